Source: an optimization exercise on an open RTL-to-GDS flow (aim: small area and a short achievable clock period). Production flows keep margins and buffers that such runs may drop.
Function was checked by simulation only, so behaviour that the tests miss may differ from the original.
Order is by start time. A run may have started before the one above it ended, and the first run may already hold edits.
The series may have gaps, and a smaller design here may also do less where the tests do not look.
Power figures rest on the tool's default switching activity, not on a simulated workload.

==> design.v <==
module ALU(func, op1, op2, result);
parameter DataWidth = 32;
input [3:0]func;
input [DataWidth-1:0] op1;
input [DataWidth-1:0] op2;
output reg [DataWidth-1:0] result;
localparam ZERO = 0,
        ADD = 1,
        SUB = 2,
        SLL = 3,
        SLT = 4,
        XOR = 5,
        OR = 6, 
        AND = 7,
        SRL = 8,
        SRA = 9,
        SLTU= 10;
always@(*)begin
        case(func)
            ADD:begin
                result <= op1 + op2;
            end
            SUB:begin
                result <= op1 - op2;
            end
            SLL:begin
                result <= (op1 << op2[4:0]);
            end
            SLT:begin
                result <= ($signed(op1) < $signed(op2));
            end
            XOR:begin
                result <= op1 ^ op2;
            end
            OR:begin
                result <= op1 | op2;
            end
            AND:begin
                result <= op1 & op2;
            end
            SRL:begin
               result <= (op1 >> op2[4:0]); 
            end
            SRA:begin
                result <= ({{32{op1[31]}}, op1} >> op2[4:0] );
            end
            SLTU:begin
                result <= op1 < op2;
            end
            default: result <= 0;
        endcase
    end
endmodule
module ALU_Ctrl(opcode, funct3, funct7, alu_funct);
input [6:0]opcode;
input [2:0]funct3;
input [6:0]funct7;
output reg [3:0]alu_funct;
localparam ZERO = 0,
        ADD = 1,
        SUB = 2,
        SLL = 3,
        SLT = 4,
        XOR = 5,
        OR = 6, 
        AND = 7,
        SRL = 8,
        SRA = 9,
        SLTU= 10;
always@(*)begin
    case(opcode)
        7'b0000011:begin     
            alu_funct <= ADD; 
        end                  
        7'b0010011:begin     
            case(funct3)
                0:  alu_funct <= ADD;
                1:  alu_funct <= SLL;
                2:  alu_funct <= SLT;
                3:  alu_funct <= SLTU;
                4:  alu_funct <= XOR;
                5:  alu_funct <= (funct7[5]) ? SRA : SRL;
                6:  alu_funct <= OR;
                7:  alu_funct <= AND;
                default: alu_funct <= ZERO;
            endcase
        end
        7'b1100111:begin     
            alu_funct <= ADD; 
        end
        7'b0100011:begin     
            alu_funct <= ADD; 
        end
        7'b0110011:begin     
            case(funct3)
                0:  alu_funct <= (funct7[5]) ? SUB : ADD;
                1:  alu_funct <= SLL;
                2:  alu_funct <= SLT;
                3:  alu_funct <= SLTU;
                4:  alu_funct <= XOR;
                5:  alu_funct <= (funct7[5]) ? SRA : SRL;
                6:  alu_funct <= OR;
                7:  alu_funct <= AND;
                default: alu_funct <= ZERO;
            endcase
        end
        7'b1100011:begin     
            alu_funct <= ADD;
        end                  
        7'b0110111:begin     
            alu_funct <= ADD; 
        end
        7'b0010111:begin     
            alu_funct <= ADD; 
        end
        7'b1101111:begin     
            alu_funct <= ADD; 
        end
        default: alu_funct <= ZERO;   
    endcase
end
endmodule
module EXE (instruction,instruction_address,reg1_data,reg2_data,immediate,aluop1_source,aluop2_source,mem_alu_result,if_jump_flag,if_jump_address);
input [31:0]instruction;
input [31:0]instruction_address;
input [31:0]reg1_data;
input [31:0]reg2_data;
input [31:0]immediate;
input aluop1_source;
input aluop2_source;
output [31:0]mem_alu_result;
output reg if_jump_flag;
output [31:0]if_jump_address;
wire [6:0] opcode;
wire [2:0] funct3;
wire [6:0] funct7;
wire [4:0] rd;
wire [4:0] uimm;
assign opcode = instruction[6:0];
assign funct3 = instruction[14:12];
assign funct7 = instruction[31:25];
assign rd = instruction[11:7];
assign uimm = instruction[19:15];
wire [3:0] func;
wire [31:0] op1;
wire [31:0] op2;
wire [31:0] result;
ALU u_ALU(.func(func), .op1(op1), .op2(op2), .result(result));
ALU_Ctrl u_ALU_Ctrl(.opcode(opcode), .funct3(funct3), .funct7(funct7), .alu_funct(func));
assign op1 = (aluop1_source == 0) ? reg1_data : instruction_address;
assign op2 = (aluop2_source == 0) ? reg2_data : immediate;
assign mem_alu_result = result;
assign if_jump_address = immediate + ((opcode == 7'b1100111) ? reg1_data : instruction_address);
always @(*)begin
        if((opcode == 7'b1101111) || 
           (opcode == 7'b1100111) || 
           ((opcode == 7'b1100011) && (
           (funct3 == 3'b000 && reg1_data == reg2_data) || 
           (funct3 == 3'b001 && reg1_data != reg2_data) ||
           (funct3 == 3'b100 && ($signed(reg1_data) < $signed(reg2_data)))  ||
           (funct3 == 3'b101 && ($signed(reg1_data) >= $signed(reg2_data))) ||
           (funct3 == 3'b110 && reg1_data < reg2_data) ||
           (funct3 == 3'b111 && reg1_data >= reg2_data)))
        )
        begin
            if_jump_flag <= 1'b1;
        end
        else 
            if_jump_flag <= 1'b0;
    end
endmodule
module ID (clk, rst, instruction, pre_jump_flag_id,instruction_to_exe,instruction_address,instruction_address_to_exe_and_wb,ex_immediate,ex_aluop1_source,ex_aluop2_source,memory_read_enable,memory_write_enable,wb_reg_write_source, read_data1, read_data2, write_data);
input clk,rst;
input  [31:0] instruction;
input pre_jump_flag_id;
input [31:0] instruction_address;
output reg [31:0] instruction_to_exe;
output reg [31:0] instruction_address_to_exe_and_wb;
input [31:0]write_data;
reg [4:0] regs_reg1_read_address;
reg [4:0] regs_reg2_read_address;
output reg [31:0] ex_immediate;
output reg ex_aluop1_source;
output reg ex_aluop2_source;
output reg memory_read_enable;
output reg memory_write_enable;
output reg [1:0] wb_reg_write_source;
reg reg_write_enable;
reg [4:0] reg_write_address;
wire [6:0] opcode;
wire [2:0] funct3;
wire [6:0] funct7;
wire [4:0] rd;
wire [4:0] rs1;
wire [4:0] rs2;
assign opcode = instruction[6:0];
assign funct3 = instruction[14:12];
assign funct7 = instruction[31:25];
assign rd = instruction[11:7];
assign rs1 = instruction[19:15];
assign rs2 = instruction[24:20];
output [31:0]read_data1;
output [31:0]read_data2;
reg [31:0]registers[0:31];
integer i;
assign read_data1 = (regs_reg1_read_address == 0) ? 0 : registers[regs_reg1_read_address];
assign read_data2 = (regs_reg2_read_address == 0) ? 0 : registers[regs_reg2_read_address];
always@(posedge clk or posedge rst)begin
    if(rst)begin
        for (i = 0;i < 32;i = i + 1) begin
            registers[i] <= 0;
        end
    end
    else begin
        if(reg_write_enable && reg_write_address != 0)begin
            registers[reg_write_address] <= write_data;
        end
    end
end
always @(posedge clk or posedge rst)begin
    if(rst)begin
        regs_reg1_read_address <= 5'd0;
        regs_reg2_read_address <= 5'd0;
        ex_immediate <= 32'd0;
        ex_aluop1_source <= 1'd0;
        ex_aluop2_source <= 1'd1;
        memory_read_enable <= 1'd0;
        memory_write_enable <= 1'd0;
        wb_reg_write_source <= 1'd0;
        reg_write_enable <= 1'd1;
        reg_write_address <= 1'd0;
        instruction_to_exe <= 32'h0000_0013;
        instruction_address_to_exe_and_wb <= 32'h00;
    end
    else begin
        regs_reg1_read_address <= (opcode == 7'b0110111)?5'd0:rs1;
        regs_reg2_read_address <= rs2;
        instruction_to_exe <= instruction;
        instruction_address_to_exe_and_wb <= instruction_address;
        case (opcode)
            7'b0010011:ex_immediate <= {{21{instruction[31]}},instruction[30:20]};                    
            7'b0000011:ex_immediate <= {{21{instruction[31]}},instruction[30:20]};                    
            7'b1100111:ex_immediate <= {{21{instruction[31]}},instruction[30:20]};                    
            7'b0100011:ex_immediate <= {{21{instruction[31]}},instruction[30:25],instruction[11:7]};  
            7'b1100011:ex_immediate <= {{20{instruction[31]}},instruction[7],instruction[30:25],instruction[11:8],1'b0};  
            7'b0110111:ex_immediate <= {{{instruction[31:12]}},{12{1'b0}}};                             
            7'b0010111:ex_immediate <= {{{instruction[31:12]}},{12{1'b0}}};                             
            7'b1101111:ex_immediate <= {{12{instruction[31]}},instruction[19:12],instruction[20],instruction[30:21],1'b0};  
            default:   ex_immediate <= {{20{instruction[31]}},instruction[31:20]};
        endcase
        case (opcode)
            7'b1100011:ex_aluop1_source <= 1'b1;  
            7'b0010111:ex_aluop1_source <= 1'b1;  
            7'b1101111:ex_aluop1_source <= 1'b1;  
            default:   ex_aluop1_source <= 1'b0;
        endcase
        ex_aluop2_source <= (opcode == 7'b0110011)?1'b0:1'b1;  
        memory_read_enable <= (opcode == 7'b0000011);        
        memory_write_enable <= (opcode == 7'b0100011);       
        case (opcode)
            7'b0000011 : wb_reg_write_source <= 2'd1;        
            7'b1101111 : wb_reg_write_source <= 2'd3;        
            7'b1100111 : wb_reg_write_source <= 2'd3;        
            default:     wb_reg_write_source <= 2'd0;        
        endcase
        case (opcode)
            7'b0110011:reg_write_enable <= 1'b1;  
            7'b0010011:reg_write_enable <= 1'b1;  
            7'b0000011:reg_write_enable <= 1'b1;  
            7'b0010111:reg_write_enable <= 1'b1;  
            7'b0110111:reg_write_enable <= 1'b1;  
            7'b1101111:reg_write_enable <= 1'b1;  
            7'b1100111:reg_write_enable <= 1'b1;  
            default:   reg_write_enable <= 1'b0;
        endcase
        reg_write_address <= rd;
        if(pre_jump_flag_id)begin
            regs_reg1_read_address <= 5'd0;
            regs_reg2_read_address <= 5'd0;
            ex_immediate <= 32'd0;
            ex_aluop1_source <= 1'd0;
            ex_aluop2_source <= 1'd1;
            memory_read_enable <= 1'd0;
            memory_write_enable <= 1'd0;
            wb_reg_write_source <= 1'd0;
            reg_write_enable <= 1'd1;
            reg_write_address <= 1'd0;
            instruction_to_exe <= 32'h0000_0013;
            instruction_address_to_exe_and_wb <= instruction_address_to_exe_and_wb;
        end
    end
end
endmodule
module IF (clk,rst,jump_flag_id,jump_address_id,instruction_read_data,instruction_address);
input clk,rst;
input jump_flag_id;
input [31:0] jump_address_id;
input [31:0] instruction_read_data;
output reg [31:0] instruction_address;
reg [31:0] pre_instruction_address;
always @(posedge clk or posedge rst)begin
    if(rst)begin
        instruction_address <= 32'h0;
        pre_instruction_address <= 32'h0;
    end
    else begin
        pre_instruction_address <= (jump_flag_id) ? jump_address_id: pre_instruction_address + 32'd4;
        instruction_address <= (jump_flag_id) ? jump_address_id: pre_instruction_address + 32'd4;
    end
end
endmodule
module MemoryAccess(alu_result, reg2_data, memory_read_enable, memory_write_enable, funct3, wb_memory_read_data, address, write_data, write_strobe, read_data); 
parameter DataWidth = 32;
parameter AddrWidth = 32;
parameter WordSize = 4;
parameter ByteBits = 8;
input [DataWidth-1:0]alu_result;
input [DataWidth-1:0]reg2_data;
input memory_read_enable;
input memory_write_enable;
input [2:0]funct3;
output reg [DataWidth-1:0]wb_memory_read_data;
output [AddrWidth-1:0]address;
output reg [DataWidth-1:0]write_data;
output reg [WordSize-1:0]write_strobe;
input [DataWidth-1:0]read_data;
wire [1:0]mem_address_index = alu_result[1:0];
wire [DataWidth-1:0]data = read_data;
assign address = alu_result;
wire [DataWidth-1:0]index_shift = (mem_address_index << 3);
integer i;
always@(*)begin
    write_data <= 0;
    write_strobe <= 0;
    wb_memory_read_data <= 0;
    if(memory_read_enable)begin
        case(funct3)
            3'b000:begin
                case(mem_address_index)
                    0:begin
                        wb_memory_read_data <= {{24{data[7]}}, data[7:0]};
                    end
                    1:begin
                        wb_memory_read_data <= {{24{data[15]}}, data[15:8]};
                    end
                    2:begin
                        wb_memory_read_data <= {{24{data[23]}}, data[23:16]};
                    end
                    default: wb_memory_read_data <= {{24{data[31]}}, data[31:24]};
                endcase
            end
            3'b100:begin
                case(mem_address_index)
                    0:begin
                        wb_memory_read_data <= {{24'd0}, data[7:0]};
                    end
                    1:begin
                        wb_memory_read_data <= {{24'd0}, data[15:8]};
                    end
                    2:begin
                        wb_memory_read_data <= {{24'd0}, data[23:16]};
                    end
                    default: wb_memory_read_data <= {{24'd0}, data[31:24]};
                endcase
            end
            3'b001:begin
                if(mem_address_index == 0)
                    wb_memory_read_data <= {{16{data[15]}}, data[15:0]};
                else
                    wb_memory_read_data <= {{16{data[31]}}, data[31:16]};
            end
            3'b101:begin
                if(mem_address_index == 0)
                    wb_memory_read_data <= {{16'd0}, data[15:0]};
                else
                    wb_memory_read_data <= {{16'd0}, data[31:16]};
            end
            3'b010:begin
                wb_memory_read_data <= data;
            end
            default: wb_memory_read_data <= 0;
        endcase
      end
      else if(memory_write_enable)begin
        write_data <= reg2_data;
        write_strobe <= 0;
        if(funct3 == 3'b000)begin
            write_strobe[mem_address_index] <= 1;
            write_data <= (reg2_data[ByteBits-1:0] << index_shift);
        end
        else if(funct3 == 3'b001)begin
            if(mem_address_index == 0)begin
                for(i=0;i<2;i=i+1)
                    write_strobe[i] <= 1;
                write_data <= reg2_data[15:0];
            end
            else begin
                for(i=2;i<4;i=i+1)begin
                    write_strobe[i] <= 1;
                end
                write_data <= (reg2_data[15:0] << 16);
            end
        end
        else if(funct3 == 3'b010)begin
            for(i=0;i<4;i=i+1)
                write_strobe[i] <= 1;
        end
      end
    end
endmodule
module WriteBack(instruction_address, alu_result, memory_read_data, regs_write_source, regs_write_data);
parameter DataWidth = 32;
parameter AddrWidth = 32;
input [AddrWidth-1:0]instruction_address;
input [DataWidth-1:0]alu_result;
input [DataWidth-1:0]memory_read_data;
input [1:0]regs_write_source;
output reg [DataWidth-1:0]regs_write_data;
always@(*)begin
    if(regs_write_source == 2'd1)
        regs_write_data <= memory_read_data;
    else if(regs_write_source == 2'd3)
        regs_write_data <= instruction_address + 4;
    else 
        regs_write_data <= alu_result;
end
endmodule
module CPU(clk,rst,data_out,instr_out,instr_read,data_read,instr_addr,data_addr,data_write,data_in);
parameter PhysicalRegisterAddrWidth = 5;
parameter DataWidth = 32;
parameter AddrWidth = 32;
parameter WordSize = 4;
parameter ByteBits = 8;
input             clk;                               
input             rst;                               
input      [31:0] data_out;   
input      [31:0] instr_out;  
output            instr_read; 
output     [31:0] instr_addr; 
output            data_read;  
output [31:0] data_addr;  
output [3:0]  data_write; 
output [31:0] data_in;    
wire [11:0] real_data_addr;
assign real_data_addr = data_addr[13:2];
assign instr_read = 1;
wire write_enable;
wire [PhysicalRegisterAddrWidth-1:0]write_address;
wire [DataWidth-1:0]write_data;
wire [PhysicalRegisterAddrWidth-1:0]read_address1;
wire [PhysicalRegisterAddrWidth-1:0]read_address2;
wire [DataWidth-1:0]read_data1;
wire [DataWidth-1:0]read_data2;
wire [31:0] instruction = instr_out;
wire jump_flag_id;
wire [31:0] jump_address_id;
wire [31:0] instruction_address;
assign instr_addr = instruction_address;
IF U_IF(
    .clk(clk),
    .rst(rst),
    .jump_flag_id(jump_flag_id),
    .jump_address_id(jump_address_id),
    .instruction_read_data(instr_out), 
    .instruction_address(instruction_address)
    );
wire [31:0] ex_immediate;
wire ex_aluop1_source;
wire ex_aluop2_source;
wire memory_read_enable;
assign data_read = memory_read_enable;
wire memory_write_enable;
wire [1:0] wb_reg_write_source;
wire [31:0] instruction_to_exe;
wire [31:0] instruction_address_to_exe_and_wb;
ID U_ID(
    .clk(clk),
    .rst(rst),
    .instruction(instr_out),
    .pre_jump_flag_id(jump_flag_id),
    .instruction_to_exe(instruction_to_exe),
    .instruction_address(instruction_address),
    .instruction_address_to_exe_and_wb(instruction_address_to_exe_and_wb),
    .read_data1(read_data1),
    .read_data2(read_data2),
    .write_data(write_data),
    .ex_immediate(ex_immediate),
    .ex_aluop1_source(ex_aluop1_source),
    .ex_aluop2_source(ex_aluop2_source),
    .memory_read_enable(memory_read_enable),
    .memory_write_enable(memory_write_enable),
    .wb_reg_write_source(wb_reg_write_source)
    );
wire [31:0]mem_alu_result;
EXE U_EXE(
    .instruction(instruction_to_exe),
    .instruction_address(instruction_address_to_exe_and_wb),
    .reg1_data(read_data1),
    .reg2_data(read_data2),
    .immediate(ex_immediate),
    .aluop1_source(ex_aluop1_source),
    .aluop2_source(ex_aluop2_source),
    .mem_alu_result(mem_alu_result),
    .if_jump_flag(jump_flag_id),
    .if_jump_address(jump_address_id)
    );
wire [DataWidth-1:0]memory_read_data;
WriteBack U_WB(
    .instruction_address(instruction_address_to_exe_and_wb), 
    .alu_result(mem_alu_result), 
    .memory_read_data(memory_read_data), 
    .regs_write_source(wb_reg_write_source),
    .regs_write_data(write_data)
    );
wire [2:0]funct3;
assign funct3 = instruction_to_exe[14:12];
MemoryAccess U_MemoryAccess(
    .alu_result(mem_alu_result), 
    .reg2_data(read_data2), 
    .memory_read_enable(memory_read_enable),
    .memory_write_enable(memory_write_enable), 
    .funct3(funct3), 
    .wb_memory_read_data(memory_read_data),
    .address(data_addr),
    .write_data(data_in),
    .write_strobe(data_write),
    .read_data(data_out)
    ); 
endmodule
==> run.sh <==
#!/bin/bash
# synth_recipe.tcl (not shown) runs the flow's synth.tcl, then flattens the netlist and writes it again
# the make line also repeats each setting of config.mk as NAME=value (left out here)
make -C /OpenROAD-flow-scripts/flow DESIGN_CONFIG=/design/flow/config.mk WORK_HOME=/design/flow/orfs CLKGATE_MAP_FILE= SYNTH_SCRIPT=/design/flow/synth_recipe.tcl finish
==> config.mk <==
export PLATFORM = sky130hd
export DESIGN_NAME = CPU
export DESIGN_NICKNAME = CPU
export VERILOG_FILES = /design/flow/design.v
export SDC_FILE = /design/flow/constraint.sdc
export NUM_CORES = 4
export LEC_CHECK = 0
export CAP_MARGIN = 20
export CORE_MARGIN = 2
export CORE_UTILIZATION = 30
export PLACE_DENSITY = 0.5
export SETUP_SLACK_MARGIN = 0.5
export SLEW_MARGIN = 20
==> constraint.sdc <==
create_clock -name core_clock -period 12.0 [get_ports {clk}]
set_input_delay 2.4000 -clock core_clock [delete_from_list [all_inputs] [get_ports {clk}]]
set_output_delay 2.4000 -clock core_clock [all_outputs]
set_load 0.01 [all_outputs]
==> reports/qor.log, run 1 <==
qor: run_status.result_of_the_run finished clean
qor: logic_synthesis.netlist-cell-type-count 123
qor: routing.drcViolationCount 0
qor: worst_setup_path.worst_ep_required_time 9600 ps
qor: worst_setup_path.critical_path_class reg -> out
qor: die.placementRows 182
qor: die.initial_core_util 30.1%
qor: timing.setup_tns 0 ps
qor: logic_synthesis.synth-compound-area-share 24.1%
qor: worst_setup_path.crit_path_max_fanout 23
qor: worst_setup_path.timing.rr.end U_ID.registers[9][23]
qor: logic_synthesis.synth-warning-count 8
qor: logic_synthesis.synth.top_cell.area_share 37.7%
qor: global_routing.maximum_number_of_pins_on_one_net_before_global_route_repair 170
qor: clocking.cts_buffers 136
qor: worst_setup_path.setup_slack_reg_to_reg 2750 ps
qor: clocking.clk_pin_slew 60 ps
qor: global_routing.via_count_of_the_first_global_routing_pass 75000
qor: worst_setup_path.critical_path_endpoint_category output port
qor: routing.dr_wl_met2 205000 um
qor: timing.max_slew.worst_pin.slew 1310 ps
qor: logic_synthesis.synth-edff-count 0
qor: routing.dr_wl_met3 71800 um
qor: logic_synthesis.synth_nets 8976
qor: die.die_width 501 um
qor: routing.ant_nets 0
qor: worst_setup_path.cp_num_cells 28
qor: logic_synthesis.synth_area_leaders sky130_fd_sc_hd__dfrtp_1, sky130_fd_sc_hd__nor2_1, sky130_fd_sc_hd__and3_1
qor: clocking.clock_sink_count 1121
qor: timing.post-route-period-util 95.5%
qor: worst_setup_path.worst_r2r_path_depth 27
qor: routing.viasPerCell 6.80
qor: die.num_io_pins 168
qor: routing.m1WireLength 206000 um
qor: worst_setup_path.critPathSlowestCell sky130_fd_sc_hd__nor4_2
qor: logic_synthesis.ys_ff_latch 1121
qor: layout.areaGrowthSynthToFinish 17.1%
qor: logic_synthesis.synth.largest_area_cell sky130_fd_sc_hd__dfrtp_1
qor: clocking.insertion_delay 900 ps
qor: routing.routed_wl 528000 um
qor: timing.finClkSkew 85.5 ps
qor: clocking.cts_max_path_buffers 3
qor: worst_setup_path.timing.critical_path.from_type flip-flop
qor: logic_synthesis.synthesized_area_per_cell 8.47 um2
qor: routing.via_count 82900
qor: routing.per_cell_routed_wire_length 43.4 um
qor: power.worst_ir_drop_vdd 0.154 mV
qor: logic_synthesis.synth_mux_area_share 5.44%
qor: power.power.density_cell_area 166 nW/um2
qor: hold_path.hold_depth 2
qor: layout.nFillCells 25100
qor: hold_path.hold_path_class reg -> reg
qor: global_routing.grtUsageTotal 40.5%
qor: timing.setup_violations 0
qor: logic_synthesis.largest_family_of_logic_cells_by_synthesized_area compound AO/OA/AOI/OAI gates
qor: layout.finalInstanceArea 86700 um2
qor: logic_synthesis.post_synth_design_cell_area 74100 um2
qor: layout.fin_nets 9022
qor: place.place_hpwl 361000 um
qor: die.die_area 251000 um2
qor: place.io_buffer_count 166
qor: worst_setup_path.crit_family compound AO/OA/AOI/OAI gates
qor: job.max-cap-violations 0
qor: timing.drv_slew 0
qor: routing.first_pass_iters 11
qor: layout.drive_gt1_share 17.4%
qor: global_routing.grt_antenna_before_repair 59
qor: logic_synthesis.postSynth.asyncResetShare 100%
qor: logic_synthesis.dominantRegCellSynth sky130_fd_sc_hd__dfrtp_1
qor: clocking.clock-root-buffer sky130_fd_sc_hd__clkbuf_16
qor: global_routing.grt_overflow_total 0
qor: die.chipHeight 501 um
qor: timing.timing.slew.headroom 12.2%
qor: clocking.clock_tree_from_tritoncts done
qor: worst_setup_path.path_buf_inv 9
qor: hold_path.timing.hold.worst_endpoint U_ID.registers[3][2]
qor: timing.worst_hold_slack 487 ps
qor: logic_synthesis.post_synth_fa_ha_maj_area_fraction 2.83%
qor: logic_synthesis.synth_simple_gate_area_share 22.7%
qor: clocking.cts-htree-levels 4
qor: worst_setup_path.cp_slowest_stage_delay 910 ps
qor: power.static-leakage-power 0.0381 uW
qor: logic_synthesis.synthXorXnorAreaFrac 1.12%
qor: global_routing.global_route_wire_length_before_repair 695000 um
qor: timing.achievable-frequency 87.3 MHz
qor: hold_path.hold_start U_ID.registers[3][2]
qor: worst_setup_path.path_common_cell sky130_fd_sc_hd__buf_4
qor: worst_setup_path.reg2reg_from U_ID.regs_reg1_read_address[2]
qor: place.gp_congestion 1.06
qor: routing.dr.max_layer_used met5
qor: logic_synthesis.synthesis.instances 8745
qor: timing.report.final.hold_viol_count 0
qor: logic_synthesis.sequential_fraction_of_the_synthesis_area 37.9%
qor: place.postPlaceCellArea 81000 um2
qor: routing.drtIter0Drc 15600
qor: worst_setup_path.worstPathArrival 9060 ps
qor: timing.fin_crit 11460 ps
qor: logic_synthesis.yosys-top-cells-count sky130_fd_sc_hd__nor2_1, sky130_fd_sc_hd__dfrtp_1, sky130_fd_sc_hd__nand2_1
qor: logic_synthesis.most_frequently_used_cell_type_in_the_post_synthesis_netlist sky130_fd_sc_hd__nor2_1
qor: timing.rsz0062_at_grt yes
qor: die.core-area 246000 um2
## kinds of logic after synthesis
logic type / after synthesis
adders and majority gates: 166
buffers and inverters: 979
and+or+nand+nor: 3487
DFF: 1121
AOI/OAI and AO/OA: 2556
xor gates and xnor gates: 95
muxes: 340
other: 1
## where the power goes
| part | leakage, uW | internal (uW) | switching [uW] | total, uW |
|---|---|---|---|---|
| Sequential | 0.0113 | 4280 | 853 | 5130 |
| Clock | 0.00238 | 2670 | 1890 | 4560 |
| Combinational | 0.0244 | 1610 | 3070 | 4680 |
| Total | 0.0381 | 8560 | 5820 | 14400 |
## per-stage QoR
stage | setup WS (ps) | utilization, % | std cells | power [uW]
finish | 540 | 35.3 | 12200 | 14400
global route | 448 | 35.2 | 12100 | 14700
CTS | 513 | 35.0 | 12100 | 14100
detailed placement | 833 | 33.0 | 11800 | 9580
global placement | 855 | 33.0 | 11800 | 9580
floorplan | -5870 | - | 8745 | 7220
## registers in the layout, summed over array words and instances, names as in the netlist
signal	cells
U_ID.ex_immediate	32
U_ID.wb_reg_write_source	2
U_ID.memory_write_enable	1
U_ID.memory_read_enable	1
U_ID.registers	992
U_ID.regs_reg1_read_address	5
U_ID.ex_aluop1_source	1
U_ID.instruction_to_exe	21
U_ID.reg_write_enable	1
U_ID.ex_aluop2_source	1
U_IF.pre_instruction_address	32
U_ID.instruction_address_to_exe_and_wb	32
## worst register-to-register path, delay by kind of cell, from the launching register on
family          cells  cell delay [ps]
compound gates     12             3620
simple gates        7             2820
buf+inv             7             1750
flops               1              610
fa+ha+maj           1              290
## metal layers
metal / GRT usage (%) / vias to the layer above
li1: - / 32100
met1: 53.0 / 41500
met2: 53.9 / 7250
met3: 15.3 / 1973
met4: 28.5 / 36
met5: 0.791 / -
## area by class of cell
cell class | count | area (um2) | area share (%)
Multi-Input combinational cell | 6650 | 42800 | 49.4
Sequential cell | 1121 | 28100 | 32.4
Timing Repair Buffer | 700 | 6140 | 7.07
Tap cell | 3220 | 4030 | 4.64
Clock buffer | 190 | 3970 | 4.58
Clock inverter | 57 | 841 | 0.969
Inverter | 182 | 687 | 0.792
Antenna cell | 63 | 158 | 0.182
## worst max-delay path by stage
stage / startpoint / end / slack, ps
2_1_floorplan: rst / U_ID.ex_aluop1_source / -5870
3_3_place_gp: U_ID.instruction_to_exe[24] / data_addr[29] / 850
3_5_place_dp: U_ID.instruction_to_exe[24] / data_in[29] / 830
4_1_cts: U_ID.instruction_to_exe[24] / data_in[29] / 510
5_1_grt: U_ID.instruction_to_exe[20] / data_in[27] / 450
6_report: U_ID.regs_reg1_read_address[2] / data_in[29] / 540
## placed cells by master, fill, tap and decap left out, drive strengths merged, types with 31 or more instances in the layout
cell           count
a2111oi          140
a211oi            66
a21boi            31
a21o              52
a21oi            802
a221oi            82
a22o              36
a22oi            368
a31oi            132
and2              62
and3             572
and4              33
buf              534
clkbuf           190
clkdlybuf4s50    166
clkinv            32
dfrtp           1116
diode             63
ha               162
inv              188
mux2             214
mux2i            102
nand2            726
nand2b            34
nand3            264
nand4            105
nor2            1290
nor2b             34
nor3             145
nor4              56
o21ai            427
o22ai             41
xnor2             54
xor2              41
## timing repair
item / in CTS / in global routing
hold endpoints to repair: 0 / 0
gates cloned: 0 / 5
endpoints found under the setup margin: 48 / 43
buffers inserted: 27 / 31
pin swaps: 11 / 14
gates resized for setup: 5 / 22
hold buffers: 0 / 0
==> run 2, diff against run 1 <==
==> design.v (replaced) <==
module CPU(clk,rst,data_out,instr_out,instr_read,data_read,instr_addr,data_addr,data_write,data_in);
input             clk;
input             rst;
input      [31:0] data_out;
input      [31:0] instr_out;
output            instr_read;
output     [31:0] instr_addr;
output            data_read;
output     [31:0] data_addr;
output     [3:0]  data_write;
output     [31:0] data_in;
localparam OP_LOAD   = 7'b0000011,
           OP_IMM    = 7'b0010011,
           OP_AUIPC  = 7'b0010111,
           OP_STORE  = 7'b0100011,
           OP_OP     = 7'b0110011,
           OP_LUI    = 7'b0110111,
           OP_BRANCH = 7'b1100011,
           OP_JALR   = 7'b1100111,
           OP_JAL    = 7'b1101111;
localparam F_ADD = 4'd0, F_SUB = 4'd1, F_SLL = 4'd2, F_SLT = 4'd3, F_SLTU = 4'd4,
           F_XOR = 4'd5, F_OR  = 4'd6, F_AND = 4'd7, F_SRL = 4'd8, F_SRA  = 4'd9;
assign instr_read = 1'b1;
reg  [31:0] pc;
reg  [31:0] x1, x2, x3;
reg  [4:0]  e_rd;
reg  [2:0]  e_f3;
reg  [3:0]  e_fn;
reg         e_wen;       
reg         e_load;
reg         e_store;
reg         e_jal;       
reg         e_br;        
reg  [31:0] rf [1:31];
reg  [31:1] rf_v;
wire [31:0] sum  = x1 + x2;
wire [32:0] diff = {1'b0, x1} - {1'b0, x2};
wire        ltu  = diff[32];
wire        lt   = diff[32] ^ x1[31] ^ x2[31];
wire        eq   = (x1 == x2);
wire [4:0]  sh   = x2[4:0];
wire        sll  = (e_fn == F_SLL);
reg  [31:0] x1_rev, sh_rev;
integer k;
always @(*) for (k = 0; k < 32; k = k + 1) x1_rev[k] = x1[31-k];
wire [31:0] sh_in  = sll ? x1_rev : x1;
wire        sh_fill = (e_fn == F_SRA) & x1[31];
wire [63:0] sh_ext = {{32{sh_fill}}, sh_in} >> sh;
wire [31:0] sh_out = sh_ext[31:0];
always @(*) for (k = 0; k < 32; k = k + 1) sh_rev[k] = sh_out[31-k];
reg  [31:0] alu;
always @(*) begin
    case (e_fn)
        F_ADD:   alu = sum;
        F_SUB:   alu = diff[31:0];
        F_SLL:   alu = sh_rev;
        F_SLT:   alu = {31'd0, lt};
        F_SLTU:  alu = {31'd0, ltu};
        F_XOR:   alu = x1 ^ x2;
        F_OR:    alu = x1 | x2;
        F_AND:   alu = x1 & x2;
        F_SRL:   alu = sh_out;
        F_SRA:   alu = sh_out;
        default: alu = 32'd0;
    endcase
end
wire [1:0] idx = sum[1:0];
assign data_addr = sum;
assign data_read = e_load;
assign data_in   = e_f3[1] ? x3 : e_f3[0] ? {2{x3[15:0]}} : {4{x3[7:0]}};
reg [3:0] strobe;
always @(*) begin
    strobe = 4'd0;
    if (e_store) begin
        case (e_f3)
            3'b000:  strobe = 4'b0001 << idx;
            3'b001:  strobe = (idx == 2'd0) ? 4'b0011 : 4'b1100;
            3'b010:  strobe = 4'b1111;
            default: strobe = 4'd0;
        endcase
    end
end
assign data_write = strobe;
reg [31:0] ld;
always @(*) begin
    case (e_f3)
        3'b000:  case (idx)
                     2'd0: ld = {{24{data_out[7]}},  data_out[7:0]};
                     2'd1: ld = {{24{data_out[15]}}, data_out[15:8]};
                     2'd2: ld = {{24{data_out[23]}}, data_out[23:16]};
                     default: ld = {{24{data_out[31]}}, data_out[31:24]};
                 endcase
        3'b100:  case (idx)
                     2'd0: ld = {24'd0, data_out[7:0]};
                     2'd1: ld = {24'd0, data_out[15:8]};
                     2'd2: ld = {24'd0, data_out[23:16]};
                     default: ld = {24'd0, data_out[31:24]};
                 endcase
        3'b001:  ld = (idx == 2'd0) ? {{16{data_out[15]}}, data_out[15:0]} : {{16{data_out[31]}}, data_out[31:16]};
        3'b101:  ld = (idx == 2'd0) ? {16'd0, data_out[15:0]} : {16'd0, data_out[31:16]};
        3'b010:  ld = data_out;
        default: ld = 32'd0;
    endcase
end
wire [31:0] wb = e_load ? ld : e_jal ? x3 : alu;
reg cond;
always @(*) begin
    case (e_f3)
        3'b000:  cond = eq;
        3'b001:  cond = ~eq;
        3'b100:  cond = lt;
        3'b101:  cond = ~lt;
        3'b110:  cond = ltu;
        3'b111:  cond = ~ltu;
        default: cond = 1'b0;
    endcase
end
wire        jump   = e_jal | (e_br & cond);
wire [31:0] target = e_br ? x3 : sum;
wire [31:0] pc4    = pc + 32'd4;
always @(posedge clk or posedge rst) begin
    if (rst) pc <= 32'd0;
    else     pc <= jump ? target : pc4;
end
assign instr_addr = pc;
integer r;
always @(posedge clk) begin
    for (r = 1; r < 32; r = r + 1)
        if (e_wen && e_rd == r) rf[r] <= wb;
end
always @(posedge clk or posedge rst) begin
    if (rst) rf_v <= 31'd0;
    else if (e_wen) rf_v[e_rd] <= 1'b1;
end
wire [31:0] in = instr_out;
wire [6:0]  opc = in[6:0];
wire [2:0]  f3  = in[14:12];
wire [4:0]  rd  = in[11:7];
wire [4:0]  rs1 = (opc == OP_LUI) ? 5'd0 : in[19:15];
wire [4:0]  rs2 = in[24:20];
reg  [31:0] rd1, rd2;
always @(*) begin
    rd1 = 32'd0;
    rd2 = 32'd0;
    for (r = 1; r < 32; r = r + 1) begin
        if (rs1 == r && rf_v[r]) rd1 = rd1 | rf[r];
        if (rs2 == r && rf_v[r]) rd2 = rd2 | rf[r];
    end
end
wire fw1 = e_wen && (e_rd == rs1);
wire fw2 = e_wen && (e_rd == rs2);
wire [31:0] v1 = fw1 ? wb : rd1;
wire [31:0] v2 = fw2 ? wb : rd2;
reg [31:0] imm;
always @(*) begin
    case (opc)
        OP_STORE:          imm = {{21{in[31]}}, in[30:25], in[11:7]};
        OP_LUI, OP_AUIPC:  imm = {in[31:12], 12'd0};
        OP_JAL:            imm = {{12{in[31]}}, in[19:12], in[20], in[30:21], 1'b0};
        default:           imm = {{21{in[31]}}, in[30:20]};
    endcase
end
wire [31:0] immb = {{20{in[31]}}, in[7], in[30:25], in[11:8], 1'b0};
wire d_op  = (opc == OP_OP);
wire d_imm = (opc == OP_IMM);
wire d_br  = (opc == OP_BRANCH);
wire d_st  = (opc == OP_STORE);
wire d_pc1 = (opc == OP_AUIPC) || (opc == OP_JAL);
wire d_jal = (opc == OP_JAL) || (opc == OP_JALR);
wire d_wen = (d_op || d_imm || opc == OP_LOAD || opc == OP_AUIPC || opc == OP_LUI || d_jal) && (rd != 5'd0);
reg [3:0] d_fn;
always @(*) begin
    d_fn = F_ADD;
    if (d_op || d_imm) begin
        case (f3)
            3'd0: d_fn = (d_op && in[30]) ? F_SUB : F_ADD;
            3'd1: d_fn = F_SLL;
            3'd2: d_fn = F_SLT;
            3'd3: d_fn = F_SLTU;
            3'd4: d_fn = F_XOR;
            3'd5: d_fn = in[30] ? F_SRA : F_SRL;
            3'd6: d_fn = F_OR;
            default: d_fn = F_AND;
        endcase
    end
end
always @(posedge clk) begin
    x1   <= d_pc1 ? pc : v1;
    x2   <= (d_op || d_br) ? v2 : imm;
    x3   <= d_st ? v2 : d_br ? (pc + immb) : pc4;
    e_rd <= rd;
    e_f3 <= f3;
    e_fn <= d_fn;
end
always @(posedge clk or posedge rst) begin
    if (rst) begin
        e_wen   <= 1'b0;
        e_load  <= 1'b0;
        e_store <= 1'b0;
        e_jal   <= 1'b0;
        e_br    <= 1'b0;
    end else if (jump) begin
        e_wen   <= 1'b0;
        e_load  <= 1'b0;
        e_store <= 1'b0;
        e_jal   <= 1'b0;
        e_br    <= 1'b0;
    end else begin
        e_wen   <= d_wen;
        e_load  <= (opc == OP_LOAD);
        e_store <= d_st;
        e_jal   <= d_jal;
        e_br    <= d_br;
    end
end
endmodule
==> run 2 against run 1 <==
  * Non-clock buffer count fell by 284
  * Core utilization fell by 0.17 points
  * Power fell by 24%
  * Synthesized cell count fell by 38%
  * Clock power fell by 13%
  * Clock-buffer cell count fell by 49
  * Clock skew fell by 9.4 ps
  * Sequential cell count rose by 47
  * Sequential share of layout area rose by 14 points
  * Maximum frequency rose by 38%
  * Still clean on timing, DRC and antenna
  * Area after synthesis fell by 16%
==> reports/qor.log, run 2 <==
qor: worst_setup_path.crit_chain buf_4 > inv_1 > ha_1 > and3_1 > a22o_1 > nand3_1 > a2111oi_1 > buf_4 > o2111ai_1 > nand3_1 > nor3b_1 > inv_1 > clkdlybuf4s50_1
qor: power.power.sequential.fraction 45.9%
qor: die.initial_core_util 30.2%
qor: power.worst_ir_drop_vdd 0.159 mV
qor: routing.routed_wl 380000 um
qor: place.gp_congestion 1.02
qor: power.internal-power 7520 uW
qor: layout.largest_reg_flops 992
qor: die.num_io_pins 168
qor: timing.finClkSkew 76.1 ps
qor: routing.first_pass_iters 14
qor: power.power.net_switching 3430 uW
qor: global_routing.grt_overflow_total 0
qor: timing.rsz0062_at_grt no
qor: clocking.cts-htree-levels 3
qor: power.switching_share_of_power 31.3%
qor: die.die_width 459 um
qor: routing.ant_nets 0
qor: die.chipHeight 459 um
qor: global_routing.global_route_wire_length_before_repair 498000 um
qor: global_routing.grtUsageTotal 34.6%
qor: clocking.cts_max_path_buffers 3
qor: power.power.density_cell_area 152 nW/um2
qor: logic_synthesis.ys_ff_latch 1168
qor: logic_synthesis.yosys-top-cells-count sky130_fd_sc_hd__edfxtp_1, sky130_fd_sc_hd__a22oi_1, sky130_fd_sc_hd__nand2_1
qor: power.power_frac_clock 36.2%
qor: logic_synthesis.synth-warning-count 2
qor: worst_setup_path.timing.critical_path.from_type flip-flop
qor: logic_synthesis.synth.largest_area_cell sky130_fd_sc_hd__edfxtp_1
qor: timing.achievable-frequency 120 MHz
qor: worst_setup_path.critical_path_endpoint_category output port
qor: routing.per_cell_routed_wire_length 45.3 um
qor: layout.areaGrowthSynthToFinish 16.2%
qor: layout.layout_common_cells sky130_fd_sc_hd__edfxtp_1, sky130_fd_sc_hd__a22oi_1, sky130_fd_sc_hd__nand2_1
qor: power.static-leakage-power 0.0241 uW
qor: timing.max_slew.worst_pin.slew 1280 ps
qor: worst_setup_path.cp_slowest_stage_delay 940 ps
qor: layout.layout.cells.most_common sky130_fd_sc_hd__edfxtp_1
qor: logic_synthesis.postSynth.asyncResetShare 5.82%
qor: global_routing.via_count_of_the_first_global_routing_pass 55200
qor: global_routing.maximum_number_of_pins_on_one_net_before_global_route_repair 69
qor: layout.drive_gt1_share 12.7%
qor: timing.report.final.hold_viol_count 0
qor: worst_setup_path.critical_path_class reg -> out
qor: timing.setup_tns 0 ps
qor: die.placementRows 166
qor: timing.timing.slew.headroom 13.8%
qor: routing.viasPerCell 7.16
qor: logic_synthesis.synth-edff-count 992
qor: clocking.postCtsSetupBuffers 0
qor: clocking.clock_sink_count 1168
qor: routing.drtIter0Drc 13500
qor: worst_setup_path.worst_ep_required_time 9600 ps
qor: timing.post-route-period-util 69.4%
qor: logic_synthesis.synthesized_area_per_cell 11.4 um2
qor: worst_setup_path.crit_path_max_fanout 32
qor: logic_synthesis.synth_area_leaders sky130_fd_sc_hd__edfxtp_1, sky130_fd_sc_hd__a22oi_1, sky130_fd_sc_hd__a221oi_1
qor: clocking.clk_pin_slew 60 ps
qor: die.die_area 210000 um2
qor: routing.via_count 60100
qor: job.max-cap-violations 0
qor: layout.top_reg_by_flops rf
qor: clocking.clock_tree_from_tritoncts done
qor: die.core-area 205000 um2
qor: logic_synthesis.post_synth_design_cell_area 62000 um2
qor: clocking.clock-root-buffer sky130_fd_sc_hd__clkbuf_16
qor: worst_setup_path.worstPathArrival 5930 ps
qor: logic_synthesis.sequential_fraction_of_the_synthesis_area 54.3%
qor: timing.setup_violations 0
qor: logic_synthesis.synthesis.instances 5460
qor: logic_synthesis.netlist-cell-type-count 100
qor: run_status.result_of_the_run finished clean
qor: clocking.post_cts.resized_instances 0
qor: layout.nFillCells 20200
qor: place.place_hpwl 245000 um
qor: place.io_buffer_count 166
qor: timing.fin_crit 8330 ps
qor: routing.drcViolationCount 0
qor: layout.fin_nets 5771
qor: clocking.insertion_delay 820 ps
qor: logic_synthesis.dominantRegCellSynth sky130_fd_sc_hd__edfxtp_1
qor: logic_synthesis.most_frequently_used_cell_type_in_the_post_synthesis_netlist sky130_fd_sc_hd__edfxtp_1
qor: power.pwr-share-comb 17.8%
qor: logic_synthesis.synth_nets 5669
qor: logic_synthesis.synth.top_cell.area_share 48.1%
qor: clocking.cts_buffers 121
qor: global_routing.grt_antenna_before_repair 42
qor: hold_path.hold_path_class reg -> reg
qor: clocking.hold_buffers 0
qor: worst_setup_path.critPathSlowestCell sky130_fd_sc_hd__nor3b_1
qor: layout.layout.core_utilization 35.1%
qor: timing.drv_slew 0
## run 2: cell count changes in the layout (fill, tap and decap cells not counted), moves of 251 or more
cell and change:
sky130_fd_sc_hd__and3_1 -539, sky130_fd_sc_hd__buf_4 -251, sky130_fd_sc_hd__a21oi_1 -318, sky130_fd_sc_hd__dfrtp_1 -1042
sky130_fd_sc_hd__nor2_1 -967, sky130_fd_sc_hd__edfxtp_1 +992, sky130_fd_sc_hd__nand2_1 -324
## run 2: worst paths after layout
| kind | from | to | slack, ps | depth (start not counted) |
|---|---|---|---|---|
| worst max-delay path | x2[4] | data_addr[28] | 3670 | 13 |
| worst min-delay path | x3[19] | pc[19] | 600 | 2 |
| worst max register to register | e_fn[1] | x1[1] | 5410 | 12 |
| worst min register to register | x3[19] | pc[19] | 600 | 2 |
| max in group asynchronous | rst | e_jal | 9030 | 3 |
| min in group asynchronous | rst | pc[13] | 2240 | 3 |
## run 2: per-layer routing
metal	vias up	track usage, %	wire (um)
met3	1683	13.2	54400
met1	29900	42.0	134000
met2	6064	49.9	156000
li1	22300	-	-
met5	-	0.0918	595
met4	38	24.6	34400
## run 2: critical path: cells and delay by family (launching register included)
family          cells  cell delay [ps]
flops               1              310
compound gates      3              930
buf+inv             5             1800
simple gates        4             1510
fa+ha+maj           1              580
## run 2: power groups by stage
stage          Combinational (uW)  Clock (uW)  Sequential [uW]
6_report                     1950        3960             5030
5_1_grt                      2020        4120             5000
4_1_cts                      1880        3960             5000
3_5_place_dp                 1880           0             5080
3_3_place_gp                 1870           0             5090
2_1_floorplan                 989           0             4860
## run 2: logic make-up after synthesis
kind of cell | synth area share [%]
buffers and inverters | 3.67
other | 0.00605
muxes | 3.26
xor gates and xnor gates | 1.47
DFF | 54.3
adders and majority gates | 2.92
and+or+nand+nor | 11.1
AOI/OAI and AO/OA | 23.3
## run 2: per-stage QoR
| step | total power [uW] | std cells | cell area, um2 | worst slack [ps] | hold WS, ps |
|---|---|---|---|---|---|
| after detailed placement | 6960 | 8125 | 67800 | 4290 | 562 |
| after global placement | 6950 | 8122 | 67800 | 3950 | 575 |
| after floorplan | 5850 | 5460 | 62000 | 5730 | 433 |
| after global routing | 11100 | 8363 | 72000 | 3570 | 610 |
| final | 10900 | 8383 | 72000 | 3670 | 600 |
| after CTS | 10800 | 8354 | 71900 | 3770 | 588 |
## run 2: cell type report
class                           instances  area (um2)  share of cell area [%]
Sequential cell                      1168       33700                    46.7
Multi-Input combinational cell       3713       26700                    37.1
Timing Repair Buffer                  416        3560                    4.94
Tap cell                             2688        3360                    4.67
Clock buffer                          141        3180                    4.41
Clock inverter                         88         923                    1.28
Inverter                              142         534                   0.742
Antenna cell                           27        67.6                  0.0938
==> run 3, diff against run 2 <==
--- a/config.mk
+++ b/config.mk
@@ -7,7 +7,7 @@
 export LEC_CHECK = 0
 export CAP_MARGIN = 20
 export CORE_MARGIN = 2
-export CORE_UTILIZATION = 30
-export PLACE_DENSITY = 0.5
-export SETUP_SLACK_MARGIN = 0.5
+export CORE_UTILIZATION = 45
+export PLACE_DENSITY = 0.6
+export SETUP_SLACK_MARGIN = 5
 export SLEW_MARGIN = 20
==> run 3 against run 2 <==
  * Maximum frequency is 18% higher
  * Clock-buffer cell count is 2 higher
  * Global-route usage is 14 points higher
  * Still clean on timing, DRC and antenna
  * Critical path depth is 2 lower
  * First-iteration DRC count is 12% higher
  * Setup slack better by 1300 ps
  * Non-clock buffer count is 28 lower
==> reports/qor.log, run 3 <==
qor: routing.ant_nets 0
qor: global_routing.global_route_wire_length_before_repair 470000 um
qor: global_routing.grt_antenna_before_repair 35
qor: layout.largest_reg_flops 992
qor: die.placementRows 136
qor: layout.drive_gt1_share 13.1%
qor: logic_synthesis.synth-compound-area-share 23.3%
qor: worst_setup_path.critical_path_class reg -> out
qor: power.static-leakage-power 0.0240 uW
qor: clocking.hold_buffers 0
qor: clocking.clock_sink_count 1168
qor: worst_setup_path.worst_ep_required_time 9600 ps
qor: logic_synthesis.synth_simple_gate_area_share 11.1%
qor: power.worst_ir_drop_vdd 0.129 mV
qor: place.place_hpwl 223000 um
qor: layout.areaGrowthSynthToFinish 14.5%
qor: logic_synthesis.post_synth_design_cell_area 62000 um2
qor: global_routing.maximum_number_of_pins_on_one_net_before_global_route_repair 69
qor: global_routing.grtUsageTotal 48.7%
qor: place.place_inst 7200
qor: timing.max_slew.worst_pin.slew 1390 ps
qor: worst_setup_path.timing.critical_path.from x2[4]
qor: logic_synthesis.postSynth.asyncResetShare 5.82%
qor: layout.layout_common_cells sky130_fd_sc_hd__edfxtp_1, sky130_fd_sc_hd__a22oi_1, sky130_fd_sc_hd__nand2_1
qor: timing.timing.slew.headroom 6.62%
qor: clocking.cts_max_path_buffers 3
qor: logic_synthesis.synth_nets 5669
qor: worst_setup_path.critical_path_endpoint_category output port
qor: logic_synthesis.dominantRegCellSynth sky130_fd_sc_hd__edfxtp_1
qor: timing.rsz0062_at_grt yes
qor: logic_synthesis.largest_family_of_logic_cells_by_synthesized_area compound AO/OA/AOI/OAI gates
qor: layout.instances_no_fill 7445
qor: worst_setup_path.worstPathArrival 4670 ps
qor: timing.drv_slew 0
qor: job.max-cap-violations 0
qor: run_status.result_of_the_run finished clean
qor: routing.first_pass_iters 14
qor: logic_synthesis.most_frequently_used_cell_type_in_the_post_synthesis_netlist sky130_fd_sc_hd__edfxtp_1
qor: logic_synthesis.post_synth_fa_ha_maj_area_fraction 2.92%
qor: die.num_io_pins 168
qor: timing.setup_tns 0 ps
qor: die.initial_core_util 45.2%
qor: worst_setup_path.path_common_cell sky130_fd_sc_hd__o21bai_1
qor: timing.finClkSkew 55.9 ps
qor: logic_synthesis.synth_mux_area_share 3.26%
qor: layout.fin_nets 5742
qor: routing.drcViolationCount 0
qor: global_routing.via_count_of_the_first_global_routing_pass 54900
qor: logic_synthesis.netlist-cell-type-count 100
qor: clocking.cts_buffers 119
qor: logic_synthesis.synthXorXnorAreaFrac 1.47%
qor: worst_setup_path.crit_family compound AO/OA/AOI/OAI gates
qor: routing.drtIter0Drc 15100
qor: worst_setup_path.cp_slowest_stage_delay 590 ps
qor: routing.via_count 60100
qor: timing.report.final.hold_viol_count 0
qor: timing.fin_crit 7070 ps
qor: die.die_area 141000 um2
qor: power.power.density_cell_area 153 nW/um2
qor: worst_setup_path.timing.critical_path.from_type flip-flop
qor: worst_setup_path.reg2reg_from e_fn[3]
qor: logic_synthesis.synth-edff-count 992
qor: worst_setup_path.critPathSlowestCell sky130_fd_sc_hd__clkdlybuf4s50_1
qor: clocking.cts-htree-levels 3
qor: routing.viasPerCell 8.08
qor: logic_synthesis.synth_area_leaders sky130_fd_sc_hd__edfxtp_1, sky130_fd_sc_hd__a22oi_1, sky130_fd_sc_hd__a221oi_1
qor: clocking.clk_pin_slew 70 ps
qor: logic_synthesis.synthesis.instances 5460
qor: logic_synthesis.ys_ff_latch 1168
qor: logic_synthesis.synthesized_area_per_cell 11.4 um2
qor: clocking.insertion_delay 780 ps
qor: layout.layout.cells.most_common sky130_fd_sc_hd__edfxtp_1
qor: logic_synthesis.sequential_fraction_of_the_synthesis_area 54.3%
qor: worst_setup_path.crit_path_max_fanout 32
qor: logic_synthesis.synth.largest_area_cell sky130_fd_sc_hd__edfxtp_1
qor: logic_synthesis.synth-warning-count 2
qor: routing.per_cell_routed_wire_length 47.6 um
qor: logic_synthesis.yosys-top-cells-count sky130_fd_sc_hd__edfxtp_1, sky130_fd_sc_hd__a22oi_1, sky130_fd_sc_hd__nand2_1
qor: hold_path.hold_path_class reg -> reg
qor: place.io_buffer_count 166
qor: global_routing.grt_overflow_total 0
qor: die.chipHeight 375 um
qor: timing.achievable-frequency 142 MHz
qor: routing.routed_wl 355000 um
qor: hold_path.hold_start rf_v[15]
qor: die.core-area 137000 um2
qor: logic_synthesis.synth.top_cell.area_share 48.1%
qor: layout.top_reg_by_flops rf
qor: worst_setup_path.path_buf_inv 3
qor: timing.setup_violations 0
qor: die.die_width 375 um
qor: timing.post-route-period-util 58.9%
qor: place.gp_congestion 1.07
qor: worst_setup_path.crit_chain buf_8 > clkinvlp_4 > ha_2 > a21o_1 > a22o_1 > a211oi_1 > o21bai_1 > a311oi_2 > o21bai_1 > xnor2_1 > clkdlybuf4s50_1
qor: clocking.clock_tree_from_tritoncts done
qor: clocking.clock-root-buffer sky130_fd_sc_hd__clkbuf_16
## run 3: cell counts after synthesis
No cell type changed its count.
## run 3: power by group
| part | total, uW | leakage (uW) | internal, uW | switching (uW) |
|---|---|---|---|---|
| Combinational | 1930 | 0.0113 | 677 | 1250 |
| Clock | 3950 | 0.00199 | 2250 | 1700 |
| Sequential | 5010 | 0.0107 | 4640 | 371 |
| Total | 10900 | 0.0240 | 7570 | 3320 |
## run 3: cells by family after synthesis
logic type | after synthesis
AO/OA/AOI/OAI | 1926
XOR/XNOR | 104
adder cells (fa/ha/maj) | 143
buffers and inverters | 579
flip-flops | 1168
multiplexers | 140
other | 1
AND/OR/NAND/NOR | 1399
## run 3: layer usage
layer | global-route usage [%] | wire (um) | up-vias
met3 | 20.9 | 58100 | 2180
met4 | 39.5 | 38700 | 46
li1 | - | - | 22300
met2 | 68.9 | 142000 | 6753
met5 | 1.61 | 665 | -
met1 | 57.3 | 115000 | 28900
## run 3: per-stage QoR
stage | cell area, um2 | setup WS, ps | util [%] | power [uW] | hold WS, ps
after floorplan | 62000 | 5730 | - | 5850 | 433
after global placement | 66400 | 4920 | 48.4 | 6870 | 540
after detailed placement | 66400 | 4860 | 48.4 | 6880 | 521
after CTS | 70700 | 4960 | 51.6 | 10700 | 544
after global routing | 70900 | 4860 | 51.7 | 11100 | 553
final | 70900 | 4930 | 51.7 | 10900 | 556
## run 3: cell type report
type                            count  area (um2)
Antenna cell                       22        55.1
Clock buffer                      143        3160
Clock inverter                     74         933
Fill cell                       12000       66200
Inverter                          142         544
Multi-Input combinational cell   3713       26900
Sequential cell                  1168       33700
Tap cell                         1794        2240
Timing Repair Buffer              388        3430
Timing Repair inverter              1        5.00
## run 3: what timing repair did
action / in CTS / in global routing
buffers inserted: 2 / 1
resized for setup: 55 / 12
endpoints found under the setup margin: 22 / 11
gates cloned: 1 / 0
## run 3: final timing paths
| path | to | slack [ps] | cells after the start |
|---|---|---|---|
| max | data_addr[20] | 4930 | 11 |
| min reg2reg | rf_v[15] | 560 | 1 |
| max reg2reg | x2[9] | 5910 | 12 |
| min in group asynchronous | pc[13] | 2230 | 3 |
| min | rf_v[15] | 560 | 1 |
| max in group asynchronous | e_jal | 9080 | 3 |
==> run 4, diff against run 3 <==
--- a/design.v
+++ b/design.v
@@ -23,9 +23,12 @@
 assign instr_read = 1'b1;
 reg  [31:0] pc;
 reg  [31:0] x1, x2, x3;
+reg  [31:0] a1, a2;      
+reg  [4:0]  e_sh;        
 reg  [4:0]  e_rd;
 reg  [2:0]  e_f3;
 reg  [3:0]  e_fn;
+reg         e_sub;
 reg         e_wen;       
 reg         e_load;
 reg         e_store;
@@ -33,26 +36,29 @@
 reg         e_br;        
 reg  [31:0] rf [1:31];
 reg  [31:1] rf_v;
-wire [31:0] sum  = x1 + x2;
-wire [32:0] diff = {1'b0, x1} - {1'b0, x2};
-wire        ltu  = diff[32];
-wire        lt   = diff[32] ^ x1[31] ^ x2[31];
+wire [32:0] as;
+Alu_Add u_as(.a(x1), .b(x2), .sub(e_sub), .s(as));
+wire        ltu  = ~as[32];
+wire        lt   = ltu ^ x1[31] ^ x2[31];
 wire        eq   = (x1 == x2);
-wire [4:0]  sh   = x2[4:0];
+wire [4:0]  sh   = e_sh;
 wire        sll  = (e_fn == F_SLL);
 reg  [31:0] x1_rev, sh_rev;
 integer k;
 always @(*) for (k = 0; k < 32; k = k + 1) x1_rev[k] = x1[31-k];
 wire [31:0] sh_in  = sll ? x1_rev : x1;
 wire        sh_fill = (e_fn == F_SRA) & x1[31];
-wire [63:0] sh_ext = {{32{sh_fill}}, sh_in} >> sh;
-wire [31:0] sh_out = sh_ext[31:0];
+wire [31:0] sh_s1  = sh[0] ? {{1{sh_fill}},  sh_in[31:1]}  : sh_in;
+wire [31:0] sh_s2  = sh[1] ? {{2{sh_fill}},  sh_s1[31:2]}  : sh_s1;
+wire [31:0] sh_s3  = sh[2] ? {{4{sh_fill}},  sh_s2[31:4]}  : sh_s2;
+wire [31:0] sh_s4  = sh[3] ? {{8{sh_fill}},  sh_s3[31:8]}  : sh_s3;
+wire [31:0] sh_out = sh[4] ? {{16{sh_fill}}, sh_s4[31:16]} : sh_s4;
 always @(*) for (k = 0; k < 32; k = k + 1) sh_rev[k] = sh_out[31-k];
 reg  [31:0] alu;
 always @(*) begin
     case (e_fn)
-        F_ADD:   alu = sum;
-        F_SUB:   alu = diff[31:0];
+        F_ADD:   alu = as[31:0];
+        F_SUB:   alu = as[31:0];
         F_SLL:   alu = sh_rev;
         F_SLT:   alu = {31'd0, lt};
         F_SLTU:  alu = {31'd0, ltu};
@@ -64,8 +70,10 @@
         default: alu = 32'd0;
     endcase
 end
-wire [1:0] idx = sum[1:0];
-assign data_addr = sum;
+wire [31:0] ea;
+Addr_Add u_ea(.a(a1), .b(a2), .s(ea));
+wire [1:0] idx = ea[1:0];
+assign data_addr = ea;
 assign data_read = e_load;
 assign data_in   = e_f3[1] ? x3 : e_f3[0] ? {2{x3[15:0]}} : {4{x3[7:0]}};
 reg [3:0] strobe;
@@ -116,7 +124,7 @@
     endcase
 end
 wire        jump   = e_jal | (e_br & cond);
-wire [31:0] target = e_br ? x3 : sum;
+wire [31:0] target = ea;
 wire [31:0] pc4    = pc + 32'd4;
 always @(posedge clk or posedge rst) begin
     if (rst) pc <= 32'd0;
@@ -136,7 +144,7 @@
 wire [6:0]  opc = in[6:0];
 wire [2:0]  f3  = in[14:12];
 wire [4:0]  rd  = in[11:7];
-wire [4:0]  rs1 = (opc == OP_LUI) ? 5'd0 : in[19:15];
+wire [4:0]  rs1 = in[19:15];
 wire [4:0]  rs2 = in[24:20];
 reg  [31:0] rd1, rd2;
 always @(*) begin
@@ -165,7 +173,7 @@
 wire d_imm = (opc == OP_IMM);
 wire d_br  = (opc == OP_BRANCH);
 wire d_st  = (opc == OP_STORE);
-wire d_pc1 = (opc == OP_AUIPC) || (opc == OP_JAL);
+wire d_lui = (opc == OP_LUI);
 wire d_jal = (opc == OP_JAL) || (opc == OP_JALR);
 wire d_wen = (d_op || d_imm || opc == OP_LOAD || opc == OP_AUIPC || opc == OP_LUI || d_jal) && (rd != 5'd0);
 reg [3:0] d_fn;
@@ -185,12 +193,16 @@
     end
 end
 always @(posedge clk) begin
-    x1   <= d_pc1 ? pc : v1;
+    x1   <= d_lui ? 32'd0 : (opc == OP_AUIPC) ? pc : v1;
+    a1   <= (d_br || opc == OP_JAL) ? pc : v1;
+    a2   <= d_br ? immb : imm;
+    e_sh <= d_op ? v2[4:0] : imm[4:0];
     x2   <= (d_op || d_br) ? v2 : imm;
-    x3   <= d_st ? v2 : d_br ? (pc + immb) : pc4;
+    x3   <= d_st ? v2 : pc4;
     e_rd <= rd;
     e_f3 <= f3;
     e_fn <= d_fn;
+    e_sub <= d_br || d_fn == F_SUB || d_fn == F_SLT || d_fn == F_SLTU;
 end
 always @(posedge clk or posedge rst) begin
     if (rst) begin
@@ -214,3 +226,14 @@
     end
 end
 endmodule
+module Addr_Add(a, b, s);
+input  [31:0] a, b;
+output [31:0] s;
+assign s = a + b;
+endmodule
+module Alu_Add(a, b, sub, s);
+input  [31:0] a, b;
+input         sub;
+output [32:0] s;
+assign s = {1'b0, a} + {1'b0, b ^ {32{sub}}} + {32'd0, sub};
+endmodule
==> flow/run.sh (new file) <==
#!/bin/bash
# The standard layout (standard.sh: standard synthesis, floorplan,
# placement, CTS, routing) with a larger setup repair margin, so that the
# resizer keeps improving paths beyond the 12 ns clock. Constraints and
# clock period are unchanged.
set -euo pipefail
bash standard.sh SETUP_SLACK_MARGIN=6.5 finish > standard_flow.log 2>&1
==> standard.sh (new file) <==
#!/bin/bash
# synth_recipe.tcl (not shown) runs the flow's synth.tcl, then flattens the netlist and writes it again
# the make line also repeats each setting of config.mk as NAME=value (left out here)
make -C /OpenROAD-flow-scripts/flow DESIGN_CONFIG=/design/flow/config.mk WORK_HOME=/design/flow/orfs CLKGATE_MAP_FILE= SYNTH_SCRIPT=/design/flow/synth_recipe.tcl "${@:-finish}"
--- a/config.mk
+++ b/config.mk
@@ -7,7 +7,10 @@
 export LEC_CHECK = 0
 export CAP_MARGIN = 20
 export CORE_MARGIN = 2
-export CORE_UTILIZATION = 45
+export CORE_UTILIZATION = 35
+export CTS_CLUSTER_DIAMETER = 100
+export CTS_CLUSTER_SIZE = 20
 export PLACE_DENSITY = 0.6
 export SETUP_SLACK_MARGIN = 5
 export SLEW_MARGIN = 20
+export SYNTH_HIERARCHICAL = 1
removed: run.sh
==> run 4 against run 3 <==
  * Still clean on timing, DRC and antenna
  * Clock power decreased by 32%
  * Area after synthesis increased by 0.96%
  * Hold slack got worse by 43 ps
  * Wire length decreased by 6.2%
  * First-iteration DRC count decreased by 6.1%
  * Register-to-register slack improved by 660 ps
  * Via count decreased by 4.1%
  * Global-route usage decreased by 13 points
  * Largest power group unchanged
==> reports/qor.log, run 4 <==
qor: layout.layout.cells.most_common sky130_fd_sc_hd__edfxtp_1
qor: timing.finClkSkew 48.0 ps
qor: routing.per_cell_routed_wire_length 42.4 um
qor: die.die_area 182000 um2
qor: die.die_width 427 um
qor: timing.postLayoutSetupSlackWorst 6150 ps
qor: routing.via_count 57700
qor: logic_synthesis.postSynth.asyncResetShare 5.49%
qor: die.placementRows 155
qor: worst_setup_path.critical_path_endpoint_category output port
qor: layout.largest_reg_flops 992
qor: logic_synthesis.yosys-top-cells-count sky130_fd_sc_hd__edfxtp_1, sky130_fd_sc_hd__a22oi_1, sky130_fd_sc_hd__nand2_1
qor: logic_synthesis.dominantRegCellSynth sky130_fd_sc_hd__edfxtp_1
qor: routing.viasPerCell 7.36
qor: die.core-area 178000 um2
qor: worst_setup_path.setup_slack_reg_to_reg 6570 ps
qor: timing.drv_slew 0
qor: routing.dr.max_layer_used met5
qor: worst_setup_path.crit_chain ha_4 > fa_2 > a21o_1 > a31o_4 > buf_6 > nand3_4 > o221ai_4 > buf_12 > nand4_1 > nand2_2 > xor2_4 > buf_6
qor: timing.report.final.hold_viol_count 0
qor: logic_synthesis.synthesized_area_per_cell 11.6 um2
qor: logic_synthesis.ys_ff_latch 1238
qor: clocking.clk_pin_slew 90 ps
qor: logic_synthesis.sequential_fraction_of_the_synthesis_area 56.0%
qor: timing.achievable-frequency 171 MHz
qor: global_routing.via_count_of_the_first_global_routing_pass 53400
qor: timing.rsz0062_at_grt yes
qor: timing.timing.slew.headroom 19.8%
qor: timing.post-route-period-util 48.7%
qor: logic_synthesis.synth-edff-count 992
qor: worst_setup_path.critPathSlowestCell sky130_fd_sc_hd__fa_2
qor: timing.max_slew.worst_pin.slew 1200 ps
qor: job.max-cap-violations 0
qor: power.static-leakage-power 0.0247 uW
qor: die.num_io_pins 168
qor: routing.routed_wl 332000 um
qor: layout.register_area 35100 um2
qor: place.postPlaceCellArea 67400 um2
qor: global_routing.maximum_number_of_pins_on_one_net_before_global_route_repair 69
qor: logic_synthesis.synth.largest_area_cell sky130_fd_sc_hd__edfxtp_1
qor: logic_synthesis.most_frequently_used_cell_type_in_the_post_synthesis_netlist sky130_fd_sc_hd__edfxtp_1
qor: timing.setup_tns 0 ps
qor: place.io_buffer_count 166
qor: logic_synthesis.synth-warning-count 8
qor: clocking.cts-htree-levels 3
qor: routing.dr_wl_met2 137000 um
qor: hold_path.hold_path_class reg -> reg
qor: die.chipHeight 427 um
qor: clocking.insertion_delay 770 ps
qor: logic_synthesis.post_synth_design_cell_area 62600 um2
qor: worst_setup_path.crit_path_max_fanout 3
qor: global_routing.grt_antenna_before_repair 16
qor: global_routing.grt_overflow_total 0
qor: layout.area_taken_by_multi_input_logic_gates 26900 um2
qor: routing.first_pass_iters 13
qor: layout.top_reg_by_flops rf
qor: run_status.result_of_the_run finished clean
qor: layout.fin_nets 5643
qor: routing.drcViolationCount 0
qor: worst_setup_path.critical_path_class reg -> out
qor: routing.drtIter0Drc 14100
qor: layout.areaGrowthSynthToFinish 13.3%
qor: clocking.cts_max_path_buffers 3
qor: routing.m1WireLength 108000 um
qor: logic_synthesis.synthesis.instances 5396
qor: clocking.clock-root-buffer sky130_fd_sc_hd__clkbuf_16
qor: logic_synthesis.synth_area_leaders sky130_fd_sc_hd__edfxtp_1, sky130_fd_sc_hd__a22oi_1, sky130_fd_sc_hd__dfxtp_1
qor: global_routing.global_route_wire_length_before_repair 444000 um
qor: layout.finalInstanceArea 70900 um2
qor: layout.nFillCells 16900
qor: timing.fin_crit 5850 ps
qor: place.gp_congestion 1.08
qor: worst_setup_path.path_common_cell sky130_fd_sc_hd__buf_6
qor: global_routing.grtUsageTotal 35.2%
qor: clocking.clock_tree_from_tritoncts done
qor: worst_setup_path.timing.critical_path.from_type flip-flop
qor: power.worst_ir_drop_vdd 0.0970 mV
qor: logic_synthesis.synth.top_cell.area_share 47.6%
qor: worst_setup_path.worstPathArrival 3450 ps
qor: layout.drive_gt1_share 13.3%
qor: timing.worst_hold_slack 514 ps
qor: routing.dr_wl_met3 52300 um
qor: layout.layout_common_cells sky130_fd_sc_hd__edfxtp_1, sky130_fd_sc_hd__a22oi_1, sky130_fd_sc_hd__nand2_1
qor: clocking.cts_buffers 73
qor: place.place_hpwl 202000 um
qor: die.initial_core_util 35.2%
qor: timing.setup_violations 0
qor: worst_setup_path.cp_slowest_stage_delay 380 ps
qor: power.power.density_cell_area 128 nW/um2
qor: logic_synthesis.synth_nets 5608
qor: place.place_ws 5180 ps
qor: logic_synthesis.netlist-cell-type-count 102
qor: clocking.clock_sink_count 1238
qor: clocking.hold_buffers 0
qor: routing.ant_nets 0
qor: worst_setup_path.worst_ep_required_time 9600 ps
-- run 4: metrics by stage --
| stage | power [uW] | cells | utilization, % |
|---|---|---|---|
| floorplan | 5610 | 5396 | - |
| global placement | 6330 | 7673 | 37.9 |
| detailed placement | 6340 | 7673 | 37.9 |
| CTS | 8940 | 7809 | 39.6 |
| global route | 9220 | 7823 | 39.8 |
| finish | 9060 | 7836 | 39.8 |
-- run 4: report_power, final --
group	internal, uW	switching, uW	leakage [uW]
Combinational	474	809	0.0124
Clock	1190	1500	0.00103
Sequential	4800	277	0.0113
-- run 4: critical path, delay by kind of cell (launching register included) --
kind | cells | cell delay, ps
AND/OR/NAND/NOR | 3 | 280
flip-flops | 1 | 340
adder cells (fa/ha/maj) | 2 | 550
AO/OA/AOI/OAI | 3 | 730
XOR/XNOR | 1 | 280
buffers and inverters | 3 | 510
-- run 4: cell families (layout without fill, tap and decap cells) --
family | Yosys count | count (layout) | share of synthesized area, %
AND/OR/NAND/NOR | 1426 | 1428 | 11.4
adder cells (fa/ha/maj) | 146 | 146 | 2.94
flip-flops | 1238 | 1238 | 56.0
AO/OA/AOI/OAI | 1721 | 1721 | 20.3
other | 1 | 14 | 0.00599
XOR/XNOR | 132 | 132 | 1.85
buffers and inverters | 546 | 616 | 3.38
multiplexers | 186 | 186 | 4.13
-- run 4: final timing paths --
kind	startpoint	to	cells past startpoint
worst max-delay path	a1[0]	data_addr[22]	12
worst min-delay path	rf_v[12]	rf_v[12]	1
worst max register to register	x1[8]	x3[17]	17
worst min register to register	rf_v[12]	rf_v[12]	1
max in group asynchronous	rst	pc[30]	3
min in group asynchronous	rst	pc[2]	2
-- run 4: modules after synthesis, one instance, submodules excluded --
module / flops+latches / cells inside / area [um2] / copies in the design
CPU: 1238 / 4855 / 58700 / 1
Alu_Add: 0 / 300 / 2100 / 1
Addr_Add: 0 / 241 / 1740 / 1
-- run 4: routing by layer --
layer	GRT usage (%)	up-vias
li1	-	21500
met1	41.2	27800
met2	51.0	6314
met3	14.2	2010
met4	27.9	18
met5	0.344	-
-- run 4: final cells by class --
class | instances | share of cell area, %
Antenna cell | 13 | 0.0459
Clock buffer | 101 | 2.78
Clock inverter | 11 | 0.208
Inverter | 118 | 0.632
Multi-Input combinational cell | 3614 | 37.9
Sequential cell | 1238 | 49.5
Tap cell | 2355 | 4.16
Timing Repair Buffer | 385 | 4.79
Timing Repair inverter | 1 | 0.0106
-- run 4: what timing repair did --
item | in CTS | in global routing
setup endpoints to repair | 218 | 265
cloned | 1 | 2
buffers inserted | 23 | 12
gates resized for setup | 214 | 88
pin swaps | 40 | 33
==> run 5, diff against run 4 <==
--- a/design.v
+++ b/design.v
@@ -22,7 +22,7 @@
            F_XOR = 4'd5, F_OR  = 4'd6, F_AND = 4'd7, F_SRL = 4'd8, F_SRA  = 4'd9;
 assign instr_read = 1'b1;
 reg  [31:0] pc;
-reg  [31:0] x1, x2, x3;
+reg  [31:0] x1, x2;      
 reg  [31:0] a1, a2;      
 reg  [4:0]  e_sh;        
 reg  [4:0]  e_rd;
@@ -37,10 +37,11 @@
 reg  [31:0] rf [1:31];
 reg  [31:1] rf_v;
 wire [32:0] as;
-Alu_Add u_as(.a(x1), .b(x2), .sub(e_sub), .s(as));
+wire [31:0] ap, ag;      
+Alu_Add u_as(.a(x1), .b(x2), .sub(e_sub), .s(as), .p(ap), .g(ag));
 wire        ltu  = ~as[32];
 wire        lt   = ltu ^ x1[31] ^ x2[31];
-wire        eq   = (x1 == x2);
+wire        eq   = &ap;     
 wire [4:0]  sh   = e_sh;
 wire        sll  = (e_fn == F_SLL);
 reg  [31:0] x1_rev, sh_rev;
@@ -62,9 +63,9 @@
         F_SLL:   alu = sh_rev;
         F_SLT:   alu = {31'd0, lt};
         F_SLTU:  alu = {31'd0, ltu};
-        F_XOR:   alu = x1 ^ x2;
-        F_OR:    alu = x1 | x2;
-        F_AND:   alu = x1 & x2;
+        F_XOR:   alu = ap;
+        F_OR:    alu = ap | ag;
+        F_AND:   alu = ag;
         F_SRL:   alu = sh_out;
         F_SRA:   alu = sh_out;
         default: alu = 32'd0;
@@ -75,7 +76,7 @@
 wire [1:0] idx = ea[1:0];
 assign data_addr = ea;
 assign data_read = e_load;
-assign data_in   = e_f3[1] ? x3 : e_f3[0] ? {2{x3[15:0]}} : {4{x3[7:0]}};
+assign data_in   = e_f3[1] ? x2 : e_f3[0] ? {2{x2[15:0]}} : {4{x2[7:0]}};
 reg [3:0] strobe;
 always @(*) begin
     strobe = 4'd0;
@@ -110,7 +111,7 @@
         default: ld = 32'd0;
     endcase
 end
-wire [31:0] wb = e_load ? ld : e_jal ? x3 : alu;
+wire [31:0] wb = e_load ? ld : e_jal ? x2 : alu;
 reg cond;
 always @(*) begin
     case (e_f3)
@@ -176,6 +177,9 @@
 wire d_lui = (opc == OP_LUI);
 wire d_jal = (opc == OP_JAL) || (opc == OP_JALR);
 wire d_wen = (d_op || d_imm || opc == OP_LOAD || opc == OP_AUIPC || opc == OP_LUI || d_jal) && (rd != 5'd0);
+wire [31:0] aimm = d_st ? {{21{in[31]}}, in[30:25], in[11:7]}
+                 : (opc == OP_JAL) ? {{12{in[31]}}, in[19:12], in[20], in[30:21], 1'b0}
+                 : {{21{in[31]}}, in[30:20]};
 reg [3:0] d_fn;
 always @(*) begin
     d_fn = F_ADD;
@@ -195,10 +199,9 @@
 always @(posedge clk) begin
     x1   <= d_lui ? 32'd0 : (opc == OP_AUIPC) ? pc : v1;
     a1   <= (d_br || opc == OP_JAL) ? pc : v1;
-    a2   <= d_br ? immb : imm;
+    a2   <= d_br ? immb : aimm;
     e_sh <= d_op ? v2[4:0] : imm[4:0];
-    x2   <= (d_op || d_br) ? v2 : imm;
-    x3   <= d_st ? v2 : pc4;
+    x2   <= (d_op || d_br || d_st) ? v2 : d_jal ? pc4 : imm;
     e_rd <= rd;
     e_f3 <= f3;
     e_fn <= d_fn;
@@ -231,9 +234,13 @@
 output [31:0] s;
 assign s = a + b;
 endmodule
-module Alu_Add(a, b, sub, s);
+module Alu_Add(a, b, sub, s, p, g);
 input  [31:0] a, b;
 input         sub;
 output [32:0] s;
-assign s = {1'b0, a} + {1'b0, b ^ {32{sub}}} + {32'd0, sub};
+output [31:0] p, g;      
+wire   [31:0] bs = b ^ {32{sub}};
+assign p = a ^ bs;
+assign g = a & bs;
+assign s = {1'b0, a} + {1'b0, bs} + {32'd0, sub};
 endmodule
==> flow/run.sh (replaced) <==
#!/bin/bash
# The standard layout (standard.sh: standard synthesis, floorplan,
# placement, CTS, routing), made with two changes:
#  - the resizer's setup repair aims past the 12 ns clock (larger margin);
#  - the port buffers are buf_2 cells instead of delay buffers.
# The clock period and constraints are unchanged; every port keeps a buffer.
set -euo pipefail
bash standard.sh SETUP_SLACK_MARGIN=6.5 "BUFFER_PORTS_ARGS=-buffer_cell sky130_fd_sc_hd__buf_2" finish > standard_flow.log 2>&1
--- a/config.mk
+++ b/config.mk
@@ -10,7 +10,7 @@
 export CORE_UTILIZATION = 35
 export CTS_CLUSTER_DIAMETER = 100
 export CTS_CLUSTER_SIZE = 20
-export PLACE_DENSITY = 0.6
+export PLACE_DENSITY = 0.5
 export SETUP_SLACK_MARGIN = 5
 export SLEW_MARGIN = 20
 export SYNTH_HIERARCHICAL = 1
==> run 5 against run 4 <==
  * Hold slack worse by 4.8 ps
  * Non-clock buffer count is 11 lower
  * Clock skew is 4.3 ps lower
  * Register-to-register slack worse by 20 ps
  * Critical path type unchanged
  * Largest power group unchanged
  * Highest routed layer unchanged
==> reports/qor.log, run 5 <==
qor: clocking.clock-root-buffer sky130_fd_sc_hd__clkbuf_16
qor: place.gp_congestion 1.05
qor: worst_setup_path.cp_slowest_stage_delay 350 ps
qor: timing.rsz0062_at_grt yes
qor: logic_synthesis.dominantRegCellSynth sky130_fd_sc_hd__edfxtp_1
qor: logic_synthesis.postSynth.asyncResetShare 5.69%
qor: global_routing.maximum_number_of_pins_on_one_net_before_global_route_repair 69
qor: logic_synthesis.synth_nets 5302
qor: logic_synthesis.most_frequently_used_cell_type_in_the_post_synthesis_netlist sky130_fd_sc_hd__edfxtp_1
qor: die.initial_core_util 35.3%
qor: timing.fin_crit 5670 ps
qor: timing.finClkSkew 43.7 ps
qor: layout.drive_gt1_share 16.3%
qor: power.static-leakage-power 0.0233 uW
qor: clocking.cts_buffers 71
qor: clocking.insertion_delay 730 ps
qor: clocking.clock_sink_count 1195
qor: logic_synthesis.netlist-cell-type-count 107
qor: logic_synthesis.synth_mux_area_share 4.43%
qor: run_status.result_of_the_run finished clean
qor: logic_synthesis.synth.top_cell.area_share 49.0%
qor: layout.fin_nets 5322
qor: layout.finalInstanceArea 67600 um2
qor: clocking.clock_tree_from_tritoncts done
qor: routing.viasPerCell 7.41
qor: timing.worst_hold_slack 509 ps
qor: global_routing.grt_antenna_before_repair 17
qor: logic_synthesis.largest_family_of_logic_cells_by_synthesized_area compound AO/OA/AOI/OAI gates
qor: layout.layout_common_cells sky130_fd_sc_hd__edfxtp_1, sky130_fd_sc_hd__a22oi_1, sky130_fd_sc_hd__nand2_1
qor: logic_synthesis.synth_area_leaders sky130_fd_sc_hd__edfxtp_1, sky130_fd_sc_hd__a22oi_1, sky130_fd_sc_hd__dfxtp_1
qor: die.die_width 421 um
qor: logic_synthesis.post_synth_fa_ha_maj_area_fraction 1.69%
qor: worst_setup_path.worstPathArrival 3270 ps
qor: logic_synthesis.synthXorXnorAreaFrac 1.99%
qor: worst_setup_path.path_buf_inv 3
qor: global_routing.via_count_of_the_first_global_routing_pass 51700
qor: logic_synthesis.synthesized_area_per_cell 11.8 um2
qor: layout.top_reg_by_flops rf
qor: worst_setup_path.worst_ep_required_time 9600 ps
qor: logic_synthesis.synth-warning-count 8
qor: timing.max_slew.worst_pin.slew 1360 ps
qor: worst_setup_path.crit_family compound AO/OA/AOI/OAI gates
qor: logic_synthesis.synth.largest_area_cell sky130_fd_sc_hd__edfxtp_1
qor: logic_synthesis.sequential_fraction_of_the_synthesis_area 56.3%
qor: logic_synthesis.ys_ff_latch 1195
qor: layout.largest_reg_flops 992
qor: power.worst_ir_drop_vdd 0.0855 mV
qor: die.core-area 172000 um2
qor: routing.drcViolationCount 0
qor: clocking.hold_buffers 0
qor: worst_setup_path.crit_path_max_fanout 4
qor: place.io_buffer_count 166
qor: clocking.cts_max_path_buffers 3
qor: layout.areaGrowthSynthToFinish 11.2%
qor: clocking.cts-htree-levels 3
qor: timing.report.final.hold_viol_count 0
qor: routing.routed_wl 351000 um
qor: die.placementRows 152
qor: clocking.clk_pin_slew 100 ps
qor: place.place_hpwl 214000 um
qor: hold_path.hold_path_class reg -> reg
qor: place.postPlaceCellArea 64600 um2
qor: timing.setup_violations 0
qor: global_routing.grtUsageTotal 38.5%
qor: logic_synthesis.synth_simple_gate_area_share 11.3%
qor: routing.first_pass_iters 14
qor: routing.drtIter0Drc 12500
qor: timing.achievable-frequency 176 MHz
qor: die.die_area 177000 um2
qor: die.chipHeight 421 um
qor: routing.ant_nets 0
qor: die.num_io_pins 168
qor: global_routing.global_route_wire_length_before_repair 461000 um
qor: timing.setup_tns 0 ps
qor: routing.per_cell_routed_wire_length 46.6 um
qor: logic_synthesis.synth-compound-area-share 21.2%
qor: timing.timing.slew.headroom 9.59%
qor: logic_synthesis.synth-edff-count 992
qor: logic_synthesis.synthesis.instances 5156
qor: timing.post-route-period-util 47.3%
qor: worst_setup_path.critical_path_endpoint_category output port
qor: logic_synthesis.post_synth_design_cell_area 60800 um2
qor: worst_setup_path.crit_chain ha_4 > fa_2 > a21o_1 > a31o_4 > nand4_1 > a21oi_2 > buf_4 > a21oi_2 > o21ai_1 > xor2_1 > buf_4 > buf_6
qor: routing.via_count 55900
qor: power.power.density_cell_area 127 nW/um2
qor: logic_synthesis.yosys-top-cells-count sky130_fd_sc_hd__edfxtp_1, sky130_fd_sc_hd__a22oi_1, sky130_fd_sc_hd__nand2_1
qor: layout.layout.cells.most_common sky130_fd_sc_hd__edfxtp_1
qor: worst_setup_path.timing.critical_path.from_type flip-flop
qor: job.max-cap-violations 0
qor: worst_setup_path.critPathSlowestCell sky130_fd_sc_hd__dfxtp_2
qor: global_routing.grt_overflow_total 0
qor: timing.drv_slew 0
qor: worst_setup_path.critical_path_class reg -> out
[run 5: cell count changes in the layout (fill, tap and decap cells not counted), moves of 62 or more]
cell                              previous run  this run
sky130_fd_sc_hd__a22oi_1                   678       744
sky130_fd_sc_hd__buf_2                       4       163
sky130_fd_sc_hd__clkdlybuf4s50_1           132         0
sky130_fd_sc_hd__ha_1                      125        63
sky130_fd_sc_hd__inv_1                     112        47
sky130_fd_sc_hd__nand2_1                   454       386
sky130_fd_sc_hd__nor2_1                    218       142
[run 5: cell type report]
cell class | count | area (um2)
Fill cell | 16400 | 105000
Sequential cell | 1195 | 34200
Multi-Input combinational cell | 3484 | 25700
Tap cell | 2310 | 2890
Timing Repair Buffer | 374 | 2510
Clock buffer | 105 | 1970
Inverter | 50 | 189
Clock inverter | 10 | 88.8
Antenna cell | 8 | 20.0
[run 5: per-module statistics from Yosys, one instance, submodules excluded]
module / times used / flip-flops and latches
Alu_Add: 1 / 0
CPU: 1 / 1195
Addr_Add: 1 / 0
[run 5: kinds of logic (layout without fill, tap and decap cells)]
| kind of cell | after synthesis | after routing |
|---|---|---|
| compound gates | 1730 | 1730 |
| xor+xnor | 138 | 138 |
| fa+ha+maj | 81 | 81 |
| buf+inv | 477 | 539 |
| flops | 1195 | 1195 |
| mux | 190 | 190 |
| other cells | 1 | 9 |
| simple gates | 1344 | 1344 |
[run 5: path summary, 6_finish.rpt]
check                           slack (ps)  startpoint  cells past startpoint             to
worst min register to register         510    rf_v[28]                      1       rf_v[28]
worst min-delay path                   510    rf_v[28]                      1       rf_v[28]
worst max register to register        6550       x2[2]                     15       rf[4][0]
worst max-delay path                  6330       a2[0]                     12  data_addr[28]
max in group asynchronous             9550         rst                      3         pc[15]
min in group asynchronous             1870         rst                      3          e_wen
[run 5: layer usage]
metal | wire, um | vias up | track usage (%)
met1 | 116000 | 27400 | 44.5
met2 | 144000 | 5746 | 56.0
li1 | - | 20900 | -
met5 | 610 | - | 1.12
met3 | 52000 | 1843 | 15.3
met4 | 38000 | 29 | 32.3
[run 5: power by group]
group / leakage, uW / switching, uW / total (uW) / internal, uW
combinational: 0.0114 / 786 / 1140 / 351
sequential: 0.0109 / 192 / 4830 / 4630
clock: 0.000988 / 1470 / 2620 / 1150
[run 5: timing repair]
item | in CTS | in global routing
pin swaps | 28 | 10
setup buffers | 16 | 7
endpoints found under the setup margin | 85 | 150
gates resized for setup | 83 | 30
[run 5: worst reg2reg max path: cells and delay by family, from the launching register on]
| family | cells | cell delay, ps |
|---|---|---|
| muxes | 1 | 150 |
| AOI/OAI and AO/OA | 8 | 2790 |
| and+or+nand+nor | 4 | 720 |
| adders and majority gates | 1 | 480 |
| xor gates and xnor gates | 1 | 150 |
| DFF | 1 | 710 |
[run 5: stage by stage]
step | total power (uW) | util, % | setup slack (ps) | cells
6_report | 8580 | 39.3 | 6330 | 7536
5_1_grt | 8730 | 39.3 | 6270 | 7528
4_1_cts | 8470 | 39.1 | 6310 | 7517
3_5_place_dp | 5940 | 37.5 | 5820 | 7386
3_3_place_gp | 5940 | 37.5 | 5810 | 7385
2_1_floorplan | 5350 | - | 6580 | 5156
==> run 6, diff against run 5 <==
--- a/config.mk
+++ b/config.mk
@@ -5,12 +5,12 @@
 export SDC_FILE = /design/flow/constraint.sdc
 export NUM_CORES = 4
 export LEC_CHECK = 0
-export CAP_MARGIN = 20
+export CAP_MARGIN = 40
 export CORE_MARGIN = 2
 export CORE_UTILIZATION = 35
 export CTS_CLUSTER_DIAMETER = 100
 export CTS_CLUSTER_SIZE = 20
 export PLACE_DENSITY = 0.5
 export SETUP_SLACK_MARGIN = 5
-export SLEW_MARGIN = 20
+export SLEW_MARGIN = 40
 export SYNTH_HIERARCHICAL = 1
==> run 6 against run 5 <==
  * Still clean on timing, DRC and antenna
  * Core utilization grew 0.27 points
  * Power is essentially flat
  * Hold slack lost 6.7 ps
  * Global-route usage is essentially flat
  * Final cell count grew 0.33%
  * Via count grew 0.50%
  * Clock skew shrank 3.9 ps
  * Die area is the same
  * Maximum frequency grew 1.1%
  * Sequential share of layout area shrank 0.34 points
  * Critical path depth shrank 3
  * Largest cell class unchanged
==> reports/qor.log, run 6 <==
qor: logic_synthesis.synth_nets 5302
qor: layout.layout_common_cells sky130_fd_sc_hd__edfxtp_1, sky130_fd_sc_hd__a22oi_1, sky130_fd_sc_hd__nand2_1
qor: logic_synthesis.ys_ff_latch 1195
qor: logic_synthesis.yosys-top-cells-count sky130_fd_sc_hd__edfxtp_1, sky130_fd_sc_hd__a22oi_1, sky130_fd_sc_hd__nand2_1
qor: die.die_area 177000 um2
qor: layout.largest_reg_flops 992
qor: routing.ant_nets 0
qor: global_routing.grtUsageTotal 38.5%
qor: timing.timing.slew.headroom 27.5%
qor: layout.register_area 34200 um2
qor: place.place_inst 7392
qor: logic_synthesis.synth_area_leaders sky130_fd_sc_hd__edfxtp_1, sky130_fd_sc_hd__a22oi_1, sky130_fd_sc_hd__dfxtp_1
qor: timing.drv_slew 0
qor: layout.drive_gt1_share 17.0%
qor: die.initial_core_util 35.3%
qor: die.num_io_pins 168
qor: routing.routed_wl 351000 um
qor: run_status.result_of_the_run finished clean
qor: worst_setup_path.timing.critical_path.from_type input pin
qor: logic_synthesis.synthesis.instances 5156
qor: clocking.clock_tree_from_tritoncts done
qor: worst_setup_path.crit_chain buf_2 > nor3b_1 > and4b_2 > buf_4 > a22oi_1 > and4_1 > nand3_1 > o21ai_0 > o211ai_1
qor: power.internal-power 6140 uW
qor: layout.top_reg_by_flops rf
qor: die.chipHeight 421 um
qor: layout.areaGrowthSynthToFinish 11.9%
qor: logic_synthesis.synth-warning-count 8
qor: die.placementRows 152
qor: power.worst_ir_drop_vdd 0.0904 mV
qor: power.total_power 8590 uW
qor: layout.area_taken_by_multi_input_logic_gates 25900 um2
qor: logic_synthesis.postSynth.asyncResetShare 5.69%
qor: global_routing.grt_antenna_before_repair 21
qor: routing.per_cell_routed_wire_length 46.4 um
qor: global_routing.via_count_of_the_first_global_routing_pass 52200
qor: timing.rsz0062_at_grt yes
qor: worst_setup_path.critical_path_endpoint_category flip-flop
qor: timing.post-route-period-util 46.7%
qor: logic_synthesis.post_synth_design_cell_area 60800 um2
qor: logic_synthesis.synthesized_area_per_cell 11.8 um2
qor: logic_synthesis.synth.largest_area_cell sky130_fd_sc_hd__edfxtp_1
qor: logic_synthesis.sequential_fraction_of_the_synthesis_area 56.3%
qor: power.power.sequential.fraction 56.2%
qor: global_routing.grt_overflow_total 0
qor: power.power_frac_clock 30.7%
qor: worst_setup_path.worstPathArrival 6260 ps
qor: logic_synthesis.synth-edff-count 992
qor: place.gp_congestion 1.05
qor: global_routing.global_route_wire_length_before_repair 462000 um
qor: clocking.clk_pin_slew 100 ps
qor: timing.fin_crit 5610 ps
qor: routing.drcViolationCount 0
qor: power.static-leakage-power 0.0234 uW
qor: routing.first_pass_iters 13
qor: timing.finClkSkew 39.8 ps
qor: clocking.cts_buffers 71
qor: hold_path.hold_depth 1
qor: die.die_width 421 um
qor: power.switching_share_of_power 28.5%
qor: layout.finalInstanceArea 68000 um2
qor: logic_synthesis.synth.top_cell.area_share 49.0%
qor: clocking.clock-root-buffer sky130_fd_sc_hd__clkbuf_16
qor: worst_setup_path.crit_path_max_fanout 21
qor: layout.layout.cells.most_common sky130_fd_sc_hd__edfxtp_1
qor: clocking.clock_sink_count 1195
qor: routing.viasPerCell 7.43
qor: clocking.hold_buffers 0
qor: layout.instances_no_fill 7561
qor: global_routing.maximum_number_of_pins_on_one_net_before_global_route_repair 69
qor: worst_setup_path.cp_slowest_stage_delay 830 ps
qor: hold_path.hold_path_class reg -> reg
qor: worst_setup_path.worst_r2r_path_depth 9
qor: routing.via_count 56200
qor: worst_setup_path.critPathSlowestCell sky130_fd_sc_hd__and4b_2
qor: layout.nFillCells 16400
qor: routing.drtIter0Drc 12100
qor: clocking.cts_max_path_buffers 3
qor: job.max-cap-violations 0
qor: timing.achievable-frequency 178 MHz
qor: die.core-area 172000 um2
qor: worst_setup_path.worst_ep_required_time 12650 ps
qor: power.pwr-share-comb 13.0%
qor: place.io_buffer_count 166
qor: logic_synthesis.dominantRegCellSynth sky130_fd_sc_hd__edfxtp_1
qor: timing.max_slew.worst_pin.slew 1090 ps
qor: clocking.insertion_delay 740 ps
qor: layout.fin_nets 5333
qor: timing.report.final.hold_viol_count 0
qor: logic_synthesis.netlist-cell-type-count 107
qor: timing.setup_violations 0
qor: clocking.cts-htree-levels 3
qor: power.power.density_cell_area 126 nW/um2
qor: place.postPlaceCellArea 64900 um2
qor: timing.setup_tns 0 ps
qor: place.place_hpwl 215000 um
qor: logic_synthesis.most_frequently_used_cell_type_in_the_post_synthesis_netlist sky130_fd_sc_hd__edfxtp_1
qor: worst_setup_path.critical_path_class in -> reg
qor: power.power.net_switching 2450 uW
## run 6: cell counts after synthesis
No cell type changed its count.
## run 6: final timing paths
path / start / end / slack, ps
min in group asynchronous: rst / e_wen / 1870
min: rf_v[28] / rf_v[28] / 500
max reg2reg: e_fn[2] / rf[29][9] / 6680
max in group asynchronous: rst / pc[23] / 9550
min reg2reg: rf_v[28] / rf_v[28] / 500
max: instr_out[17] / a1[30] / 6390
## run 6: Yosys stat by module (local to each module, per instance)
module | cells inside | area (um2) | times used | flip-flops and latches
Addr_Add | 241 | 1740 | 1 | 0
Alu_Add | 291 | 2080 | 1 | 0
CPU | 4624 | 57000 | 1 | 1195
## run 6: cell type report
cell class              count  share of cell area (%)
diodes                     21                  0.0772
clock buffers             107                    2.87
clock inverters             9                   0.188
inverters                  50                   0.279
multi-input cells        3484                    38.1
flip-flops and latches   1195                    50.3
well taps                2310                    4.25
repair buffers            385                    3.95
## run 6: metal layers
| metal | wire, um | part of all wire, % | global-route usage, % | up-vias |
|---|---|---|---|---|
| met5 | 483 | 0.14 | 1.23 | - |
| met4 | 36300 | 10 | 32.0 | 14 |
| met3 | 51200 | 15 | 15.1 | 1787 |
| met2 | 146000 | 42 | 55.8 | 5831 |
| met1 | 117000 | 33 | 44.8 | 27600 |
| li1 | - | - | - | 20900 |
## run 6: logic make-up (layout without fill, tap and decap cells)
group           after synthesis  count (layout)  share of synthesized area [%]
compound gates             1730            1730                           21.2
xor+xnor                    138             138                           1.99
fa+ha+maj                    81              81                           1.69
buf+inv                     477             551                           3.10
flops                      1195            1195                           56.3
mux                         190             190                           4.43
other cells                   1              22                        0.00617
simple gates               1344            1344                           11.3
## run 6: power by group through the flow
stage	sequential, uW	combinational (uW)	clock (uW)
2_1_floorplan	4810	539	0
3_3_place_gp	4910	1020	0
3_5_place_dp	4910	1030	0
4_1_cts	4820	1050	2620
5_1_grt	4820	1150	2770
6_report	4830	1120	2640
## run 6: timing repair
| action | CTS | global route |
|---|---|---|
| endpoints found under the hold margin | 0 | 0 |
| endpoints found under the setup margin | 54 | 80 |
| buffers inserted | 17 | 9 |
| resized for setup | 80 | 46 |
| pin swaps | 27 | 17 |
| cloned | 0 | 0 |
## run 6: per-stage QoR
step           setup slack (ps)  util (%)  hold slack (ps)
3_3_place_gp               5810      37.5              481
2_1_floorplan              6580         -              433
6_report                   6390      39.5              502
5_1_grt                    6310      39.5              530
4_1_cts                    6360      39.3              499
3_5_place_dp               5970      37.7              479
## run 6: critical path, delay by kind of cell
kind	cells	cell delay (ps)
buffers and inverters	2	950
and+or+nand+nor	4	2220
AOI/OAI and AO/OA	3	640
==> run 7, diff against run 6 <==
--- a/design.v
+++ b/design.v
@@ -24,7 +24,6 @@
 reg  [31:0] pc;
 reg  [31:0] x1, x2;      
 reg  [31:0] a1, a2;      
-reg  [4:0]  e_sh;        
 reg  [4:0]  e_rd;
 reg  [2:0]  e_f3;
 reg  [3:0]  e_fn;
@@ -42,7 +41,7 @@
 wire        ltu  = ~as[32];
 wire        lt   = ltu ^ x1[31] ^ x2[31];
 wire        eq   = &ap;     
-wire [4:0]  sh   = e_sh;
+wire [4:0]  sh   = x2[4:0];
 wire        sll  = (e_fn == F_SLL);
 reg  [31:0] x1_rev, sh_rev;
 integer k;
@@ -200,7 +199,6 @@
     x1   <= d_lui ? 32'd0 : (opc == OP_AUIPC) ? pc : v1;
     a1   <= (d_br || opc == OP_JAL) ? pc : v1;
     a2   <= d_br ? immb : aimm;
-    e_sh <= d_op ? v2[4:0] : imm[4:0];
     x2   <= (d_op || d_br || d_st) ? v2 : d_jal ? pc4 : imm;
     e_rd <= rd;
     e_f3 <= f3;
==> run 7 against run 6 <==
  * First-iteration DRC count rose by 0.86%
  * Wire length fell by 1.6%
  * Setup slack improved by 3.7 ps
  * Hold slack improved by 26 ps
  * Non-clock buffer count rose by 12
  * Clock skew rose by 39 ps
  * Maximum frequency barely moved
  * Sequential share of layout area rose by 0.43 points
  * Still clean on timing, DRC and antenna
  * Synthesized cell count fell by 2.5%
  * Register-to-register slack barely moved
  * Core utilization rose by 0.13 points
  * Area after synthesis fell by 1.4%
==> reports/qor.log, run 7 <==
qor: logic_synthesis.synth.largest_area_cell sky130_fd_sc_hd__edfxtp_1
qor: global_routing.via_count_of_the_first_global_routing_pass 50700
qor: routing.drtIter0Drc 12300
qor: routing.viasPerCell 7.51
qor: timing.setup_violations 0
qor: routing.via_count 55100
qor: logic_synthesis.synth_area_leaders sky130_fd_sc_hd__edfxtp_1, sky130_fd_sc_hd__a22oi_1, sky130_fd_sc_hd__dfxtp_1
qor: die.chipHeight 418 um
qor: timing.report.final.hold_viol_count 0
qor: global_routing.global_route_wire_length_before_repair 454000 um
qor: layout.drive_gt1_share 17.1%
qor: logic_synthesis.synth-warning-count 8
qor: global_routing.grt_overflow_total 0
qor: clocking.insertion_delay 750 ps
qor: worst_setup_path.crit_chain buf_2 > nor2_1 > and3_2 > buf_4 > a22o_1 > a221oi_1 > nand4_1 > or3_1 > o21ai_0 > o21ai_0
qor: worst_setup_path.critPathSlowestCell sky130_fd_sc_hd__and3_2
qor: place.place_ws 5660 ps
qor: hold_path.hold_path_class reg -> reg
qor: place.gp_congestion 1.06
qor: timing.rsz0062_at_grt yes
qor: clocking.clock_sink_count 1190
qor: clocking.clk_pin_slew 90 ps
qor: clocking.cts_max_path_buffers 3
qor: worst_setup_path.cp_slowest_stage_delay 840 ps
qor: power.power.density_cell_area 128 nW/um2
qor: place.io_buffer_count 166
qor: logic_synthesis.dominantRegCellSynth sky130_fd_sc_hd__edfxtp_1
qor: logic_synthesis.synthesized_area_per_cell 11.9 um2
qor: worst_setup_path.worst_ep_required_time 12650 ps
qor: timing.setup_tns 0 ps
qor: logic_synthesis.ys_ff_latch 1190
qor: die.die_area 175000 um2
qor: logic_synthesis.postSynth.asyncResetShare 5.71%
qor: logic_synthesis.synth_nets 5173
qor: global_routing.grt_antenna_before_repair 22
qor: layout.areaGrowthSynthToFinish 12.3%
qor: layout.layout.cells.most_common sky130_fd_sc_hd__edfxtp_1
qor: layout.layout.core_utilization 39.7%
qor: logic_synthesis.yosys-top-cells-count sky130_fd_sc_hd__edfxtp_1, sky130_fd_sc_hd__a22oi_1, sky130_fd_sc_hd__clkbuf_1
qor: timing.achievable-frequency 178 MHz
qor: logic_synthesis.synth.top_cell.area_share 49.7%
qor: clocking.hold_buffers 0
qor: clocking.cts-htree-levels 3
qor: die.initial_core_util 35.3%
qor: logic_synthesis.netlist-cell-type-count 110
qor: die.num_io_pins 168
qor: logic_synthesis.synth-edff-count 992
qor: logic_synthesis.most_frequently_used_cell_type_in_the_post_synthesis_netlist sky130_fd_sc_hd__edfxtp_1
qor: worst_setup_path.critical_path_endpoint_category flip-flop
qor: timing.drv_slew 0
qor: timing.finClkSkew 78.5 ps
qor: logic_synthesis.post_synth_design_cell_area 59900 um2
qor: layout.largest_reg_flops 992
qor: routing.per_cell_routed_wire_length 47.1 um
qor: timing.max_slew.worst_pin.slew 1060 ps
qor: timing.postLayoutSetupSlackWorst 6400 ps
qor: routing.first_pass_iters 17
qor: timing.fin_crit 5600 ps
qor: job.max-cap-violations 0
qor: global_routing.maximum_number_of_pins_on_one_net_before_global_route_repair 69
qor: clocking.cts_buffers 72
qor: routing.ant_nets 0
qor: logic_synthesis.synthesis.instances 5027
qor: place.place_hpwl 209000 um
qor: routing.routed_wl 345000 um
qor: worst_setup_path.critical_path_class in -> reg
qor: layout.top_reg_by_flops rf
qor: global_routing.grtUsageTotal 38.1%
qor: die.core-area 170000 um2
qor: die.die_width 418 um
qor: worst_setup_path.timing.critical_path.from_type input pin
qor: clocking.clock_tree_from_tritoncts done
qor: timing.timing.slew.headroom 29.2%
qor: clocking.clock-root-buffer sky130_fd_sc_hd__clkbuf_16
qor: layout.layout_common_cells sky130_fd_sc_hd__edfxtp_1, sky130_fd_sc_hd__a22oi_1, sky130_fd_sc_hd__nand2_1
qor: layout.fin_nets 5216
qor: routing.drcViolationCount 0
qor: worst_setup_path.crit_path_max_fanout 18
qor: worst_setup_path.path_common_cell sky130_fd_sc_hd__o21ai_0
qor: power.worst_ir_drop_vdd 0.114 mV
qor: worst_setup_path.worstPathArrival 6250 ps
qor: run_status.result_of_the_run finished clean
qor: timing.post-route-period-util 46.7%
qor: power.static-leakage-power 0.0227 uW
qor: die.placementRows 151
qor: logic_synthesis.sequential_fraction_of_the_synthesis_area 56.9%
-- run 7: changes by cell type after synthesis, sizes merged, moves of 20 or more --
| cell | previous run | this run |
|---|---|---|
| nor2 | 164 | 197 |
| a221oi | 87 | 186 |
| mux2i | 75 | 55 |
| a22oi | 745 | 592 |
| a22o | 83 | 188 |
| nand2 | 391 | 308 |
| and3 | 133 | 94 |
| mux2 | 58 | 26 |
-- run 7: routing by layer --
layer / vias to the layer above / track usage, % / wire length, um
met5: - / 0 / 331
li1: 20600 / - / -
met1: 27300 / 46.5 / 120000
met2: 5579 / 55.7 / 144000
met4: 34 / 26.3 / 30900
met3: 1605 / 14.2 / 50100
-- run 7: cells by family after synthesis --
family,synth area share [%]
AO/OA/AOI/OAI,22.2
adder cells (fa/ha/maj),1.71
buffers and inverters,3.17
other,0.00626
AND/OR/NAND/NOR,10.7
multiplexers,3.34
XOR/XNOR,2.02
flip-flops,56.9
-- run 7: repair_timing --
item	4_1_cts	5_1_grt
gates cloned	0	0
resized for setup	85	55
endpoints found under the setup margin	23	54
buffers inserted	21	3
pin swaps	23	26
-- run 7: final timing paths --
path / startpoint / endpoint / slack, ps / depth (start not counted)
setup / recovery: instr_out[16] / a1[12] / 6400 / 10
hold / removal: rf_v[29] / rf_v[29] / 530 / 1
setup reg to reg: x2[15] / a1[26] / 6690 / 15
hold reg to reg: rf_v[29] / rf_v[29] / 530 / 1
max in group asynchronous: rst / rf_v[25] / 9660 / 3
min in group asynchronous: rst / pc[24] / 1830 / 3
-- run 7: layout make-up --
class	count	area (um2)
inverters	48	181
clock buffers	100	1960
repair buffers	397	2750
fillers	16200	102000
diodes	11	27.5
flip-flops and latches	1190	34100
multi-input cells	3361	25300
well taps	2218	2780
clock inverters	11	191
-- run 7: power by group --
part,switching [uW],leakage [uW],internal [uW]
logic,792,0.0108,339
registers,205,0.0109,4620
clock network,1500,0.00103,1170
total,2500,0.0227,6130
-- run 7: per-module statistics from Yosys (local to each module, per instance) --
module / copies in the design / flops+latches / cells / cell area [um2]
CPU: 1 / 1190 / 4495 / 56100
Alu_Add: 1 / 0 / 291 / 2080
Addr_Add: 1 / 0 / 241 / 1740
-- run 7: per-stage QoR --
stage               total power (uW)  hold slack (ps)  area (um2)  cells
floorplan                       5360              433       59900   5027
global placement                5950              505       63800   7179
detailed placement              5960              494       64200   7189
CTS                             8560              522       66900   7321
global route                    8800              581       67300   7326
finish                          8630              528       67300   7336
-- run 7: critical path, delay by kind of cell --
family                 cells  cell delay [ps]
AND/OR/NAND/NOR            4             1940
AO/OA/AOI/OAI              4              990
buffers and inverters      2              840
==> run 8, diff against run 7 <==
==> flow/run.sh (replaced) <==
#!/bin/bash
# The standard layout (standard.sh: standard synthesis, floorplan,
# placement, CTS, routing), made with two changes:
#  - the resizer's setup repair aims past the 12 ns clock (larger margin);
#  - the port buffers are buf_1 cells instead of delay buffers.
# The clock period and constraints are unchanged; every port keeps a buffer.
set -euo pipefail
bash standard.sh SETUP_SLACK_MARGIN=6.5 "BUFFER_PORTS_ARGS=-buffer_cell sky130_fd_sc_hd__buf_1" finish > standard_flow.log 2>&1
--- a/config.mk
+++ b/config.mk
@@ -7,10 +7,11 @@
 export LEC_CHECK = 0
 export CAP_MARGIN = 40
 export CORE_MARGIN = 2
-export CORE_UTILIZATION = 35
+export CORE_UTILIZATION = 40
 export CTS_CLUSTER_DIAMETER = 100
 export CTS_CLUSTER_SIZE = 20
-export PLACE_DENSITY = 0.5
+export PLACE_DENSITY = 0.55
 export SETUP_SLACK_MARGIN = 5
 export SLEW_MARGIN = 40
 export SYNTH_HIERARCHICAL = 1
+export TNS_END_PERCENT = 10
==> run 8 against run 7 <==
  * Sequential share of layout area grew 0.70 points
  * Critical path depth is the same
  * Maximum frequency is 2.9% lower
  * Sequential cell count unchanged
  * Via count is 0.73% higher
  * Setup slack lost 170 ps
  * Hold slack better by 26 ps
  * First-iteration DRC count is 2.4% lower
  * Clock skew fell by 8.0 ps
  * Non-clock buffer count decreased by 1
  * Final cell count decreased by 3.9%
==> reports/qor.log, run 8 <==
qor: layout.register_area 34100 um2
qor: logic_synthesis.synthesis.instances 5027
qor: worst_setup_path.critical_path_class in -> reg
qor: timing.finClkSkew 70.5 ps
qor: timing.setup_violations 0
qor: clocking.cts_buffers 72
qor: timing.setup_tns 0 ps
qor: logic_synthesis.synth_area_leaders sky130_fd_sc_hd__edfxtp_1, sky130_fd_sc_hd__a22oi_1, sky130_fd_sc_hd__dfxtp_1
qor: timing.report.final.hold_viol_count 0
qor: logic_synthesis.synth_nets 5173
qor: global_routing.grt_overflow_total 0
qor: routing.drcViolationCount 0
qor: clocking.insertion_delay 750 ps
qor: timing.worst_hold_slack 554 ps
qor: die.die_area 153000 um2
qor: logic_synthesis.synth.largest_area_cell sky130_fd_sc_hd__edfxtp_1
qor: logic_synthesis.post_synth_design_cell_area 59900 um2
qor: logic_synthesis.synthesized_area_per_cell 11.9 um2
qor: logic_synthesis.sequential_fraction_of_the_synthesis_area 56.9%
qor: place.gp_congestion 1.04
qor: worst_setup_path.worstPathArrival 6400 ps
qor: worst_setup_path.critical_path_endpoint_category flip-flop
qor: timing.fin_crit 5770 ps
qor: logic_synthesis.synth.top_cell.area_share 49.7%
qor: layout.largest_reg_flops 992
qor: power.static-leakage-power 0.0222 uW
qor: logic_synthesis.synth-edff-count 992
qor: worst_setup_path.crit_path_max_fanout 19
qor: hold_path.hold_path_class reg -> reg
qor: die.core-area 149000 um2
qor: die.num_io_pins 168
qor: layout.layout_common_cells sky130_fd_sc_hd__edfxtp_1, sky130_fd_sc_hd__a22oi_1, sky130_fd_sc_hd__nand2_1
qor: layout.finalInstanceArea 66300 um2
qor: clocking.hold_buffers 0
qor: worst_setup_path.timing.critical_path.from_type input pin
qor: clocking.clock-root-buffer sky130_fd_sc_hd__clkbuf_16
qor: logic_synthesis.ys_ff_latch 1190
qor: clocking.cts_max_path_buffers 3
qor: job.max-cap-violations 0
qor: global_routing.global_route_wire_length_before_repair 451000 um
qor: die.chipHeight 391 um
qor: layout.fin_nets 5216
qor: layout.drive_gt1_share 13.2%
qor: logic_synthesis.yosys-top-cells-count sky130_fd_sc_hd__edfxtp_1, sky130_fd_sc_hd__a22oi_1, sky130_fd_sc_hd__clkbuf_1
qor: layout.area_taken_by_multi_input_logic_gates 25000 um2
qor: logic_synthesis.dominantRegCellSynth sky130_fd_sc_hd__edfxtp_1
qor: timing.achievable-frequency 173 MHz
qor: logic_synthesis.most_frequently_used_cell_type_in_the_post_synthesis_netlist sky130_fd_sc_hd__edfxtp_1
qor: global_routing.maximum_number_of_pins_on_one_net_before_global_route_repair 69
qor: global_routing.grt_antenna_before_repair 16
qor: layout.nFillCells 13600
qor: routing.viasPerCell 7.87
qor: routing.per_cell_routed_wire_length 48.7 um
qor: routing.via_count 55500
qor: clocking.clock_tree_from_tritoncts done
qor: run_status.result_of_the_run finished clean
qor: routing.drtIter0Drc 12000
qor: timing.max_slew.worst_pin.slew 1010 ps
qor: global_routing.via_count_of_the_first_global_routing_pass 50800
qor: clocking.cts-htree-levels 3
qor: logic_synthesis.netlist-cell-type-count 110
qor: timing.post-route-period-util 48.1%
qor: place.postPlaceCellArea 63700 um2
qor: clocking.clk_pin_slew 100 ps
qor: power.power.density_cell_area 129 nW/um2
qor: place.io_buffer_count 166
qor: logic_synthesis.synth-warning-count 8
qor: routing.first_pass_iters 14
qor: routing.routed_wl 344000 um
qor: die.die_width 391 um
qor: layout.top_reg_by_flops rf
qor: die.initial_core_util 40.2%
qor: timing.drv_slew 0
qor: place.place_hpwl 214000 um
qor: routing.ant_nets 0
qor: layout.areaGrowthSynthToFinish 10.7%
qor: worst_setup_path.worst_ep_required_time 12630 ps
qor: timing.rsz0062_at_grt yes
qor: global_routing.grtUsageTotal 43.5%
qor: die.placementRows 142
qor: timing.timing.slew.headroom 32.7%
qor: logic_synthesis.postSynth.asyncResetShare 5.71%
qor: layout.layout.cells.most_common sky130_fd_sc_hd__edfxtp_1
qor: clocking.clock_sink_count 1190
qor: power.worst_ir_drop_vdd 0.102 mV
-- run 8: cell counts after synthesis --
Identical to the previous run, type by type.
-- run 8: metrics by stage --
| stage | util (%) | worst slack, ps | total power (uW) | instances |
|---|---|---|---|---|
| after detailed placement | 42.7 | 5640 | 5930 | 6925 |
| after global placement | 42.5 | 5420 | 5930 | 6920 |
| after global routing | 44.4 | 6290 | 8700 | 7041 |
| after CTS | 44.3 | 6400 | 8460 | 7038 |
| final | 44.4 | 6230 | 8530 | 7050 |
| after floorplan | - | 6520 | 5360 | 5027 |
-- run 8: critical path, stage by stage --
cell and delay [ps]:
sky130_fd_sc_hd__buf_1 590, sky130_fd_sc_hd__nor3b_1 580, sky130_fd_sc_hd__and3_2 760, sky130_fd_sc_hd__buf_4 590
sky130_fd_sc_hd__a22o_1 230, sky130_fd_sc_hd__a221oi_1 60, sky130_fd_sc_hd__nand4b_1 130, sky130_fd_sc_hd__nor3_1 130
sky130_fd_sc_hd__or3_1 550, sky130_fd_sc_hd__o21ai_0 290
-- run 8: modules after synthesis (local to each module, per instance) --
module	flops+latches	cell area (um2)	copies in the design
CPU	1190	56100	1
Alu_Add	0	2080	1
Addr_Add	0	1740	1
-- run 8: timing repair --
action                                  4_1_cts  5_1_grt
cloned                                        1        0
resized for setup                            60       18
setup buffers                                11        2
endpoints found under the setup margin       57       52
pin swaps                                    19        6
-- run 8: where the power goes --
part | switching [uW] | internal [uW] | total [uW]
logic | 786 | 311 | 1100
clock network | 1460 | 1150 | 2610
registers | 205 | 4620 | 4830
total | 2450 | 6080 | 8530
-- run 8: routing by layer --
metal | share of wire (%) | track usage, % | up-vias | routed length (um)
met2 | 41 | 62.4 | 5942 | 140000
met4 | 9.5 | 31.2 | 16 | 32700
met1 | 34 | 53.1 | 27200 | 118000
met5 | 0.046 | 0.255 | - | 158
met3 | 15 | 17.3 | 1752 | 52300
li1 | - | - | 20600 | -
-- run 8: cells by family after synthesis --
| logic type | count (synthesis) | share of synthesized area, % |
|---|---|---|
| AO/OA/AOI/OAI | 1762 | 22.2 |
| AND/OR/NAND/NOR | 1250 | 10.7 |
| flip-flops | 1190 | 56.9 |
| buffers and inverters | 476 | 3.17 |
| XOR/XNOR | 137 | 2.02 |
| multiplexers | 130 | 3.34 |
| adder cells (fa/ha/maj) | 81 | 1.71 |
| other | 1 | 0.00626 |
-- run 8: area by class of cell --
type	instances	area share, %
multi-input combinational	3362	37.6
antenna	9	0.0340
clock inverter	10	0.243
timing repair buffer	396	3.80
clock buffer	91	2.89
inverter	48	0.274
sequential	1190	51.4
tap	1944	3.67
-- run 8: path summary, 6_finish.rpt --
kind                          startpoint        to  slack [ps]  cells past startpoint
max                        instr_out[18]     a1[5]        6230                     10
min                             rf_v[19]  rf_v[19]         550                      1
max reg2reg                        e_sub     a1[0]        6420                     17
min reg2reg                     rf_v[19]  rf_v[19]         550                      1
max in group asynchronous            rst    e_load        9670                      3
min in group asynchronous            rst    pc[30]        1810                      3
==> run 9, diff against run 8 <==
--- a/config.mk
+++ b/config.mk
@@ -9,7 +9,7 @@
 export CORE_MARGIN = 2
 export CORE_UTILIZATION = 40
 export CTS_CLUSTER_DIAMETER = 100
-export CTS_CLUSTER_SIZE = 20
+export CTS_CLUSTER_SIZE = 25
 export PLACE_DENSITY = 0.55
 export SETUP_SLACK_MARGIN = 5
 export SLEW_MARGIN = 40
==> run 9 against run 8 <==
  * Setup slack got worse by 68 ps
  * Via count rose by 0.16%
  * Clock-buffer cell count fell by 20
  * Area after synthesis did not move
  * Global-route usage fell by 0.18 points
  * Critical endpoint is now a1[20]
==> reports/qor.log, run 9 <==
qor: clocking.insertion_delay 790 ps
qor: timing.setup_tns 0 ps
qor: power.worst_ir_drop_vdd 0.130 mV
qor: timing.max_slew.worst_pin.slew 1040 ps
qor: clocking.clock_sink_count 1190
qor: routing.via_count 55600
qor: logic_synthesis.ys_ff_latch 1190
qor: worst_setup_path.crit_chain buf_1 > nor2b_1 > and3_2 > buf_4 > a22o_1 > a221oi_1 > nand3_1 > or4_1 > o22ai_1 > o21ai_0
qor: logic_synthesis.yosys-top-cells-count sky130_fd_sc_hd__edfxtp_1, sky130_fd_sc_hd__a22oi_1, sky130_fd_sc_hd__clkbuf_1
qor: clocking.cts-htree-levels 2
qor: global_routing.maximum_number_of_pins_on_one_net_before_global_route_repair 69
qor: die.placementRows 142
qor: worst_setup_path.critPathSlowestCell sky130_fd_sc_hd__buf_1
qor: place.place_hpwl 214000 um
qor: place.gp_congestion 1.04
qor: die.chipHeight 391 um
qor: logic_synthesis.post_synth_design_cell_area 59900 um2
qor: routing.first_pass_iters 14
qor: power.static-leakage-power 0.0220 uW
qor: routing.per_cell_routed_wire_length 48.7 um
qor: routing.drcViolationCount 0
qor: global_routing.grtUsageTotal 43.3%
qor: hold_path.timing.hold.worst_endpoint rf_v[16]
qor: place.io_buffer_count 166
qor: worst_setup_path.worst_ep_required_time 12610 ps
qor: worst_setup_path.worst_r2r_path_depth 17
qor: worst_setup_path.reg2reg_from e_sub
qor: die.die_area 153000 um2
qor: die.initial_core_util 40.2%
qor: hold_path.hold_start rf_v[16]
qor: layout.top_reg_by_flops rf
qor: layout.areaGrowthSynthToFinish 10.1%
qor: global_routing.grt_met2_usage 62.3%
qor: logic_synthesis.synth_nets 5173
qor: layout.nFillCells 13700
qor: job.max-cap-violations 0
qor: routing.drtIter0Drc 12000
qor: clocking.clock_tree_from_tritoncts done
qor: global_routing.global_route_wire_length_before_repair 451000 um
qor: clocking.clock-root-buffer sky130_fd_sc_hd__clkbuf_16
qor: logic_synthesis.most_frequently_used_cell_type_in_the_post_synthesis_netlist sky130_fd_sc_hd__edfxtp_1
qor: global_routing.grt_use_met1 53.3%
qor: place.place_inst 6925
qor: worst_setup_path.worstPathArrival 6450 ps
qor: timing.postLayoutSetupSlackWorst 6160 ps
qor: logic_synthesis.synth-edff-count 992
qor: die.die_width 391 um
qor: worst_setup_path.critical_path_class in -> reg
qor: global_routing.grt_antenna_before_repair 25
qor: layout.layout.cells.most_common sky130_fd_sc_hd__edfxtp_1
qor: place.place_ws 5640 ps
qor: layout.fin_nets 5201
qor: global_routing.globalRoute.busiestLayer met2
qor: logic_synthesis.postSynth.asyncResetShare 5.71%
qor: timing.finClkSkew 96.4 ps
qor: worst_setup_path.timing.critical_path.from_type input pin
qor: timing.achievable-frequency 171 MHz
qor: die.core-area 149000 um2
qor: routing.ant_nets 0
qor: logic_synthesis.synth_area_leaders sky130_fd_sc_hd__edfxtp_1, sky130_fd_sc_hd__a22oi_1, sky130_fd_sc_hd__dfxtp_1
qor: global_routing.via_count_of_the_first_global_routing_pass 50600
qor: logic_synthesis.synthesis.instances 5027
qor: global_routing.grt_overflow_total 0
qor: timing.post-route-period-util 48.7%
qor: logic_synthesis.netlist-cell-type-count 110
qor: hold_path.hold_path_class reg -> reg
qor: clocking.cts_max_path_buffers 3
qor: timing.worst_hold_slack 552 ps
qor: logic_synthesis.sequential_fraction_of_the_synthesis_area 56.9%
qor: timing.rsz0062_at_grt yes
qor: timing.timing.slew.headroom 30.4%
qor: layout.drive_gt1_share 13.1%
qor: layout.instances_no_fill 7033
qor: layout.largest_reg_flops 992
qor: worst_setup_path.timing.rr.end a1[0]
qor: worst_setup_path.cp_slowest_stage_delay 640 ps
qor: logic_synthesis.synth.largest_area_cell sky130_fd_sc_hd__edfxtp_1
qor: routing.viasPerCell 7.90
qor: logic_synthesis.synth-warning-count 8
qor: timing.drv_slew 0
qor: power.power.density_cell_area 126 nW/um2
qor: run_status.result_of_the_run finished clean
qor: global_routing.groute.layer.met3.usage 16.4%
qor: clocking.clk_pin_slew 110 ps
qor: layout.layout_common_cells sky130_fd_sc_hd__edfxtp_1, sky130_fd_sc_hd__a22oi_1, sky130_fd_sc_hd__nand2_1
qor: hold_path.hold_depth 1
qor: logic_synthesis.synth.top_cell.area_share 49.7%
qor: timing.fin_crit 5840 ps
qor: clocking.cts_buffers 58
qor: timing.setup_violations 0
qor: timing.report.final.hold_viol_count 0
qor: worst_setup_path.crit_path_max_fanout 17
qor: clocking.hold_buffers 0
qor: die.num_io_pins 168
qor: logic_synthesis.dominantRegCellSynth sky130_fd_sc_hd__edfxtp_1
qor: worst_setup_path.setup_slack_reg_to_reg 6400 ps
qor: routing.routed_wl 343000 um
qor: worst_setup_path.critical_path_endpoint_category flip-flop
qor: logic_synthesis.synthesized_area_per_cell 11.9 um2
-- run 9: changes by cell type in the layout (fill, tap and decap cells not counted), sizes merged --
| cell | delta |
|---|---|
| buf | +1 |
| clkbuf | -22 |
| clkinv | +1 |
| diode | +2 |
| inv | +1 |
-- run 9: final cells by class --
type	instances	area (um2)	share of cell area, %
Antenna cell	11	27.5	0.0417
Clock buffer	71	1530	2.32
Clock inverter	12	211	0.320
Inverter	48	181	0.275
Multi-Input combinational cell	3362	25000	37.8
Sequential cell	1190	34100	51.7
Tap cell	1944	2430	3.69
Timing Repair Buffer	395	2510	3.81
-- run 9: cells by family (layout without fill, tap and decap cells) --
group	after synthesis	in the layout	synth area share, %
simple gates	1250	1250	10.7
mux	130	130	3.34
flops	1190	1190	56.9
fa+ha+maj	81	81	1.71
compound gates	1762	1763	22.2
xor+xnor	137	137	2.02
other cells	1	12	0.00626
buf+inv	476	526	3.17
-- run 9: metrics by stage --
step | power [uW] | instance area, um2 | util [%]
floorplan | 5360 | 59900 | -
detailed placement | 5930 | 63700 | 42.7
global placement | 5930 | 63400 | 42.5
global route | 8450 | 66000 | 44.2
finish | 8290 | 66000 | 44.2
CTS | 8200 | 65900 | 44.1
-- run 9: per-module statistics from Yosys, one instance, submodules excluded --
module / times used / cells inside
Addr_Add: 1 / 241
Alu_Add: 1 / 291
CPU: 1 / 4495
-- run 9: layer usage --
metal	part of all wire (%)	vias up
met3	15	1781
met2	41	5944
li1	-	20500
met5	0.056	-
met1	34	27300
met4	9.6	24
-- run 9: worst max-delay path, delay by kind of cell --
kind	cells	cell delay, ps
AND/OR/NAND/NOR	4	1600
AO/OA/AOI/OAI	4	1340
buffers and inverters	2	1070
-- run 9: worst max path at each step --
stage,from,to
after floorplan,data_out[15],x2[16]
after global placement,instr_out[16],a1[27]
after detailed placement,instr_out[16],x1[23]
after CTS,a2[4],data_addr[31]
after global routing,a1[13],data_addr[28]
final,instr_out[15],a1[20]
-- run 9: power by group --
group / leakage [uW] / internal [uW] / switching [uW]
clock network: 0.000841 / 936 / 1420
logic: 0.0103 / 311 / 783
registers: 0.0109 / 4620 / 207
total: 0.0220 / 5870 / 2410
-- run 9: what timing repair did --
| item | in CTS | in global routing |
|---|---|---|
| endpoints found under the setup margin | 55 | 47 |
| gates cloned | 1 | 0 |
| pin swaps | 26 | 1 |
| gates resized for setup | 78 | 4 |
| buffers inserted | 12 | 0 |
==> run 10, diff against run 9 <==
--- a/design.v
+++ b/design.v
@@ -146,13 +146,16 @@
 wire [4:0]  rd  = in[11:7];
 wire [4:0]  rs1 = in[19:15];
 wire [4:0]  rs2 = in[24:20];
+wire [31:1] sel1, sel2;
+Reg_Sel u_sel1(.addr(rs1), .valid(rf_v), .sel(sel1));
+Reg_Sel u_sel2(.addr(rs2), .valid(rf_v), .sel(sel2));
 reg  [31:0] rd1, rd2;
 always @(*) begin
     rd1 = 32'd0;
     rd2 = 32'd0;
     for (r = 1; r < 32; r = r + 1) begin
-        if (rs1 == r && rf_v[r]) rd1 = rd1 | rf[r];
-        if (rs2 == r && rf_v[r]) rd2 = rd2 | rf[r];
+        if (sel1[r]) rd1 = rd1 | rf[r];
+        if (sel2[r]) rd2 = rd2 | rf[r];
     end
 end
 wire fw1 = e_wen && (e_rd == rs1);
@@ -242,3 +245,10 @@
 assign g = a & bs;
 assign s = {1'b0, a} + {1'b0, bs} + {32'd0, sub};
 endmodule
+module Reg_Sel(addr, valid, sel);
+input  [4:0]  addr;
+input  [31:1] valid;
+output reg [31:1] sel;
+integer r;
+always @(*) for (r = 1; r < 32; r = r + 1) sel[r] = (addr == r) && valid[r];
+endmodule
==> flow/run.sh (replaced) <==
#!/bin/bash
# The standard layout (standard.sh: standard synthesis, floorplan,
# placement, CTS, routing), made with two changes:
#  - the resizer's setup repair aims past the 12 ns clock (larger margin);
#  - the port buffers are buf_2 cells instead of delay buffers.
# The clock period and constraints are unchanged; every port keeps a buffer.
set -euo pipefail
bash standard.sh SETUP_SLACK_MARGIN=6.5 "BUFFER_PORTS_ARGS=-buffer_cell sky130_fd_sc_hd__buf_2" finish > standard_flow.log 2>&1
--- a/config.mk
+++ b/config.mk
@@ -7,11 +7,10 @@
 export LEC_CHECK = 0
 export CAP_MARGIN = 40
 export CORE_MARGIN = 2
-export CORE_UTILIZATION = 40
+export CORE_UTILIZATION = 35
 export CTS_CLUSTER_DIAMETER = 100
-export CTS_CLUSTER_SIZE = 25
-export PLACE_DENSITY = 0.55
+export CTS_CLUSTER_SIZE = 20
+export PLACE_DENSITY = 0.5
 export SETUP_SLACK_MARGIN = 5
 export SLEW_MARGIN = 40
 export SYNTH_HIERARCHICAL = 1
-export TNS_END_PERCENT = 10
==> run 10 against run 9 <==
  * Combinational power is 17% higher
  * Wire length grew 2.8%
  * Setup slack gained 240 ps
  * Final cell count grew 3.8%
  * First-iteration DRC count grew 1.6%
  * Critical endpoint is now a1[21]
  * Via count fell by 0.33%
  * Design area increased by 2.3%
  * Power increased by 6.0%
==> reports/qor.log, run 10 <==
qor: routing.drcViolationCount 0
qor: timing.setup_violations 0
qor: layout.finalInstanceArea 67500 um2
qor: die.num_io_pins 168
qor: timing.setup_tns 0 ps
qor: timing.drv_slew 0
qor: die.initial_core_util 35.1%
qor: clocking.clk_pin_slew 80 ps
qor: die.die_area 175000 um2
qor: logic_synthesis.synth.largest_area_cell sky130_fd_sc_hd__edfxtp_1
qor: logic_synthesis.synthesized_area_per_cell 12.2 um2
qor: logic_synthesis.synth_nets 5068
qor: worst_setup_path.timing.critical_path.from_type input pin
qor: routing.per_cell_routed_wire_length 48.3 um
qor: worst_setup_path.crit_path_max_fanout 19
qor: layout.areaGrowthSynthToFinish 12.2%
qor: timing.rsz0062_at_grt yes
qor: clocking.clock_sink_count 1190
qor: layout.instances_no_fill 7299
qor: timing.fin_crit 5600 ps
qor: global_routing.grt_overflow_total 0
qor: logic_synthesis.synth-edff-count 992
qor: die.die_width 419 um
qor: timing.max_slew.worst_pin.slew 1010 ps
qor: global_routing.global_route_wire_length_before_repair 463000 um
qor: power.worst_ir_drop_vdd 0.104 mV
qor: logic_synthesis.most_frequently_used_cell_type_in_the_post_synthesis_netlist sky130_fd_sc_hd__edfxtp_1
qor: routing.ant_nets 0
qor: die.chipHeight 419 um
qor: logic_synthesis.post_synth_design_cell_area 60200 um2
qor: timing.post-route-period-util 46.7%
qor: timing.timing.slew.headroom 31.8%
qor: global_routing.maximum_number_of_pins_on_one_net_before_global_route_repair 50
qor: worst_setup_path.critical_path_class in -> reg
qor: logic_synthesis.synthesis.instances 4924
qor: global_routing.via_count_of_the_first_global_routing_pass 51500
qor: worst_setup_path.critical_path_endpoint_category flip-flop
qor: logic_synthesis.yosys-top-cells-count sky130_fd_sc_hd__edfxtp_1, sky130_fd_sc_hd__a221oi_1, sky130_fd_sc_hd__a22o_1
qor: clocking.clock_tree_from_tritoncts done
qor: clocking.cts_max_path_buffers 3
qor: die.core-area 171000 um2
qor: timing.postLayoutSetupSlackWorst 6400 ps
qor: power.power.density_cell_area 130 nW/um2
qor: global_routing.grt_antenna_before_repair 27
qor: layout.fin_nets 5159
qor: place.place_hpwl 220000 um
qor: layout.layout.cells.most_common sky130_fd_sc_hd__edfxtp_1
qor: layout.largest_reg_flops 992
qor: timing.finClkSkew 45.2 ps
qor: layout.top_reg_by_flops rf
qor: place.place_inst 7153
qor: run_status.result_of_the_run finished clean
qor: clocking.insertion_delay 760 ps
qor: timing.report.final.hold_viol_count 0
qor: clocking.cts_buffers 72
qor: logic_synthesis.ys_ff_latch 1190
qor: place.gp_congestion 1.05
qor: timing.achievable-frequency 178 MHz
qor: worst_setup_path.worst_ep_required_time 12560 ps
qor: clocking.clock-root-buffer sky130_fd_sc_hd__clkbuf_16
qor: routing.via_count 55400
qor: place.place_ws 5930 ps
qor: die.placementRows 152
qor: layout.nFillCells 16200
qor: layout.drive_gt1_share 18.6%
qor: logic_synthesis.netlist-cell-type-count 106
qor: logic_synthesis.dominantRegCellSynth sky130_fd_sc_hd__edfxtp_1
qor: routing.first_pass_iters 9
qor: logic_synthesis.postSynth.asyncResetShare 5.71%
qor: hold_path.hold_path_class reg -> reg
qor: logic_synthesis.synth-warning-count 9
qor: job.max-cap-violations 0
qor: routing.viasPerCell 7.59
qor: worst_setup_path.worst_r2r_path_depth 13
qor: place.postPlaceCellArea 64600 um2
qor: clocking.cts-htree-levels 3
qor: logic_synthesis.sequential_fraction_of_the_synthesis_area 56.7%
qor: global_routing.grtUsageTotal 39.0%
qor: routing.drtIter0Drc 12200
qor: logic_synthesis.synth.top_cell.area_share 49.5%
qor: place.io_buffer_count 166
qor: hold_path.hold_depth 1
qor: routing.routed_wl 352000 um
qor: power.static-leakage-power 0.0228 uW
qor: logic_synthesis.synth_area_leaders sky130_fd_sc_hd__edfxtp_1, sky130_fd_sc_hd__a221oi_1, sky130_fd_sc_hd__a22o_1
qor: worst_setup_path.worstPathArrival 6160 ps
qor: layout.layout_common_cells sky130_fd_sc_hd__edfxtp_1, sky130_fd_sc_hd__a221oi_1, sky130_fd_sc_hd__a22o_1
==> run 10: cell types whose count changed after synthesis, sizes merged, moves of 53 or more <==
cell,change
mux2,+53
a22o,+124
nand3,-58
a22oi,-284
a221oi,+158
clkbuf,-71
==> run 10: path summary, 6_finish.rpt <==
| check | start | to | slack, ps |
|---|---|---|---|
| max reg2reg | x2[11] | rf[19][30] | 6690 |
| min | rf_v[5] | rf_v[5] | 530 |
| min reg2reg | rf_v[5] | rf_v[5] | 530 |
| max | instr_out[16] | a1[21] | 6400 |
| min in group asynchronous | rst | rf_v[23] | 1630 |
| max in group asynchronous | rst | pc[24] | 9380 |
==> run 10: timing repair <==
item,in CTS,in global routing
pin swaps,23,13
gates cloned,0,0
setup endpoints to repair,20,141
setup buffers,13,6
hold buffers,0,0
resized for setup,83,28
==> run 10: logic make-up after synthesis <==
| group | after synthesis | share of synthesized area [%] |
|---|---|---|
| xor gates and xnor gates | 135 | 1.97 |
| buffers and inverters | 418 | 2.78 |
| other | 1 | 0.00623 |
| DFF | 1190 | 56.7 |
| adders and majority gates | 78 | 1.65 |
| and+or+nand+nor | 1170 | 10.1 |
| muxes | 177 | 4.28 |
| AOI/OAI and AO/OA | 1755 | 22.6 |
==> run 10: metal layers <==
metal	GRT usage [%]	share of wire, %
met1	45.6	34
met2	57.6	42
met3	15.4	14
met4	29.1	10
met5	0.917	0.071
==> run 10: area by class of cell <==
class | count | area [um2] | area share [%]
tap | 2233 | 2790 | 4.14
sequential | 1190 | 34100 | 50.6
antenna | 16 | 40.0 | 0.0593
inverter | 45 | 171 | 0.254
multi-input combinational | 3316 | 25500 | 37.9
timing repair buffer | 390 | 2670 | 3.96
clock buffer | 99 | 1950 | 2.88
clock inverter | 10 | 166 | 0.247
==> run 10: metrics by stage <==
step	utilization (%)	hold WS, ps	power [uW]
finish	39.4	529	8780
global route	39.4	542	8950
CTS	39.2	522	8700
detailed placement	37.7	498	6130
global placement	37.5	505	6120
floorplan	-	423	5460
==> run 10: power by group <==
group	internal (uW)	switching (uW)	total (uW)
Combinational	381	897	1280
Sequential	4650	213	4860
Clock	1160	1480	2640
Total	6190	2590	8780
==> run 10: per-module statistics from Yosys (local to each module, per instance) <==
module    copies in the design  flops+latches  cells  cell area (um2)
Reg_Sel                      2              0     47              318
CPU                          1           1190   4267            55500
Alu_Add                      1              0    322             2330
Addr_Add                     1              0    241             1740
==> run 10: critical path, cell delays in order <==
cell	delay [ps]
sky130_fd_sc_hd__buf_2	280
sky130_fd_sc_hd__and3b_2	270
sky130_fd_sc_hd__and3_2	460
sky130_fd_sc_hd__buf_4	450
sky130_fd_sc_hd__a22o_1	320
sky130_fd_sc_hd__a221oi_1	230
sky130_fd_sc_hd__nand3_1	120
sky130_fd_sc_hd__or4_1	630
sky130_fd_sc_hd__o22ai_1	710
sky130_fd_sc_hd__o21ai_0	230
==> run 11, diff against run 10 <==
--- a/flow/run.sh
+++ b/flow/run.sh
@@ -5,4 +5,4 @@
 #  - the port buffers are buf_2 cells instead of delay buffers.
 # The clock period and constraints are unchanged; every port keeps a buffer.
 set -euo pipefail
-bash standard.sh SETUP_SLACK_MARGIN=6.5 "BUFFER_PORTS_ARGS=-buffer_cell sky130_fd_sc_hd__buf_2" finish > standard_flow.log 2>&1
+bash standard.sh SETUP_SLACK_MARGIN=6.7 "BUFFER_PORTS_ARGS=-buffer_cell sky130_fd_sc_hd__buf_2" finish > standard_flow.log 2>&1
==> run 11 against run 10 <==
  * Critical endpoint is now data_addr[26]
  * Critical path depth stayed put
  * Clock-buffer cell count stayed put
  * Via count is 0.23% higher
  * Still clean
==> reports/qor.log, run 11 <==
qor: worst_setup_path.worstPathArrival 3190 ps
qor: routing.viasPerCell 7.60
qor: global_routing.maximum_number_of_pins_on_one_net_before_global_route_repair 50
qor: die.initial_core_util 35.1%
qor: worst_setup_path.worst_ep_required_time 9600 ps
qor: layout.layout.core_utilization 39.6%
qor: worst_setup_path.cp_slowest_stage_delay 380 ps
qor: logic_synthesis.netlist-cell-type-count 106
qor: routing.per_cell_routed_wire_length 48.3 um
qor: logic_synthesis.ys_ff_latch 1190
qor: die.num_io_pins 168
qor: power.worst_ir_drop_vdd 0.104 mV
qor: clocking.hold_buffers 0
qor: worst_setup_path.crit_chain ha_4 > fa_2 > a21o_1 > a31o_4 > nand3_4 > o221ai_4 > a311oi_2 > o21bai_1 > xor2_1 > buf_4
qor: timing.max_slew.worst_pin.slew 1040 ps
qor: layout.layout.cells.most_common sky130_fd_sc_hd__edfxtp_1
qor: worst_setup_path.critical_path_class reg -> out
qor: power.power.density_cell_area 130 nW/um2
qor: routing.first_pass_iters 12
qor: logic_synthesis.sequential_fraction_of_the_synthesis_area 56.7%
qor: die.chipHeight 419 um
qor: logic_synthesis.synthesized_area_per_cell 12.2 um2
qor: die.die_area 175000 um2
qor: timing.finClkSkew 39.2 ps
qor: place.place_hpwl 220000 um
qor: routing.drcViolationCount 0
qor: layout.fin_nets 5170
qor: die.die_width 419 um
qor: logic_synthesis.synthesis.instances 4924
qor: power.static-leakage-power 0.0230 uW
qor: timing.timing.slew.headroom 30.8%
qor: global_routing.grt_overflow_total 0
qor: timing.drv_slew 0
qor: clocking.cts_max_path_buffers 3
qor: routing.via_count 55500
qor: timing.report.final.hold_viol_count 0
qor: logic_synthesis.most_frequently_used_cell_type_in_the_post_synthesis_netlist sky130_fd_sc_hd__edfxtp_1
qor: worst_setup_path.timing.critical_path.from_type flip-flop
qor: timing.post-route-period-util 46.6%
qor: layout.layout_common_cells sky130_fd_sc_hd__edfxtp_1, sky130_fd_sc_hd__a221oi_1, sky130_fd_sc_hd__a22o_1
qor: clocking.clk_pin_slew 80 ps
qor: logic_synthesis.synth.top_cell.area_share 49.5%
qor: logic_synthesis.synth_area_leaders sky130_fd_sc_hd__edfxtp_1, sky130_fd_sc_hd__a221oi_1, sky130_fd_sc_hd__a22o_1
qor: timing.achievable-frequency 179 MHz
qor: job.max-cap-violations 0
qor: routing.ant_nets 0
qor: logic_synthesis.synth-warning-count 9
qor: clocking.insertion_delay 750 ps
qor: worst_setup_path.crit_path_max_fanout 4
qor: clocking.cts_buffers 72
qor: logic_synthesis.postSynth.asyncResetShare 5.71%
qor: die.placementRows 152
qor: layout.drive_gt1_share 19.3%
qor: worst_setup_path.critical_path_endpoint_category output port
qor: die.core-area 171000 um2
qor: timing.setup_violations 0
qor: clocking.clock_tree_from_tritoncts done
qor: routing.drtIter0Drc 12100
qor: logic_synthesis.yosys-top-cells-count sky130_fd_sc_hd__edfxtp_1, sky130_fd_sc_hd__a221oi_1, sky130_fd_sc_hd__a22o_1
qor: layout.largest_reg_flops 992
qor: global_routing.grtUsageTotal 39.0%
qor: timing.worst_hold_slack 526 ps
qor: timing.rsz0062_at_grt yes
qor: clocking.clock-root-buffer sky130_fd_sc_hd__clkbuf_16
qor: global_routing.global_route_wire_length_before_repair 464000 um
qor: logic_synthesis.synth.largest_area_cell sky130_fd_sc_hd__edfxtp_1
qor: run_status.result_of_the_run finished clean
qor: logic_synthesis.synth_nets 5068
qor: routing.routed_wl 353000 um
qor: hold_path.hold_path_class reg -> reg
qor: logic_synthesis.dominantRegCellSynth sky130_fd_sc_hd__edfxtp_1
qor: global_routing.grt_antenna_before_repair 29
qor: logic_synthesis.synth-edff-count 992
qor: worst_setup_path.critPathSlowestCell sky130_fd_sc_hd__fa_2
qor: place.io_buffer_count 166
qor: layout.areaGrowthSynthToFinish 12.8%
qor: clocking.cts-htree-levels 3
qor: logic_synthesis.post_synth_design_cell_area 60200 um2
qor: timing.fin_crit 5590 ps
qor: global_routing.via_count_of_the_first_global_routing_pass 51700
qor: place.gp_congestion 1.05
qor: timing.setup_tns 0 ps
qor: clocking.clock_sink_count 1190
qor: layout.top_reg_by_flops rf
-- run 11: cell count changes in the layout (fill, tap and decap cells not counted), moves of 5 or more --
| cell | change |
|---|---|
| sky130_fd_sc_hd__buf_4 | +9 |
| sky130_fd_sc_hd__a21oi_2 | +6 |
| sky130_fd_sc_hd__a21oi_1 | -5 |
| sky130_fd_sc_hd__buf_6 | +5 |
| sky130_fd_sc_hd__diode_2 | -5 |
| sky130_fd_sc_hd__ha_1 | -5 |
| sky130_fd_sc_hd__xor2_1 | -5 |
-- run 11: what timing repair did --
action | 4_1_cts | 5_1_grt
cloned | 1 | 0
endpoints found under the setup margin | 93 | 183
pin swaps | 37 | 25
gates resized for setup | 114 | 46
setup buffers | 17 | 12
-- run 11: path summary, 6_finish.rpt --
path                       startpoint            end  slack, ps  cells after the start
hold / removal                rf_v[5]        rf_v[5]        530                      1
hold reg to reg               rf_v[5]        rf_v[5]        530                      1
setup / recovery                a1[0]  data_addr[26]       6410                     10
max in group asynchronous         rst         pc[24]       9360                      3
min in group asynchronous         rst        rf_v[3]       1640                      2
setup reg to reg                e_sub         a1[29]       6750                     14
-- run 11: per-stage QoR --
stage          power, uW  worst slack, ps  instance area (um2)  instances
2_1_floorplan       5460             6770                60200       4924
3_3_place_gp        6120             5320                64200       7146
3_5_place_dp        6130             5930                64600       7153
4_1_cts             8710             6430                67300       7280
5_1_grt             8980             6350                67800       7297
6_report            8810             6410                67800       7305
-- run 11: cell families after synthesis --
kind of cell	after synthesis	share of synthesized area (%)
buffers and inverters	418	2.78
AO/OA/AOI/OAI	1755	22.6
XOR/XNOR	135	1.97
AND/OR/NAND/NOR	1170	10.1
flip-flops	1190	56.7
adder cells (fa/ha/maj)	78	1.65
other	1	0.00623
multiplexers	177	4.28
-- run 11: power breakdown --
part / leakage, uW / internal [uW] / total [uW] / switching (uW)
Clock: 0.00102 / 1160 / 2640 / 1480
Combinational: 0.0110 / 395 / 1300 / 905
Sequential: 0.0109 / 4650 / 4860 / 213
Total: 0.0230 / 6210 / 8810 / 2600
-- run 11: final cells by class --
class | instances | area, um2
antenna | 11 | 27.5
clock buffer | 99 | 1950
timing repair buffer | 400 | 2790
timing repair inverter | 1 | 7.51
tap | 2233 | 2790
fill | 16100 | 103000
sequential | 1190 | 34100
multi-input combinational | 3316 | 25800
inverter | 45 | 174
clock inverter | 10 | 166
-- run 11: critical path: cells and delay by family, from the launching register on --
kind,cells,cell delay [ps]
AOI/OAI and AO/OA,5,1000
xor gates and xnor gates,1,240
adders and majority gates,2,580
buffers and inverters,1,190
DFF,1,370
and+or+nand+nor,1,80
-- run 11: metal layers --
metal / global-route usage, % / share of wire (%) / wire, um / vias to the layer above
li1: - / - / - / 20600
met1: 45.4 / 34 / 119000 / 27400
met2: 57.7 / 42 / 148000 / 5632
met3: 15.7 / 14 / 50400 / 1813
met4: 29.2 / 9.7 / 34300 / 30
met5: 1.25 / 0.11 / 394 / -
-- run 11: per-module statistics from Yosys (local to each module, per instance) --
module	times used	cell area (um2)
CPU	1	55500
Alu_Add	1	2330
Addr_Add	1	1740
Reg_Sel	2	318

[static timing again, ports no longer ideal]
The flow's constraints put no driver on any port. The routed layouts listed below were extracted and timed again, unchanged, in two steps. Step 1: set_driving_cell puts a clkbuf_16 on clk and a buf_2 on each other input, an assumption about the parent block. Step 2 times the ports against the registers' clock, not the clock port: input delays grow and output delays shrink by t, the midpoint of the rising clock arrivals with the driver on. a / b / c = no drivers / after step 1 / after step 2; a / b = the first two.
| run | shift t [ns] | setup WS [ns] | hold slack, ns | worst setup path after step 2 | pins driven straight from the clock port |
|---|---|---|---|---|---|
| run 1 | 0.942 | 0.540 / 0.451 / 1.393 | 0.487 / 0.487 / 0.487 | register to output | 1 |
| run 2 | 0.863 | 3.672 / 3.587 / 4.149 | 0.600 / 0.600 / 0.600 | input to register | 1 |
| run 3 | 0.833 | 4.934 / 4.857 / 4.493 | 0.556 / 0.556 / 0.556 | input to register | 1 |
| run 4 | 0.821 | 6.153 / 6.073 / 5.436 | 0.514 / 0.514 / 0.514 | input to register | 1 |
| run 5 | 0.790 | 6.329 / 6.248 / 5.711 | 0.509 / 0.509 / 0.509 | input to register | 1 |
| run 6 | 0.804 | 6.392 / 6.313 / 5.646 | 0.502 / 0.502 / 0.502 | input to register | 1 |
| run 7 | 0.790 | 6.395 / 6.345 / 5.663 | 0.528 / 0.528 / 0.528 | input to register | 1 |
| run 8 | 0.797 | 6.229 / 6.275 / 5.478 | 0.554 / 0.554 / 0.554 | input to register | 1 |
| run 9 | 0.823 | 6.161 / 6.210 / 5.387 | 0.552 / 0.552 / 0.552 | input to register | 1 |
| run 10 | 0.820 | 6.396 / 6.332 / 5.635 | 0.529 / 0.529 / 0.529 | input to register | 1 |
| run 11 | 0.815 | 6.411 / 6.327 / 5.874 | 0.526 / 0.526 / 0.526 | input to register | 1 |
After both steps every run listed still meets setup and hold. The setup slack of run 9, which loses most, moves by +0.049 ns with the drivers and by -0.774 ns with both steps.
